Background: an optimization exercise with open tools, aiming at small area. Do not read the settings as production practice. The RTL was checked by simulation tests, not by an equivalence proof against the original design. Order is by start time. A run may have started before the one above it ended, and the first run may already hold edits. Some runs may be left out. An edit can pass the tests and still lose a function that they never use. No driver is modelled on the clock port, so clocking that relies on it looks cheaper here than on a real chip. Power and IR drop assume default switching activity.

### flow/design.v
module CODES(
	input  clk,         
	input  reset,       
	input  enable,
	output available,
	input  [ADDR_WIDTH - 1:0] addr_in,
	input  [DATA_WIDTH - 1:0] data_in,
	input  [128:0] code,
	output reg genie_ovr,
	output reg [DATA_WIDTH - 1:0] genie_data
);
parameter ADDR_WIDTH   = 24;  
parameter DATA_WIDTH   = 8;   
parameter MAX_CODES    = 32;
localparam INDEX_SIZE  = $clog2(MAX_CODES-1);  
localparam DATA_S      = DATA_WIDTH - 1;
localparam COMP_S      = DATA_S + DATA_WIDTH;
localparam ADDR_S      = COMP_S + ADDR_WIDTH;
localparam COMP_F_S    = ADDR_S + 1;
localparam ENA_F_S     = COMP_F_S + 1;
localparam CODE_WIDTH  = ENA_F_S + 1;
reg [ENA_F_S:0] codes[MAX_CODES];
wire [ADDR_WIDTH-1: 0] code_addr    = code[64+:ADDR_WIDTH];
wire [DATA_WIDTH-1: 0] code_compare = code[32+:DATA_WIDTH];
wire [DATA_WIDTH-1: 0] code_data    = code[0+:DATA_WIDTH];
wire code_comp_f = code[96];
wire [COMP_F_S:0] code_trimmed = {code_comp_f, code_addr, code_compare, code_data};
wire [INDEX_SIZE-1:0] index;
reg [INDEX_SIZE-1:0] dup_index;
reg [INDEX_SIZE:0] next_index;
reg found_dup;
assign index = found_dup ? dup_index : next_index[INDEX_SIZE-1:0];
always_comb begin
	dup_index = 0;
	found_dup = 0;
	for (int x = 0; x < MAX_CODES; x = x + 1) begin
		if (codes[x][ADDR_S-:ADDR_WIDTH] == code_addr) begin
			dup_index = x[INDEX_SIZE-1:0];
			found_dup = 1;
		end
	end
end
assign available = |next_index;
reg code_change;
always_ff @(posedge clk) begin
	if (reset) begin
		next_index <= 0;
		code_change <= 0;
		for (int x = 0; x < MAX_CODES; x = x + 1) codes[x] <= '0;
	end else begin
		code_change <= code[128];
		if (code[128] && ~code_change && (found_dup || next_index < MAX_CODES)) begin  
			codes[index] <= {1'b1, code_trimmed};
			if (~found_dup) next_index <= next_index + 1'b1;
		end
	end
end
always_comb begin
	genie_ovr = 0;
	genie_data = '0;
	if (enable) begin
		for (int x = 0; x < MAX_CODES; x = x + 1) begin
			if (codes[x][ENA_F_S] && codes[x][ADDR_S-:ADDR_WIDTH] == addr_in) begin
				if (!codes[x][COMP_F_S] || (codes[x][COMP_S-:DATA_WIDTH] == data_in)) begin
					genie_ovr = 1;
					genie_data = codes[x][DATA_S-:DATA_WIDTH];
				end
			end
		end
	end
end
endmodule
### flow/run.sh
#!/bin/bash
# synth_recipe.tcl (not shown) runs the flow's synth.tcl, then flattens the netlist and writes it again
# the make line also repeats each setting of config.mk as NAME=value (left out here)
make -C /OpenROAD-flow-scripts/flow DESIGN_CONFIG=/design/flow/config.mk WORK_HOME=/design/flow/orfs CLKGATE_MAP_FILE= SYNTH_SCRIPT=/design/flow/synth_recipe.tcl finish
### flow/config.mk
export PLATFORM = sky130hd
export DESIGN_NAME = CODES
export DESIGN_NICKNAME = CODES
export VERILOG_FILES = /design/flow/design.v
export SDC_FILE = /design/flow/constraint.sdc
export NUM_CORES = 4
export LEC_CHECK = 0
export CAP_MARGIN = 20
export CORE_MARGIN = 2
export CORE_UTILIZATION = 40
export SLEW_MARGIN = 20
### flow/constraint.sdc
create_clock -name core_clock -period 10.0 [get_ports {clk}]
set_input_delay 2.0000 -clock core_clock [delete_from_list [all_inputs] [get_ports {clk}]]
set_output_delay 2.0000 -clock core_clock [all_outputs]
set_load 0.01 [all_outputs]
==> impl_metrics.yaml, run 1 <==
status:
  run_status: "finished clean"
pwr:
  netSwitchingPower_uw: 3410
  static-leakage-power_uw: 0.0307
  p_clk_share_pct: 40.7
  pwr-share-comb_pct: 9.9
  cellInternalPower_uw: 9830
  powerDensity_mw_per_mm2: 159
  irDropWorstVdd_mv: 0.199
  sequentialPowerShare_pct: 49.4
  power_switching_share_pct: 25.7
cts:
  tritoncts_num_sinks: 1351
  cts_inserted_buffers: 150
  post_cts_hold_buffer_count: 0
  tritoncts_clock_tree: "yes"
  clockRootBuffer: "clkbuf_16"
  cts_setup_buffers: 0
  clock_buffer_depth: 3
  cts.repair.resized: 0
  h-tree-depth: 4
  insertion_delay_ns: 0.83
  worst_setup_hold_path_clk_slew_ns: 0.06
setup_path:
  path_class: "in2out"
  rr_worst_depth: 14
  crit_top_cell: "buf_4"
  cp_max_fo: 21
  critical_path.startpoint_type: "input pin"
  crit_slowest_cell: "a2111oi_1"
  endpoint_kind: "output port"
  worst_ep_arrival_time_ns: 7.76
  timing.critical_path.slowest_cell_delay_ns: 1.19
  cells_traversed_along_the_worst_timing_path: "buf_4 -> xnor2_1 -> nand4_1 -> nor4_1 -> nand3_1 -> nand2_1 -> a221oi_1 -> o211ai_1 -> o2111ai_1 -> a2111oi_1 -> buf_4 -> o311ai_0 -> buf_4 -> a21oi_1 -> clkdlybuf4s50_1"
  cp_data_required_time_ns: 8.00
routing:
  route.detailed.vias_per_inst: 5.45
  dr.pass1.iters: 16
  drt-initial-drc-count: 4901
  drc: 0
  route.final.wire_length_um: 245000
  ant_nets: 0
  vias: 48500
  wire_per_inst_um: 27.4
synthesis:
  synth_async_reset_ratio_pct: 0
  postSynth.topFlopCell: "edfxtp_1"
  syn-cell-area_mm2: 0.0756
  postSynthCellCount: 6326
  synth_warnings: 1
  sequential_element_share_of_the_synthesized_area_pct: 53.2
  synthesized_flop_and_latch_total: 1351
  mappedNetlistNets: 6492
  number_of_flops_mapped_to_enable_cells_by_yosys: 1312
  synth.avg_cell_area_um2: 11.9
  synth_cell_type_count: 73
grt:
  largest_net_degree_at_the_start_of_global_routing: 46
  globalRouteOverflowTotal: 0
  grt_util_overall_pct: 25.1
  grt_pass1_vias: 47500
  antenna_found_initial: 11
  grt_first_pass_wirelength_um: 348000
place:
  hpwl_um: 154000
  gp_congestion: 0.916
  dpl.cell_count: 8629
  place.port_buffers: 86
finish:
  layout.core_utilization_pct: 44.4
  post_layout_nonfiller_instances: 8912
  syn2layout_area_growth_pct: 10.3
  final_net_count: 6453
  drive_above_1_share_pct: 10.1
hold_path:
  whs_path_depth: 1
  min_delay_worst_type: "reg2reg"
floorplan:
  std_cell_rows: 159
  total_i_o_pin_count: 174
  chipWidth_um: 439
  die_area_mm2: 0.192
  die_h_um: 439
  floorplan.core_area_mm2: 0.188
  start_util_pct: 40.2
sta:
  fmax_mhz: 102
  tightestPinTransition_ns: 1.28
  final_period_minus_worst_setup_slack_ns: 9.76
  slew_headroom_pct: 14.7
  hold_viol: 0
  final_min_period_over_clock_period_pct: 97.6
  final_max_slew_viol_count: 0
  skew_ns: 0.0462
  setup-violations-final: 0
  finalSetupTns_ns: 0
  rsz0062_at_grt: "no"
job:
  drv_cap: 0
-- sequential cells by signal (all words and copies together), names as in the netlist --
name	cells
code_change	1
codes	1344
next_index	6
-- through the flow --
step,instance area (um^2),hold WS (ns),setup WS (ns),total power (uW)
2_1_floorplan,75600,0.422,3.01,7470
3_3_place_gp,78600,0.428,0.287,7940
3_5_place_dp,78600,0.435,0.512,7950
4_1_cts,83300,0.448,0.467,13300
5_1_grt,83300,0.461,0.345,13600
6_report,83400,0.448,0.236,13200
-- worst paths after layout --
kind	from	endpoint	slack (ns)
worst max register to register	codes[11][34]	codes[26][37]	3.95
worst min-delay path	codes[7][41]	codes[7][41]	0.45
worst max-delay path	addr_in[14]	genie_data[0]	0.24
worst min register to register	codes[7][41]	codes[7][41]	0.45
-- synth_stat cells (7+ instances only) --
cell,n,area [um^2]
nor2b_1,7,43.8
nor3_1,56,280
nand2b_1,7,43.8
o2111a_1,9,101
buf_6,44,495
buf_4,68,510
a21oi_1,35,175
buf_2,224,1120
clkbuf_1,171,642
inv_1,77,289
nor4_1,242,1510
nor4_2,7,87.6
nand2_1,90,338
or2_1,16,100
nor3_2,17,170
mux2i_1,49,490
o22ai_1,8,50.1
o21ai_0,87,435
nor3b_1,11,82.6
o211ai_1,16,120
edfxtp_1,1312,39400
a31oi_1,17,106
a2111oi_0,23,201
o21bai_1,8,60.1
nor3_4,20,325
nand4_1,249,1560
mux2_2,24,270
and2_1,1314,8220
or2_2,25,156
xor2_1,943,8260
nand3_1,60,300
a21o_1,33,248
o2111ai_1,8,70.1
a221oi_1,8,70.1
dfxtp_1,39,781
xnor2_1,853,7470
nor2_1,82,308
-- power by group through the flow --
stage | clock, uW | combinational (uW) | sequential (uW)
6_report | 5390 | 1310 | 6540
5_1_grt | 5650 | 1380 | 6560
4_1_cts | 5450 | 1300 | 6540
3_5_place_dp | 0 | 1290 | 6660
3_3_place_gp | 0 | 1290 | 6650
2_1_floorplan | 0 | 839 | 6630
-- final cells by class --
type,count,area [um^2]
antenna,9,22.5
clock buffer,192,4020
clock inverter,81,646
fill,17300,104000
inverter,77,289
multi-input combinational,4385,32400
sequential,1351,40200
tap,2495,3120
timing repair buffer,322,2640
-- metal layers --
layer | vias to the layer above | wire [um] | track usage [%]
met5 | - | 0 | 0
met4 | 0 | 8230 | 8.26
met3 | 402 | 17600 | 3.23
met2 | 1924 | 115000 | 41.0
met1 | 24600 | 104000 | 34.3
li1 | 21600 | - | -
-- placed cells by master (no fill, tap or decap), types with 16 or more instances in the layout --
cell type	instances
clkinv_1	31
clkinv_2	28
a21o_1	33
dfxtp_1	39
xor2_1	943
o211ai_1	16
a2111oi_0	22
nor4_1	238
nor2_1	82
nor3_1	55
clkbuf_1	32
buf_12	17
nand2_1	90
buf_2	17
nand4_1	249
xnor2_1	853
or2_2	24
a21oi_1	35
o21ai_0	87
inv_1	76
mux2_2	24
buf_4	268
a31oi_1	17
nand3_1	60
edfxtp_1	1312
clkdlybuf4s50_1	20
clkbuf_16	151
mux2i_1	49
and2_1	1314
nor3_4	32
-- logic make-up after synthesis --
family                     Yosys count  synth area share (%)
DFF                               1351                  53.2
buffers and inverters              590                  4.08
and+or+nand+nor                   2228                  18.2
AOI/OAI and AO/OA                  286                  2.67
xor gates and xnor gates          1796                  20.8
muxes                               73                  1.01
adders and majority gates            2                0.0331
-- worst max-delay path: cells and delay by family --
kind / cells / cell delay, ns
xor+xnor: 1 / 0.20
buf+inv: 4 / 1.67
simple gates: 4 / 1.84
compound gates: 6 / 2.00
==> inputs of run 2 (changes only) <==
==> flow/design.v (replaced) <==
module CODES(
	input  clk,
	input  reset,
	input  enable,
	output available,
	input  [ADDR_WIDTH - 1:0] addr_in,
	input  [DATA_WIDTH - 1:0] data_in,
	input  [128:0] code,
	output genie_ovr,
	output [DATA_WIDTH - 1:0] genie_data
);
parameter ADDR_WIDTH   = 24;
parameter DATA_WIDTH   = 8;
localparam MAX_CODES   = 32;
wire [ADDR_WIDTH-1:0] code_addr    = code[64+:ADDR_WIDTH];
wire [DATA_WIDTH-1:0] code_compare = code[32+:DATA_WIDTH];
wire [DATA_WIDTH-1:0] code_data    = code[0+:DATA_WIDTH];
wire                  code_comp_f  = code[96];
reg [ADDR_WIDTH-1:0] e_addr [MAX_CODES];
reg [DATA_WIDTH-1:0] e_cmp  [MAX_CODES];
reg [DATA_WIDTH-1:0] e_data [MAX_CODES];
reg                  e_cf   [MAX_CODES];
reg [5:0] count;
reg       code_change;
reg       zq;
assign available = |count;
wire [MAX_CODES-1:0] alloc_v;
genvar g;
generate
	for (g = 0; g < MAX_CODES; g = g + 1) begin : gv
		assign alloc_v[g] = (count > g);
	end
endgenerate
reg [MAX_CODES-1:0] dm;
always_comb begin
	for (int x = 0; x < MAX_CODES; x = x + 1)
		dm[x] = alloc_v[x] && (e_addr[x] == code_addr);
end
wire zhit      = (code_addr == 0) && !count[5];
wire found_dup = (|dm) || zhit;
wire load      = code[128] && !code_change;
wire alloc     = load && !found_dup && !count[5];
reg [MAX_CODES-1:0] we;
always_comb begin
	for (int x = 0; x < MAX_CODES; x = x + 1)
		we[x] = load && (dm[x] || (!found_dup && !count[5] && count[4:0] == x));
	we[MAX_CODES-1] = we[MAX_CODES-1] || (load && zhit);
end
always_ff @(posedge clk) begin
	for (int x = 0; x < MAX_CODES; x = x + 1) begin
		if (we[x]) begin
			e_addr[x] <= code_addr;
			e_cmp[x]  <= code_compare;
			e_data[x] <= code_data;
			e_cf[x]   <= code_comp_f;
		end
	end
end
always_ff @(posedge clk) begin
	if (reset) begin
		count       <= 0;
		code_change <= 0;
		zq          <= 0;
	end else begin
		code_change <= code[128];
		if (alloc) count <= count + 1'b1;
		if (load && zhit) zq <= 1;
	end
end
reg [MAX_CODES-1:0] m;
always_comb begin
	for (int x = 0; x < MAX_CODES; x = x + 1)
		m[x] = alloc_v[x] && (e_addr[x] == addr_in);
	m[MAX_CODES-1] = (alloc_v[MAX_CODES-1] || zq) && (e_addr[MAX_CODES-1] == addr_in);
end
reg [DATA_WIDTH-1:0] s_cmp, s_data;
reg                  s_cf;
always_comb begin
	s_cmp  = '0;
	s_data = '0;
	s_cf   = 0;
	for (int x = 0; x < MAX_CODES; x = x + 1) begin
		s_cmp  = s_cmp  | ({DATA_WIDTH{m[x]}} & e_cmp[x]);
		s_data = s_data | ({DATA_WIDTH{m[x]}} & e_data[x]);
		s_cf   = s_cf   | (m[x] & e_cf[x]);
	end
end
assign genie_ovr  = enable && (|m) && (!s_cf || s_cmp == data_in);
assign genie_data = s_data;
endmodule
==> impl_metrics.yaml, run 2 <==
status:
  run_status: "finished clean"
routing:
  route.detailed.vias_per_inst: 6.02
  drt-initial-drc-count: 5659
  ant_nets: 0
  route.final.wire_length_um: 225000
  dr.pass1.iters: 7
  wire_per_inst_um: 33.1
  drc: 0
  vias: 40900
floorplan:
  die_h_um: 402
  total_i_o_pin_count: 174
  die_area_mm2: 0.161
  start_util_pct: 40.4
  chipWidth_um: 402
  floorplan.core_area_mm2: 0.157
  std_cell_rows: 145
grt:
  grt_util_overall_pct: 27.4
  largest_net_degree_at_the_start_of_global_routing: 46
  grt_first_pass_wirelength_um: 310000
  antenna_found_initial: 5
  globalRouteOverflowTotal: 0
  grt_pass1_vias: 39100
setup_path:
  cp_max_fo: 21
  timing.critical_path.slowest_cell_delay_ns: 1.16
  crit_top_cell: "buf_4"
  cp_data_required_time_ns: 8.00
  critical_path.startpoint_type: "input pin"
  worst_ep_arrival_time_ns: 7.10
  cells_traversed_along_the_worst_timing_path: "buf_4 -> buf_4 -> xor2_1 -> nor4_1 -> nand4_2 -> nor2_1 -> a2111oi_0 -> nand4_1 -> or3_1 -> a22o_1 -> nor4_2 -> o211a_1 -> clkdlybuf4s50_1"
  endpoint_kind: "output port"
  path_class: "in2out"
  crit_slowest_cell: "a2111oi_0"
cts:
  cts_inserted_buffers: 144
  cts.repair.resized: 0
  h-tree-depth: 4
  cts_setup_buffers: 0
  worst_setup_hold_path_clk_slew_ns: 0.06
  insertion_delay_ns: 0.79
  clock_buffer_depth: 3
  post_cts_hold_buffer_count: 0
  clockRootBuffer: "clkbuf_16"
  tritoncts_num_sinks: 1320
  tritoncts_clock_tree: "yes"
sta:
  fmax_mhz: 110
  worst_hold_slack_ns: 0.499
  setup-violations-final: 0
  final_max_slew_viol_count: 0
  skew_ns: 0.0383
  finalSetupTns_ns: 0
  tightestPinTransition_ns: 1.28
  hold_viol: 0
  final_min_period_over_clock_period_pct: 91.0
  final_period_minus_worst_setup_slack_ns: 9.10
  rsz0062_at_grt: "no"
  slew_headroom_pct: 12.6
synthesis:
  synth_top_cells_by_area: "edfxtp_1 (62%), xnor2_1 (13%), xor2_1 (7.9%)"
  yosysMostFrequentCell: "edfxtp_1"
  synth_async_reset_ratio_pct: 0
  postSynth.topFlopCell: "edfxtp_1"
  postSynthCellCount: 4426
  synth_commonest_cells: "edfxtp_1 (1312), xnor2_1 (969), xor2_1 (570), nand4_1 (325), nor4_1 (189)"
  synth_cell_type_count: 77
  synthesized_flop_and_latch_total: 1320
  synth_largest_type_area_fraction_pct: 62.3
  synth_warnings: 5
  syn-cell-area_mm2: 0.0633
  synthDominantAreaCellType: "edfxtp_1"
  synth.avg_cell_area_um2: 14.3
  sequential_element_share_of_the_synthesized_area_pct: 62.5
  number_of_flops_mapped_to_enable_cells_by_yosys: 1312
  mappedNetlistNets: 4596
pwr:
  powerDensity_mw_per_mm2: 171
  static-leakage-power_uw: 0.0222
  irDropWorstVdd_mv: 0.173
place:
  dpl.cell_count: 6539
  gp_congestion: 0.922
  post_dp_cell_area_mm2: 0.0669
  place.port_buffers: 86
  hpwl_um: 141000
finish:
  largest_registers: "e_addr: 768 flops, e_cmp: 256 flops, e_data: 256 flops"
  syn2layout_area_growth_pct: 12.9
  largest_register_ffs: 768
  largest_register: "e_addr"
  drive_above_1_share_pct: 11.3
  post_layout_nonfiller_instances: 6798
  most_frequent_standard_cell_in_the_layout_excluding_fill_and_tap_cells: "edfxtp_1"
  final_net_count: 4797
  postLayoutCellArea_mm2: 0.0714
  layout.core_utilization_pct: 45.6
  mostFrequentLayoutCells: "edfxtp_1 (1312), xnor2_1 (969), xor2_1 (570)"
  fill_cells: 13900
  num_antenna_cells: 0
hold_path:
  min_delay_worst_type: "reg2reg"
job:
  drv_cap: 0
[run 2: cell count changes in the layout (fill, tap and decap cells not counted), sizes merged, moves of 78 or more]
| cell | before | now |
|---|---|---|
| a22oi | 0 | 86 |
| o21ai | 89 | 11 |
| xnor2 | 853 | 969 |
| and2 | 1315 | 26 |
| xor2 | 943 | 570 |
| nand3 | 60 | 167 |
[run 2: power by group]
part / total (uW) / leakage, uW / switching (uW) / internal (uW)
Sequential: 6130 / 0.0119 / 15.3 / 6110
Combinational: 853 / 0.00814 / 592 / 261
Clock: 5220 / 0.00218 / 2250 / 2970
Total: 12200 / 0.0222 / 2860 / 9340
[run 2: cell type report]
cell class | count | area [um^2] | area share [%]
inverter | 60 | 225 | 0.315
clock buffer | 189 | 3840 | 5.37
clock inverter | 70 | 658 | 0.921
timing repair buffer | 302 | 2570 | 3.61
multi-input combinational | 2799 | 22000 | 30.8
tap | 2058 | 2570 | 3.61
sequential | 1320 | 39600 | 55.4
[run 2: final timing paths]
path,to,depth (start not counted),slack (ns),startpoint
setup / recovery,genie_ovr,13,0.90,addr_in[7]
hold / removal,zq,2,0.50,zq
setup reg to reg,e_cmp[11][7],12,3.83,count[0]
hold reg to reg,zq,2,0.50,zq
[run 2: logic make-up after synthesis]
| kind of cell | count (synthesis) | share of synthesized area, % |
|---|---|---|
| xor gates and xnor gates | 1539 | 21.3 |
| DFF | 1320 | 62.5 |
| and+or+nand+nor | 983 | 9.36 |
| buffers and inverters | 307 | 3.29 |
| AOI/OAI and AO/OA | 270 | 3.35 |
| adders and majority gates | 6 | 0.119 |
| muxes | 1 | 0.0178 |
[run 2: layer usage]
| metal | track usage, % | vias to the layer above | wire [um] |
|---|---|---|---|
| li1 | - | 16900 | - |
| met1 | 38.5 | 21200 | 92900 |
| met2 | 42.6 | 2379 | 102000 |
| met3 | 4.97 | 406 | 22400 |
| met4 | 9.39 | 4 | 8310 |
| met5 | 0 | - | 21 |
[run 2: metrics by stage]
| stage | setup slack, ns | total power, uW |
|---|---|---|
| final | 0.903 | 12200 |
| after detailed placement | 1.10 | 7080 |
| after CTS | 1.04 | 12200 |
| after global placement | 1.19 | 7080 |
| after floorplan | 3.29 | 6730 |
| after global routing | 0.858 | 12500 |
[run 2: worst max-delay path: cells and delay by family]
kind,cells,cell delay (ns)
buf+inv,3,1.59
simple gates,6,1.60
compound gates,3,1.68
xor+xnor,1,0.20
==> inputs of run 3 (changes only) <==
--- a/flow/config.mk
+++ b/flow/config.mk
@@ -7,5 +7,7 @@
 export LEC_CHECK = 0
 export CAP_MARGIN = 20
 export CORE_MARGIN = 2
-export CORE_UTILIZATION = 40
+export CORE_UTILIZATION = 55
+export CTS_BUF_LIST = sky130_fd_sc_hd__clkbuf_4 sky130_fd_sc_hd__clkbuf_8
+export CTS_CLUSTER_SIZE = 20
 export SLEW_MARGIN = 20
==> impl_metrics.yaml, run 3 <==
sta:
  hold_viol: 0
  setup-violations-final: 0
  slew_headroom_pct: 16.8
  final_max_slew_viol_count: 0
  fmax_mhz: 115
  skew_ns: 0.0633
  finalSetupTns_ns: 0
  rsz0062_at_grt: "no"
  tightestPinTransition_ns: 1.24
  fin_ws_ns: 1.30
  final_period_minus_worst_setup_slack_ns: 8.70
  final_min_period_over_clock_period_pct: 87.0
cts:
  cts_inserted_buffers: 219
  h-tree-depth: 4
  tritoncts_clock_tree: "yes"
  insertion_delay_ns: 0.98
  cts_setup_buffers: 0
  cts.repair.resized: 0
  worst_setup_hold_path_clk_slew_ns: 0.06
  clockRootBuffer: "clkbuf_8"
  tritoncts_num_sinks: 1320
  post_cts_hold_buffer_count: 0
  clock_buffer_depth: 3
setup_path:
  worst_ep_arrival_time_ns: 6.70
  rr_worst_depth: 12
  path_class: "in2out"
  crit_slowest_cell: "nor4_2"
  cp_top_family: "buffers and inverters"
  crit-reg2reg-launch: "count[0]"
  cp_max_fo: 20
  rr_endpoint: "e_cmp[9][3]"
  reg2reg_setup_slack_ns: 3.88
  critPathBufInv: 4
  critical_path.startpoint_type: "input pin"
  crit_top_cell: "buf_4"
  cp_data_required_time_ns: 8.00
  cells_traversed_along_the_worst_timing_path: "buf_4 -> buf_4 -> xnor2_1 -> nand4_1 -> nor4_2 -> and2_1 -> buf_4 -> a22oi_1 -> and4_1 -> a31o_2 -> a22o_1 -> nor4_2 -> o211a_1 -> clkdlybuf4s50_1"
  timing.critical_path.slowest_cell_delay_ns: 0.66
  endpoint_kind: "output port"
hold_path:
  min_from: "zq"
  whs_path_depth: 2
  min_delay_worst_type: "reg2reg"
  whs_endpoint: "zq"
routing:
  drc: 0
  route.final.wire_length_um: 225000
  vias: 41100
  drt-initial-drc-count: 5938
  wire_per_inst_um: 35.3
  dr.pass1.iters: 5
  route.detailed.vias_per_inst: 6.43
  ant_nets: 0
floorplan:
  die_h_um: 343
  std_cell_rows: 124
  die_area_mm2: 0.118
  start_util_pct: 55.4
  total_i_o_pin_count: 174
  floorplan.core_area_mm2: 0.114
  chipWidth_um: 343
grt:
  grt_pass1_vias: 39700
  antenna_found_initial: 5
  globalRouteOverflowTotal: 0
  largest_net_degree_at_the_start_of_global_routing: 44
  grt_util_overall_pct: 38.3
  grt_first_pass_wirelength_um: 311000
finish:
  largest_registers: "e_addr: 768 flops, e_cmp: 256 flops, e_data: 256 flops"
  mostFrequentLayoutCells: "edfxtp_1 (1312), xnor2_1 (969), xor2_1 (570)"
  drive_above_1_share_pct: 13.9
  layout.core_utilization_pct: 61.8
  largest_register_ffs: 768
  syn2layout_area_growth_pct: 11.5
  largest_register: "e_addr"
  final_net_count: 4861
  most_frequent_standard_cell_in_the_layout_excluding_fill_and_tap_cells: "edfxtp_1"
pwr:
  fin_total_pwr_uw: 11700
  irDropWorstVdd_mv: 0.133
  static-leakage-power_uw: 0.0222
  powerDensity_mw_per_mm2: 166
synthesis:
  postSynth.topFlopCell: "edfxtp_1"
  sequential_element_share_of_the_synthesized_area_pct: 62.5
  synth_async_reset_ratio_pct: 0
  synth_commonest_cells: "edfxtp_1 (1312), xnor2_1 (969), xor2_1 (570), nand4_1 (325), nor4_1 (189)"
  synth_cell_type_count: 77
  synth.avg_cell_area_um2: 14.3
  synthDominantAreaCellType: "edfxtp_1"
  yosysMostFrequentCell: "edfxtp_1"
  mappedNetlistNets: 4596
  synthesized_flop_and_latch_total: 1320
  synth_largest_type_area_fraction_pct: 62.3
  synth_top_cells_by_area: "edfxtp_1 (62%), xnor2_1 (13%), xor2_1 (7.9%)"
  syn-cell-area_mm2: 0.0633
  synth_warnings: 5
  number_of_flops_mapped_to_enable_cells_by_yosys: 1312
  postSynthCellCount: 4426
status:
  run_status: "finished clean"
place:
  hpwl_um: 141000
  post_place_setup_slack_ns: 1.38
  place.port_buffers: 86
  gp_congestion: 0.929
job:
  drv_cap: 0
-- run 3: cell counts after synthesis --
Identical to the previous run, type by type.
-- run 3: cell type report --
type                       count  area, um^2
clock buffer                 297        3610
fill                        9129       43700
inverter                      60         225
sequential                  1320       39600
timing repair buffer         291        2590
antenna                        6        15.0
multi-input combinational   2799       22000
clock inverter                98         586
tap                         1512        1890
-- run 3: through the flow --
stage	area [um^2]	cells	hold WS, ns
floorplan	63300	4426	0.441
global placement	66300	5980	0.466
detailed placement	66300	5982	0.467
CTS	70500	6377	0.481
global route	70500	6380	0.497
finish	70500	6383	0.486
-- run 3: tightest hold or removal path, stage by stage (launching register included) --
cell	delay, ns
dfxtp_1	0.33
nor2_1	0.05
nor2_1	0.07
-- run 3: power by group --
part	switching, uW	internal (uW)	leakage [uW]
Combinational	593	268	0.00815
Clock	2290	2400	0.00222
Sequential	14.4	6110	0.0119
Total	2900	8780	0.0222
-- run 3: worst max path at each step --
stage,end,cells past startpoint,start
after floorplan,e_addr[29][0],7,code[76]
after global placement,genie_ovr,14,addr_in[17]
after detailed placement,genie_ovr,14,addr_in[17]
after CTS,genie_ovr,14,addr_in[17]
after global routing,genie_ovr,14,addr_in[1]
final,genie_ovr,14,addr_in[17]
-- run 3: logic make-up (layout without fill, tap and decap cells) --
family                     count (synthesis)  count (layout)  synth area share, %
other                                      0               6                    0
and+or+nand+nor                          983             983                 9.36
buffers and inverters                    307             746                 3.29
muxes                                      1               1               0.0178
DFF                                     1320            1320                 62.5
AOI/OAI and AO/OA                        270             270                 3.35
xor gates and xnor gates                1539            1539                 21.3
adders and majority gates                  6               6                0.119
-- run 3: layer usage --
layer / wire length (um) / up-vias / global-route usage (%)
met5: 0 / - / 0
met3: 22100 / 471 / 7.13
li1: - / 17100 / -
met2: 102000 / 2438 / 59.5
met4: 10700 / 0 / 16.6
met1: 90100 / 21100 / 53.1
==> inputs of run 4 (changes only) <==
--- a/flow/design.v
+++ b/flow/design.v
@@ -86,5 +86,5 @@
 	end
 end
 assign genie_ovr  = enable && (|m) && (!s_cf || s_cmp == data_in);
-assign genie_data = s_data;
+assign genie_data = s_data & {DATA_WIDTH{genie_ovr}};
 endmodule
==> flow/flow/run.sh (new file) <==
#!/bin/bash
set -euo pipefail
HERE=$(pwd)
C=sky130_fd_sc_hd__clkbuf
export CTS_ARGS="-sink_clustering_enable -repair_clock_nets -dont_use_dummy_load -root_buf ${C}_16 -tree_buf ${C}_16 -sink_clustering_buffer ${C}_8 -buf_list {${C}_8 ${C}_16} -sink_clustering_size 20 -sink_clustering_max_diameter 60 -distance_between_buffers 100"
export POST_CTS_TCL="$HERE/flow/post_cts.tcl"
export FLOW_CLK_SLEW_LIM=0.09
bash standard.sh finish > "$HERE/flow_make.log" 2>&1
==> flow/flow/post_cts.tcl (new file) <==
# Upsize clock buffers whose sinks see a slow clock edge, then re-legalise.
set_propagated_clock [all_clocks]
estimate_parasitics -placement
proc my_sink_slew {c} {
  set z [get_pins -of_objects $c -filter "direction==output"]
  set net [get_nets -of_objects $z]
  set mx 0
  foreach p [get_pins -of_objects $net -filter "direction==input"] {
    set s [get_property $p slew_max]
    if {$s > $mx} { set mx $s }
  }
  return $mx
}
set lim $::env(FLOW_CLK_SLEW_LIM)
for {set it 0} {$it < 4} {incr it} {
  set n 0
  foreach c [get_cells clkbuf_*] {
    if {[my_sink_slew $c] > $lim} {
      set r [get_property $c ref_name]
      if {$r == "sky130_fd_sc_hd__clkbuf_4"} {
        replace_cell $c sky130_fd_sc_hd__clkbuf_8; incr n
      } elseif {$r == "sky130_fd_sc_hd__clkbuf_8"} {
        replace_cell $c sky130_fd_sc_hd__clkbuf_16; incr n
      }
    }
  }
  estimate_parasitics -placement
  puts "post_cts: pass $it upsized $n clock buffers"
  if {$n == 0} break
}
detailed_placement
check_placement -verbose
estimate_parasitics -placement
set mx 0
foreach p [get_pins -hierarchical */CLK] {
  set s [get_property $p slew_max]
  if {$s > $mx} { set mx $s }
}
puts "post_cts: max flip-flop clock slew $mx"
==> flow/standard.sh (new file) <==
#!/bin/bash
# synth_recipe.tcl (not shown) runs the flow's synth.tcl, then flattens the netlist and writes it again
# the make line also repeats each setting of config.mk as NAME=value (left out here)
make -C /OpenROAD-flow-scripts/flow DESIGN_CONFIG=/design/flow/config.mk WORK_HOME=/design/flow/orfs CLKGATE_MAP_FILE= SYNTH_SCRIPT=/design/flow/synth_recipe.tcl "${@:-finish}"
--- a/flow/config.mk
+++ b/flow/config.mk
@@ -8,6 +8,4 @@
 export CAP_MARGIN = 20
 export CORE_MARGIN = 2
 export CORE_UTILIZATION = 55
-export CTS_BUF_LIST = sky130_fd_sc_hd__clkbuf_4 sky130_fd_sc_hd__clkbuf_8
-export CTS_CLUSTER_SIZE = 20
 export SLEW_MARGIN = 20
removed: flow/run.sh
==> impl_metrics.yaml, run 4 <==
status:
  run_status: "finished clean"
setup_path:
  cp_max_fo: 24
  cp_data_required_time_ns: 8.00
  cells_traversed_along_the_worst_timing_path: "buf_4 -> xor2_1 -> nor4_1 -> nand3b_1 -> nor2_1 -> buf_4 -> a2111oi_0 -> nand4_1 -> or4_1 -> a22o_1 -> o41ai_4 -> buf_4 -> o311a_1 -> clkdlybuf4s50_1"
  timing.critical_path.slowest_cell_delay_ns: 0.65
  critical_path.startpoint_type: "input pin"
  crit_slowest_cell: "buf_4"
  endpoint_kind: "output port"
  rr_worst_depth: 13
  worst_ep_arrival_time_ns: 7.07
  path_class: "in2out"
  crit_top_cell: "buf_4"
finish:
  post_layout_nonfiller_instances: 6119
  mostFrequentLayoutCells: "edfxtp_1 (1312), xnor2_1 (822), xor2_1 (717)"
  largest_register: "e_addr"
  most_frequent_standard_cell_in_the_layout_excluding_fill_and_tap_cells: "edfxtp_1"
  final_net_count: 4777
  largest_register_ffs: 768
  syn2layout_area_growth_pct: 8.53
  drive_above_1_share_pct: 10.3
  largest_registers: "e_addr: 768 flops, e_cmp: 256 flops, e_data: 256 flops"
  postLayoutCellArea_mm2: 0.0685
cts:
  worst_setup_hold_path_clk_slew_ns: 0.08
  insertion_delay_ns: 0.78
  tritoncts_clock_tree: "yes"
  tritoncts_num_sinks: 1320
synthesis:
  number_of_flops_mapped_to_enable_cells_by_yosys: 1312
  synth_largest_type_area_fraction_pct: 62.4
  synth_top_cells_by_area: "edfxtp_1 (62%), xnor2_1 (11%), xor2_1 (10%)"
  sequential_element_share_of_the_synthesized_area_pct: 62.7
  postSynthCellCount: 4429
  synth_commonest_cells: "edfxtp_1 (1312), xnor2_1 (822), xor2_1 (717), nand4_1 (301), nor4_1 (219)"
  syn-cell-area_mm2: 0.0631
  synth_cell_type_count: 79
  synth.avg_cell_area_um2: 14.2
  mappedNetlistNets: 4599
  synthDominantAreaCellType: "edfxtp_1"
  postSynth.topFlopCell: "edfxtp_1"
  synthesized_flop_and_latch_total: 1320
  synth_warnings: 5
  synth_async_reset_ratio_pct: 0
  yosysMostFrequentCell: "edfxtp_1"
sta:
  skew_ns: 0.0816
  final_period_minus_worst_setup_slack_ns: 9.07
  fmax_mhz: 110
  hold_viol: 0
  slew_headroom_pct: 19.7
  final_min_period_over_clock_period_pct: 90.7
  setup-violations-final: 0
  final_max_slew_viol_count: 0
  rsz0062_at_grt: "no"
  tightestPinTransition_ns: 1.20
  fin_ws_ns: 0.928
  finalSetupTns_ns: 0
routing:
  route.detailed.vias_per_inst: 6.65
  route.final.wire_length_um: 227000
  vias: 40700
  ant_nets: 0
  dr.pass1.iters: 6
  drt-initial-drc-count: 6207
  drc: 0
  wire_per_inst_um: 37.1
pwr:
  static-leakage-power_uw: 0.0214
  irDropWorstVdd_mv: 0.170
  powerDensity_mw_per_mm2: 151
floorplan:
  chipWidth_um: 343
  die_h_um: 343
  floorplan.core_area_mm2: 0.114
  die_area_mm2: 0.117
  start_util_pct: 55.3
  total_i_o_pin_count: 174
  std_cell_rows: 124
place:
  gp_congestion: 0.909
  place.port_buffers: 86
  post_place_setup_slack_ns: 1.17
  post_dp_cell_area_mm2: 0.0662
  dpl.cell_count: 5991
  hpwl_um: 144000
grt:
  grt_first_pass_wirelength_um: 313000
  largest_net_degree_at_the_start_of_global_routing: 52
  antenna_found_initial: 9
  grt_pass1_vias: 39400
  grt_util_overall_pct: 38.4
  globalRouteOverflowTotal: 0
hold_path:
  whs_path_depth: 2
  min_delay_worst_type: "reg2reg"
job:
  drv_cap: 0
## run 4: layer usage
layer | global-route usage, % | wire length [um]
met1 | 54.5 | 90100
met2 | 58.7 | 101000
met3 | 7.44 | 24800
met4 | 15.4 | 11000
met5 | 0 | 0
## run 4: final cells by class
type	instances	area [um^2]
fill	9082	45500
sequential	1320	39600
multi-input combinational	2782	21900
timing repair buffer	303	2650
clock buffer	125	2230
tap	1512	1890
inverter	75	282
antenna	2	5.00
## run 4: worst max-delay path: cells and delay by family
family / cells / cell delay, ns
xor gates and xnor gates: 1 / 0.24
buffers and inverters: 4 / 1.69
and+or+nand+nor: 5 / 1.77
AOI/OAI and AO/OA: 4 / 1.28
## run 4: where the power goes
group          switching (uW)  internal [uW]
clock                    1840           1510
sequential               17.9           6110
combinational             619            264
## run 4: cell families after synthesis
logic type	count (synthesis)	share of synthesized area [%]
multiplexers	1	0.0159
AND/OR/NAND/NOR	930	8.73
AO/OA/AOI/OAI	306	3.79
XOR/XNOR	1539	21.4
buffers and inverters	327	3.31
flip-flops	1320	62.7
adder cells (fa/ha/maj)	6	0.119
## run 4: per-stage QoR
step	power (uW)	util (%)	hold slack, ns
2_1_floorplan	6740	-	0.432
3_3_place_gp	7110	58.0	0.543
3_5_place_dp	7120	58.1	0.537
5_1_grt	10600	60.1	0.586
6_report	10400	60.1	0.554
## run 4: path summary, 6_finish.rpt
check,from,end,slack [ns]
min,zq,zq,0.55
max reg2reg,count[0],e_addr[20][17],3.58
min reg2reg,zq,zq,0.55
max,addr_in[6],genie_data[3],0.93
==> inputs of run 5 (changes only) <==
==> flow/run.sh (new file) <==
#!/bin/bash
# synth_recipe.tcl (not shown) runs the flow's synth.tcl, then flattens the netlist and writes it again
# the make line also repeats each setting of config.mk as NAME=value (left out here)
make -C /OpenROAD-flow-scripts/flow DESIGN_CONFIG=/design/flow/config.mk WORK_HOME=/design/flow/orfs CLKGATE_MAP_FILE= SYNTH_SCRIPT=/design/flow/synth_recipe.tcl finish
==> flow/config.mk (replaced) <==
export PLATFORM = sky130hd
export DESIGN_NAME = CODES
export DESIGN_NICKNAME = CODES
export VERILOG_FILES = /design/flow/design.v
export SDC_FILE = /design/flow/constraint.sdc
export NUM_CORES = 4
export LEC_CHECK = 0
export CAP_MARGIN = 0
export CORE_MARGIN = 2
export CORE_UTILIZATION = 60
export CTS_BUF_LIST = sky130_fd_sc_hd__clkbuf_8 sky130_fd_sc_hd__clkbuf_16
export CTS_CLUSTER_DIAMETER = 60
export CTS_CLUSTER_SIZE = 20
export SLEW_MARGIN = 0
removed: flow/flow/run.sh
removed: flow/flow/post_cts.tcl
removed: flow/standard.sh
==> impl_metrics.yaml, run 5 <==
setup_path:
  cp_data_required_time_ns: 8.00
  reg2reg_setup_slack_ns: 3.54
  rr_worst_depth: 11
  rr_endpoint: "e_data[19][1]"
  endpoint_kind: "output port"
  crit-reg2reg-launch: "count[4]"
  path_class: "in2out"
  critical_path.startpoint_type: "input pin"
  worst_ep_arrival_time_ns: 7.15
  cp_max_fo: 23
pwr:
  power_switching_share_pct: 25.3
  irDropWorstVdd_mv: 0.170
  powerDensity_mw_per_mm2: 169
  cellInternalPower_uw: 8860
  p_clk_share_pct: 40.8
  sequentialPowerShare_pct: 51.6
  static-leakage-power_uw: 0.0223
  fin_total_pwr_uw: 11900
  pwr-share-comb_pct: 7.5
  netSwitchingPower_uw: 3010
place:
  dpl.cell_count: 5873
  gp_congestion: 0.938
  hpwl_um: 141000
  place.port_buffers: 86
cts:
  post_cts_hold_buffer_count: 0
  tritoncts_clock_tree: "yes"
  clock_buffer_depth: 3
  tritoncts_num_sinks: 1320
  cts_inserted_buffers: 114
  cts_setup_buffers: 0
  cts.repair.resized: 0
  worst_setup_hold_path_clk_slew_ns: 0.08
  clockRootBuffer: "clkbuf_16"
  h-tree-depth: 3
  insertion_delay_ns: 0.75
finish:
  most_frequent_standard_cell_in_the_layout_excluding_fill_and_tap_cells: "edfxtp_1"
  largest_register: "e_addr"
  drive_above_1_share_pct: 11.9
  layout.core_utilization_pct: 67.6
  largest_register_ffs: 768
  post_layout_nonfiller_instances: 6090
  syn2layout_area_growth_pct: 11.3
  mostFrequentLayoutCells: "edfxtp_1 (1312), xnor2_1 (822), xor2_1 (717)"
  final_net_count: 4779
  largest_registers: "e_addr: 768 flops, e_cmp: 256 flops, e_data: 256 flops"
grt:
  grt_util_overall_pct: 41.0
  grt_first_pass_wirelength_um: 305000
  grt_pass1_vias: 39300
  largest_net_degree_at_the_start_of_global_routing: 43
  antenna_found_initial: 8
  globalRouteOverflowTotal: 0
hold_path:
  whs_path_depth: 2
  min_from: "zq"
  min_delay_worst_type: "reg2reg"
  whs_endpoint: "zq"
synthesis:
  yosysMostFrequentCell: "edfxtp_1"
  synth_top_cells_by_area: "edfxtp_1 (62%), xnor2_1 (11%), xor2_1 (10%)"
  synthesized_flop_and_latch_total: 1320
  synth_async_reset_ratio_pct: 0
  synth_commonest_cells: "edfxtp_1 (1312), xnor2_1 (822), xor2_1 (717), nand4_1 (301), nor4_1 (219)"
  sequential_element_share_of_the_synthesized_area_pct: 62.7
  mappedNetlistNets: 4599
  synth_cell_type_count: 79
  postSynthCellCount: 4429
  postSynth.topFlopCell: "edfxtp_1"
  synth_warnings: 5
  syn-cell-area_mm2: 0.0631
  synth_largest_type_area_fraction_pct: 62.4
  synthDominantAreaCellType: "edfxtp_1"
  synth.avg_cell_area_um2: 14.2
  number_of_flops_mapped_to_enable_cells_by_yosys: 1312
sta:
  tightestPinTransition_ns: 1.25
  final_period_minus_worst_setup_slack_ns: 9.15
  finalSetupTns_ns: 0
  hold_viol: 0
  fmax_mhz: 109
  setup-violations-final: 0
  skew_ns: 0.0367
  final_min_period_over_clock_period_pct: 91.5
  final_max_slew_viol_count: 0
  rsz0062_at_grt: "no"
  slew_headroom_pct: 14.5
status:
  run_status: "finished clean"
floorplan:
  total_i_o_pin_count: 174
  die_h_um: 328
  chipWidth_um: 328
  std_cell_rows: 118
  start_util_pct: 60.7
  floorplan.core_area_mm2: 0.104
  die_area_mm2: 0.108
routing:
  drc: 0
  drt-initial-drc-count: 6468
  route.final.wire_length_um: 222000
  dr.pass1.iters: 6
  vias: 41100
  wire_per_inst_um: 36.5
  route.detailed.vias_per_inst: 6.76
  ant_nets: 0
job:
  drv_cap: 0
## run 5: changes by cell type in the layout (fill, tap and decap cells not counted), moves of 8 or more
| cell | previous run | this run |
|---|---|---|
| clkbuf_8 | 80 | 0 |
| clkbuf_16 | 45 | 114 |
| inv_8 | 0 | 20 |
| buf_4 | 243 | 262 |
| clkinv_4 | 0 | 15 |
| clkinv_8 | 0 | 15 |
| inv_6 | 0 | 15 |
| bufinv_16 | 0 | 10 |
| clkinvlp_4 | 0 | 8 |
## run 5: metal layers
layer	vias to the layer above	GRT usage, %	part of all wire [%]	routed length, um
li1	16900	-	-	-
met1	20900	56.9	38	84000
met2	2814	62.9	45	99600
met3	585	8.94	12	26700
met4	6	17.9	5.2	11600
met5	-	0	0.019	42
## run 5: per-stage QoR
step / hold slack (ns) / cell area [um^2] / worst slack [ns]
5_1_grt: 0.654 / 70200 / 0.887
3_5_place_dp: 0.583 / 66100 / 1.13
6_report: 0.608 / 70200 / 0.851
4_1_cts: 0.594 / 70200 / 1.09
2_1_floorplan: 0.432 / 63100 / 3.09
3_3_place_gp: 0.569 / 66100 / 1.13
## run 5: kinds of logic after synthesis
group,share of synthesized area [%]
AOI/OAI and AO/OA,3.79
xor gates and xnor gates,21.4
adders and majority gates,0.119
buffers and inverters,3.31
DFF,62.7
muxes,0.0159
and+or+nand+nor,8.73
## run 5: power groups by stage
stage | registers (uW) | logic, uW | clock network [uW]
final | 6130 | 894 | 4850
after global routing | 6130 | 917 | 5060
after floorplan | 6250 | 489 | 0
after detailed placement | 6260 | 870 | 0
after CTS | 6130 | 874 | 4860
after global placement | 6250 | 867 | 0
## run 5: how the worst max path moves through the flow
stage	from	cells after the start	slack [ns]	endpoint
2_1_floorplan	code[71]	13	3.09	e_addr[12][0]
3_3_place_gp	addr_in[22]	14	1.13	genie_data[7]
3_5_place_dp	addr_in[22]	14	1.13	genie_data[7]
4_1_cts	addr_in[13]	15	1.09	genie_data[7]
5_1_grt	addr_in[13]	15	0.89	genie_data[7]
6_report	addr_in[13]	15	0.85	genie_data[7]
## run 5: worst max-delay path, cell delays in order
cell and delay, ns:
buf_4 0.67, buf_4 0.33, xor2_1 0.17, nor4_1 0.07
nand4_2 0.31, nor2_1 0.11, buf_4 0.26, a22o_1 0.21
nor4_1 1.03, nand4_1 0.18, a22o_1 0.28, o41ai_4 0.34
buf_4 0.27, o311a_1 0.27, clkdlybuf4s50_1 0.56
## run 5: area by class of cell
| type | instances | area [um^2] |
|---|---|---|
| diodes | 2 | 5.00 |
| flip-flops and latches | 1320 | 39600 |
| well taps | 1380 | 1730 |
| repair buffers | 316 | 2660 |
| clock inverters | 101 | 1260 |
| clock buffers | 114 | 2850 |
| inverters | 75 | 282 |
| multi-input cells | 2782 | 21900 |
| fillers | 7578 | 33700 |
==> inputs of run 6 (changes only) <==
==> flow/design.v (replaced) <==
module CODES_aoi2(
	input  a0, b0, a1, b1,
	output y
);
assign y = ~((a0 & b0) | (a1 & b1));
endmodule
module CODES_aoi3(
	input  a0, b0, a1, b1, a2, b2,
	output y
);
assign y = ~((a0 & b0) | (a1 & b1) | (a2 & b2));
endmodule
module CODES_oai22(
	input  a1, a2, b1, b2,
	output y
);
assign y = ~((a1 | a2) & (b1 | b2));
endmodule
module CODES_ao22(
	input  t, n, k, q,
	output y
);
assign y = (t & n) | (k & q);
endmodule
module CODES_nand4(
	input  a, b, c, d,
	output y
);
assign y = ~(a & b & c & d);
endmodule
module CODES_nor2(
	input  a, b,
	output y
);
assign y = ~(a | b);
endmodule
module CODES_eq #(parameter W = 24) (
	input  [W-1:0] a,
	input  [W-1:0] an,
	input  [W-1:0] x,
	input  [W-1:0] xn,
	output [1:0]   eq        
);
wire [2*W-1:0] tp, tq;
genvar i;
generate
	for (i = 0; i < W; i = i + 1) begin : gt
		assign tp[2*i]   = a[i];
		assign tq[2*i]   = xn[i];
		assign tp[2*i+1] = an[i];
		assign tq[2*i+1] = x[i];
	end
endgenerate
wire [2*W/3-1:0] ok;
generate
	for (i = 0; i < 2*W/3; i = i + 1) begin : gg
		CODES_aoi3 u (.a0(tp[3*i]), .b0(tq[3*i]), .a1(tp[3*i+1]), .b1(tq[3*i+1]),
		              .a2(tp[3*i+2]), .b2(tq[3*i+2]), .y(ok[i]));
	end
endgenerate
wire [3:0] nk;
generate
	for (i = 0; i < 4; i = i + 1) begin : gn
		CODES_nand4 u (.a(ok[4*i]), .b(ok[4*i+1]), .c(ok[4*i+2]), .d(ok[4*i+3]), .y(nk[i]));
	end
endgenerate
CODES_nor2 u_lo (.a(nk[0]), .b(nk[1]), .y(eq[0]));
CODES_nor2 u_hi (.a(nk[2]), .b(nk[3]), .y(eq[1]));
endmodule
module CODES(
	input  clk,
	input  reset,
	input  enable,
	output available,
	input  [ADDR_WIDTH - 1:0] addr_in,
	input  [DATA_WIDTH - 1:0] data_in,
	input  [128:0] code,
	output genie_ovr,
	output [DATA_WIDTH - 1:0] genie_data
);
parameter ADDR_WIDTH   = 24;
parameter DATA_WIDTH   = 8;
localparam MAX_CODES   = 32;
localparam EW          = ADDR_WIDTH + 2*DATA_WIDTH + 1;    
wire [ADDR_WIDTH-1:0] code_addr = code[64+:ADDR_WIDTH];
wire [EW-1:0]         tbl  [MAX_CODES];    
wire [ADDR_WIDTH-1:0] tbln [MAX_CODES];    
wire [2*DATA_WIDTH:0] fld  [MAX_CODES];    
reg [5:0] count;
reg       code_change;
reg       zq;
assign available = |count;
wire [MAX_CODES-1:0] alloc_v;
genvar g;
generate
	for (g = 0; g < MAX_CODES; g = g + 1) begin : gv
		assign alloc_v[g] = (count > g);
	end
endgenerate
wire [ADDR_WIDTH-1:0] addr_in_n   = ~addr_in;
wire [ADDR_WIDTH-1:0] code_addr_n = ~code_addr;
wire [1:0] eqp_code [MAX_CODES];
wire [1:0] eqp_in   [MAX_CODES];
wire [MAX_CODES-1:0] eq_code, eq_in;
generate
	for (g = 0; g < MAX_CODES; g = g + 1) begin : gc
		wire [ADDR_WIDTH-1:0] ea  = tbl[g][2*DATA_WIDTH+:ADDR_WIDTH];
		wire [ADDR_WIDTH-1:0] ean = tbln[g];
		CODES_eq #(.W(ADDR_WIDTH)) u_dup (.a(ea), .an(ean), .x(code_addr), .xn(code_addr_n), .eq(eqp_code[g]));
		CODES_eq #(.W(ADDR_WIDTH)) u_lu  (.a(ea), .an(ean), .x(addr_in),   .xn(addr_in_n),   .eq(eqp_in[g]));
		assign eq_code[g] = &eqp_code[g];
		assign eq_in[g]   = &eqp_in[g];
	end
endgenerate
wire [MAX_CODES-1:0] dm = alloc_v & eq_code;
wire zhit      = (code_addr == 0) && !count[5];
wire found_dup = (|dm) || zhit;
wire load      = code[128] && !code_change;
wire alloc     = load && !found_dup && !count[5];
reg [MAX_CODES-1:0] we;
always_comb begin
	for (int x = 0; x < MAX_CODES; x = x + 1)
		we[x] = load && (dm[x] || (!found_dup && !count[5] && count[4:0] == x));
	we[MAX_CODES-1] = we[MAX_CODES-1] || (load && zhit);
end
localparam FW = 2*DATA_WIDTH + 1;    
wire [FW-1:0] code_fields = {code[96], code[32+:DATA_WIDTH], code[0+:DATA_WIDTH]};
generate
	for (g = 0; g < MAX_CODES; g = g + 1) begin : ge
		wire t = we[g];
		wire k = !we[g];
		reg  [ADDR_WIDTH-1:0] an;
		wire [ADDR_WIDTH-1:0] a = ~an;
		wire [ADDR_WIDTH-1:0] dn;
		genvar b;
		for (b = 0; b < ADDR_WIDTH; b = b + 1) begin : gb
			CODES_oai22 u (.a1(code_addr[b]), .a2(k), .b1(a[b]), .b2(t), .y(dn[b]));
		end
		always_ff @(posedge clk)
			an <= dn;
		reg  [FW-1:0] f;
		wire [FW-1:0] d;
		for (b = 0; b < FW; b = b + 1) begin : gf
			CODES_ao22 u (.t(t), .n(code_fields[b]), .k(k), .q(f[b]), .y(d[b]));
		end
		always_ff @(posedge clk)
			f <= d;
		assign tbl[g]  = {f[FW-1], a, f[FW-2:0]};
		assign tbln[g] = an;
		assign fld[g]  = f;
	end
endgenerate
always_ff @(posedge clk) begin
	if (reset) begin
		count       <= 0;
		code_change <= 0;
		zq          <= 0;
	end else begin
		code_change <= code[128];
		if (alloc) count <= count + 1'b1;
		if (load && zhit) zq <= 1;
	end
end
wire [MAX_CODES-1:0] lv = {alloc_v[MAX_CODES-1] | zq, alloc_v[MAX_CODES-2:0]};
wire [MAX_CODES-1:0] m  = lv & eq_in;
reg [FW-1:0] sel;
generate
	for (g = 0; g < FW; g = g + 1) begin : gs
		wire [MAX_CODES-1:0] dd;
		wire [10:0] nz;    
		genvar j;
		for (j = 0; j < MAX_CODES; j = j + 1) begin : gd
			assign dd[j] = fld[j][g];
		end
		for (j = 0; j < 10; j = j + 1) begin : gj
			CODES_aoi3 u (.a0(m[3*j]), .b0(dd[3*j]), .a1(m[3*j+1]), .b1(dd[3*j+1]),
			              .a2(m[3*j+2]), .b2(dd[3*j+2]), .y(nz[j]));
		end
		CODES_aoi2 u_last (.a0(m[30]), .b0(dd[30]), .a1(m[31]), .b1(dd[31]), .y(nz[10]));
		always_comb sel[g] = ~&nz;
	end
endgenerate
wire                  s_cf   = sel[FW-1];
wire [DATA_WIDTH-1:0] s_cmp  = sel[DATA_WIDTH+:DATA_WIDTH];
wire [DATA_WIDTH-1:0] s_data = sel[0+:DATA_WIDTH];
assign genie_ovr  = enable && (|m) && (!s_cf || s_cmp == data_in);
assign genie_data = s_data & {DATA_WIDTH{genie_ovr}};
endmodule
==> flow/flow/run.sh (new file) <==
#!/bin/bash
set -euo pipefail
HERE=$(pwd)
C=sky130_fd_sc_hd__clkbuf
export CTS_ARGS="-sink_clustering_enable -repair_clock_nets -dont_use_dummy_load -root_buf ${C}_16 -tree_buf ${C}_16 -sink_clustering_buffer ${C}_8 -buf_list {${C}_8 ${C}_16} -sink_clustering_size 20 -sink_clustering_max_diameter 60 -distance_between_buffers 100"
export POST_CTS_TCL="$HERE/flow/post_cts.tcl"
export FLOW_CLK_SLEW_LIM=0.09
bash standard.sh finish > "$HERE/flow_make.log" 2>&1
==> flow/flow/post_cts.tcl (new file) <==
# Upsize clock buffers whose sinks see a slow clock edge, then re-legalise.
set_propagated_clock [all_clocks]
estimate_parasitics -placement
proc my_sink_slew {c} {
  set z [get_pins -of_objects $c -filter "direction==output"]
  set net [get_nets -of_objects $z]
  set mx 0
  foreach p [get_pins -of_objects $net -filter "direction==input"] {
    set s [get_property $p slew_max]
    if {$s > $mx} { set mx $s }
  }
  return $mx
}
set lim $::env(FLOW_CLK_SLEW_LIM)
for {set it 0} {$it < 4} {incr it} {
  set n 0
  foreach c [get_cells clkbuf_*] {
    if {[my_sink_slew $c] > $lim} {
      set r [get_property $c ref_name]
      if {$r == "sky130_fd_sc_hd__clkbuf_4"} {
        replace_cell $c sky130_fd_sc_hd__clkbuf_8; incr n
      } elseif {$r == "sky130_fd_sc_hd__clkbuf_8"} {
        replace_cell $c sky130_fd_sc_hd__clkbuf_16; incr n
      }
    }
  }
  estimate_parasitics -placement
  puts "post_cts: pass $it upsized $n clock buffers"
  if {$n == 0} break
}
detailed_placement
check_placement -verbose
estimate_parasitics -placement
set mx 0
foreach p [get_pins -hierarchical */CLK] {
  set s [get_property $p slew_max]
  if {$s > $mx} { set mx $s }
}
puts "post_cts: max flip-flop clock slew $mx"
==> flow/standard.sh (new file) <==
#!/bin/bash
# synth_recipe.tcl (not shown) runs the flow's synth.tcl, then flattens the netlist and writes it again
# the make line also repeats each setting of config.mk as NAME=value (left out here)
make -C /OpenROAD-flow-scripts/flow DESIGN_CONFIG=/design/flow/config.mk WORK_HOME=/design/flow/orfs CLKGATE_MAP_FILE= SYNTH_SCRIPT=/design/flow/synth_recipe.tcl "${@:-finish}"
==> flow/config.mk (replaced) <==
export PLATFORM = sky130hd
export DESIGN_NAME = CODES
export DESIGN_NICKNAME = CODES
export VERILOG_FILES = /design/flow/design.v
export SDC_FILE = /design/flow/constraint.sdc
export NUM_CORES = 4
export LEC_CHECK = 0
export CAP_MARGIN = 20
export CORE_MARGIN = 2
export CORE_UTILIZATION = 55
export SLEW_MARGIN = 20
export SYNTH_HIERARCHICAL = 1
removed: flow/run.sh
==> impl_metrics.yaml, run 6 <==
status:
  run_status: "finished with violations"
  reasons_for_failing_layout_checks: "negative setup slack"
sta:
  fin_ws_ns: -0.0639
  final_max_slew_viol_count: 0
  skew_ns: 0.0891
  slew_headroom_pct: 18.7
  hold_viol: 0
  fmax_mhz: 99.4
  setup-violations-final: 2
  final_min_period_over_clock_period_pct: 101
  rsz0062_at_grt: "no"
  tightestPinTransition_ns: 1.22
  final_period_minus_worst_setup_slack_ns: 10.06
grt:
  grt_pass1_vias: 56200
  grt_first_pass_wirelength_um: 377000
  antenna_found_initial: 5
  grt_util_overall_pct: 48.2
  globalRouteOverflowTotal: 0
  largest_net_degree_at_the_start_of_global_routing: 66
place:
  gp_congestion: 1.05
  dpl.cell_count: 7206
  hpwl_um: 166000
  place.port_buffers: 86
routing:
  met3RoutedLength_um: 44800
  route.final.wire_length_um: 266000
  ant_nets: 0
  route.detailed.vias_per_inst: 8.31
  drc: 0
  detailroute.wirelength.met2_um: 107000
  drt-initial-drc-count: 15800
  dr.pass1.iters: 17
  total_routed_wire_length_on_the_met1_layer_um: 91700
  vias: 60900
  wire_per_inst_um: 36.3
  dr.max_layer_used: "met5"
cts:
  worst_setup_hold_path_clk_slew_ns: 0.07
  insertion_delay_ns: 0.79
  tritoncts_clock_tree: "yes"
  tritoncts_num_sinks: 1320
finish:
  largest_register: "ge.an"
  drive_above_1_share_pct: 9.14
  largest_register_ffs: 768
  largest_registers: "ge.an: 768 flops, ge.f: 544 flops, count: 6 flops"
  syn2layout_area_growth_pct: 13.3
  layout.core_utilization_pct: 62.6
  final_net_count: 6127
  post_layout_nonfiller_instances: 7322
  most_frequent_standard_cell_in_the_layout_excluding_fill_and_tap_cells: "dfxtp_1"
  mostFrequentLayoutCells: "dfxtp_1 (1320), a222oi_1 (1194), inv_1 (811)"
setup_path:
  timing.critical_path.slowest_cell_delay_ns: 0.80
  critical_path.startpoint_type: "input pin"
  cells_traversed_along_the_worst_timing_path: "clkdlybuf4s50_1 -> inv_1 -> a222oi_1 -> nand4_1 -> nor2_1 -> o211a_1 -> buf_4 -> a222oi_1 -> nand4_1 -> nor3_1 -> xor2_1 -> nand4_1 -> o21ai_0 -> o311ai_2 -> a41oi_1 -> clkdlybuf4s50_1"
  worst_ep_arrival_time_ns: 8.06
  cp_top_family: "compound AO/OA/AOI/OAI gates"
  path_class: "in2out"
  cp_data_required_time_ns: 8.00
  cp_max_fo: 16
  critPathBufInv: 4
  crit_top_cell: "nand4_1"
  crit_slowest_cell: "o211a_1"
  endpoint_kind: "output port"
floorplan:
  die_h_um: 323
  std_cell_rows: 117
  total_i_o_pin_count: 174
  floorplan.core_area_mm2: 0.101
  start_util_pct: 55.3
  chipWidth_um: 323
  die_area_mm2: 0.104
synthesis:
  postSynth.topFlopCell: "dfxtp_1"
  synth_warnings: 7
  mappedNetlistNets: 5668
  synth_top_cells_by_area: "dfxtp_1 (47%), a222oi_1 (21%), o22ai_1 (8.6%)"
  number_of_flops_mapped_to_enable_cells_by_yosys: 0
  sequential_element_share_of_the_synthesized_area_pct: 47.1
  synth_async_reset_ratio_pct: 0
  synthDominantAreaCellType: "dfxtp_1"
  synth_commonest_cells: "dfxtp_1 (1320), a222oi_1 (1194), inv_1 (821), o22ai_1 (772), a22o_1 (545)"
  synth_cell_type_count: 58
  synth_largest_type_area_fraction_pct: 47.1
  postSynthCellCount: 5496
  synthesized_flop_and_latch_total: 1320
  syn-cell-area_mm2: 0.0561
  yosysMostFrequentCell: "dfxtp_1"
  synth.avg_cell_area_um2: 10.2
pwr:
  powerDensity_mw_per_mm2: 169
  p_clk_share_pct: 31.5
  irDropWorstVdd_mv: 0.136
  static-leakage-power_uw: 0.0274
  netSwitchingPower_uw: 3020
  sequentialPowerShare_pct: 54.8
  power_switching_share_pct: 28.2
  pwr-share-comb_pct: 13.7
  cellInternalPower_uw: 7690
hold_path:
  min_delay_worst_type: "reg2reg"
job:
  drv_cap: 0
[run 6: cells by family (layout without fill, tap and decap cells)]
logic type | count (synthesis) | after routing | synth area share, %
AO/OA/AOI/OAI | 2674 | 2674 | 40.8
flip-flops | 1320 | 1320 | 47.1
XOR/XNOR | 8 | 8 | 0.125
other | 0 | 1 | 0
adder cells (fa/ha/maj) | 8 | 8 | 0.179
buffers and inverters | 856 | 1313 | 5.77
AND/OR/NAND/NOR | 630 | 630 | 6.03
[run 6: stage by stage]
step	setup WS (ns)	hold slack, ns	total power (uW)	instance area, um^2	TNS [ns]
final	-0.0639	0.472	10700	63500	-0.0691
after detailed placement	0.410	0.453	7360	61300	0
after global placement	0.394	0.450	7310	61300	0
after global routing	0.0307	0.482	11000	63500	0
after floorplan	2.77	0.437	6750	56100	0
[run 6: path summary, 6_finish.rpt]
kind / from / to / slack, ns / cells past startpoint
hold / removal: ge[17].f[13] / ge[17].f[13] / 0.47 / 1
hold reg to reg: ge[17].f[13] / ge[17].f[13] / 0.47 / 1
setup reg to reg: count[5] / ge[14].an[2] / 3.86 / 8
setup / recovery: addr_in[15] / genie_data[5] / -0.06 / 16
[run 6: routing by layer]
metal  global-route usage (%)  vias up
met2                     68.5     5517
met1                     61.2    29100
met3                     16.6     1103
li1                         -    25200
met4                     33.1        8
met5                        0        -
[run 6: final cells by class]
type / count / area, um^2
clock buffers: 114 / 2210
fillers: 8658 / 38000
diodes: 1 / 2.50
repair buffers: 377 / 2990
inverters: 822 / 3090
well taps: 1368 / 1710
flip-flops and latches: 1320 / 26400
multi-input cells: 3320 / 27100
[run 6: power groups by stage]
stage               Clock [uW]  Sequential (uW)  Combinational [uW]
floorplan                    0             5920                 827
global placement             0             5960                1350
detailed placement           0             5970                1380
global route              3540             5910                1540
finish                    3370             5870                1470
[run 6: modules after synthesis, one instance, submodules excluded, excerpt]
| module | area, um^2 | times used | flops+latches | cells |
|---|---|---|---|---|
| CODES_aoi2 | 12.5 | 17 | 0 | 1 |
| CODES_aoi3 | 10.0 | 1194 | 0 | 1 |
| CODES_oai22 | 6.26 | 768 | 0 | 1 |
| CODES | 32200 | 1 | 1320 | 2589 |
| CODES_nor2 | 3.75 | 128 | 0 | 1 |
| CODES_nand4 | 6.26 | 256 | 0 | 1 |
| CODES_ao22 | 8.76 | 544 | 0 | 1 |
[run 6: worst register-to-register path, cell delays in order (launching register included)]
cell and delay, ns:
dfxtp_1 0.95, clkinv_1 0.88, a21oi_1 0.88, nor3_1 0.15
nand4_1 0.56, nand2b_1 0.95, o32a_2 1.05, buf_4 0.49
o22ai_1 0.13
==> inputs of run 7 (changes only) <==
==> flow/design.v (replaced) <==
module CODES_ao22(
	input  t, n, k, q,
	output y
);
assign y = (t & n) | (k & q);
endmodule
module CODES(
	input  clk,
	input  reset,
	input  enable,
	output available,
	input  [ADDR_WIDTH - 1:0] addr_in,
	input  [DATA_WIDTH - 1:0] data_in,
	input  [128:0] code,
	output genie_ovr,
	output [DATA_WIDTH - 1:0] genie_data
);
parameter ADDR_WIDTH   = 24;
parameter DATA_WIDTH   = 8;
localparam MAX_CODES   = 32;
wire [ADDR_WIDTH-1:0] code_addr    = code[64+:ADDR_WIDTH];
wire [DATA_WIDTH-1:0] code_compare = code[32+:DATA_WIDTH];
wire [DATA_WIDTH-1:0] code_data    = code[0+:DATA_WIDTH];
wire                  code_comp_f  = code[96];
wire [ADDR_WIDTH-1:0] e_addr [MAX_CODES];
wire [DATA_WIDTH-1:0] e_cmp  [MAX_CODES];
wire [DATA_WIDTH-1:0] e_data [MAX_CODES];
wire                  e_cf   [MAX_CODES];
reg [5:0] count;
reg       code_change;
reg       zq;
assign available = |count;
wire [MAX_CODES-1:0] alloc_v;
genvar g;
generate
	for (g = 0; g < MAX_CODES; g = g + 1) begin : gv
		assign alloc_v[g] = (count > g);
	end
endgenerate
reg [MAX_CODES-1:0] dm;
always_comb begin
	for (int x = 0; x < MAX_CODES; x = x + 1)
		dm[x] = alloc_v[x] && (e_addr[x] == code_addr);
end
wire zhit      = (code_addr == 0) && !count[5];
wire found_dup = (|dm) || zhit;
wire load      = code[128] && !code_change;
wire alloc     = load && !found_dup && !count[5];
reg [MAX_CODES-1:0] we;
always_comb begin
	for (int x = 0; x < MAX_CODES; x = x + 1)
		we[x] = load && (dm[x] || (!found_dup && !count[5] && count[4:0] == x));
	we[MAX_CODES-1] = we[MAX_CODES-1] || (load && zhit);
end
localparam EW = ADDR_WIDTH + 2*DATA_WIDTH + 1;
wire [EW-1:0] code_entry = {code_comp_f, code_addr, code_compare, code_data};
genvar g2;
generate
	for (g2 = 0; g2 < MAX_CODES; g2 = g2 + 1) begin : ge
		wire t = we[g2];
		wire k = !we[g2];
		reg  [EW-1:0] r;
		wire [EW-1:0] d;
		genvar b;
		for (b = 0; b < EW; b = b + 1) begin : gb
			CODES_ao22 u (.t(t), .n(code_entry[b]), .k(k), .q(r[b]), .y(d[b]));
		end
		always_ff @(posedge clk)
			r <= d;
		assign {e_cf[g2], e_addr[g2], e_cmp[g2], e_data[g2]} = r;
	end
endgenerate
always_ff @(posedge clk) begin
	if (reset) begin
		count       <= 0;
		code_change <= 0;
		zq          <= 0;
	end else begin
		code_change <= code[128];
		if (alloc) count <= count + 1'b1;
		if (load && zhit) zq <= 1;
	end
end
reg [MAX_CODES-1:0] m;
always_comb begin
	for (int x = 0; x < MAX_CODES; x = x + 1)
		m[x] = alloc_v[x] && (e_addr[x] == addr_in);
	m[MAX_CODES-1] = (alloc_v[MAX_CODES-1] || zq) && (e_addr[MAX_CODES-1] == addr_in);
end
reg [DATA_WIDTH-1:0] s_cmp, s_data;
reg                  s_cf;
always_comb begin
	s_cmp  = '0;
	s_data = '0;
	s_cf   = 0;
	for (int x = 0; x < MAX_CODES; x = x + 1) begin
		s_cmp  = s_cmp  | ({DATA_WIDTH{m[x]}} & e_cmp[x]);
		s_data = s_data | ({DATA_WIDTH{m[x]}} & e_data[x]);
		s_cf   = s_cf   | (m[x] & e_cf[x]);
	end
end
assign genie_ovr  = enable && (|m) && (!s_cf || s_cmp == data_in);
assign genie_data = s_data & {DATA_WIDTH{genie_ovr}};
endmodule
==> impl_metrics.yaml, run 7 <==
synthesis:
  sequential_element_share_of_the_synthesized_area_pct: 43.2
  synth_warnings: 7
  synth_cell_type_count: 65
  xor_xnor_fraction_of_synth_area_pct: 22.0
  number_of_flops_mapped_to_enable_cells_by_yosys: 0
  yosys-mux-area-fraction_pct: 0.0164
  synth_async_reset_ratio_pct: 0
  synth_top_family_by_area: "compound AO/OA/AOI/OAI gates"
  synth_simple_gate_area_share_pct: 9.26
  synth.avg_cell_area_um2: 10.7
  synth_largest_type_area_fraction_pct: 43.2
  syn-cell-area_mm2: 0.0611
  synth_adder_area_share_pct: 0.123
  synthDominantAreaCellType: "dfxtp_1"
  synthesized_flop_and_latch_total: 1320
  synth_commonest_cells: "a22o_1 (1352), dfxtp_1 (1320), xnor2_1 (995), xor2_1 (543), nand4_1 (333)"
  synth_compound_area_share_pct: 22.7
  postSynth.topFlopCell: "dfxtp_1"
  yosysMostFrequentCell: "a22o_1"
  postSynthCellCount: 5693
  mappedNetlistNets: 5863
  synth_top_cells_by_area: "dfxtp_1 (43%), a22o_1 (19%), xnor2_1 (14%)"
place:
  hpwl_um: 165000
  place.port_buffers: 86
  gp_congestion: 0.941
  dpl.cell_count: 7297
status:
  run_status: "finished clean"
floorplan:
  start_util_pct: 55.4
  std_cell_rows: 122
  chipWidth_um: 337
  die_h_um: 337
  total_i_o_pin_count: 174
  floorplan.core_area_mm2: 0.110
  die_area_mm2: 0.114
cts:
  tritoncts_clock_tree: "yes"
  tritoncts_num_sinks: 1320
  insertion_delay_ns: 0.81
  worst_setup_hold_path_clk_slew_ns: 0.07
sta:
  final_period_minus_worst_setup_slack_ns: 8.86
  final_max_slew_viol_count: 0
  final_min_period_over_clock_period_pct: 88.6
  setup-violations-final: 0
  hold_viol: 0
  fmax_mhz: 113
  rsz0062_at_grt: "no"
  tightestPinTransition_ns: 1.23
  worst_hold_slack_ns: 0.473
  slew_headroom_pct: 17.4
  finalSetupTns_ns: 0
  skew_ns: 0.0574
grt:
  globalRouteOverflowTotal: 0
  grt_util_overall_pct: 44.8
  grt_pass1_vias: 49300
  grt_first_pass_wirelength_um: 368000
  antenna_found_initial: 3
  largest_net_degree_at_the_start_of_global_routing: 58
finish:
  largest_register: "ge.r"
  mostFrequentLayoutCells: "a22o_1 (1352), dfxtp_1 (1320), xnor2_1 (995)"
  multi_input_area_mm2: 0.0335
  syn2layout_area_growth_pct: 10.1
  largest_registers: "ge.r: 1312 flops, count: 6 flops"
  largest_register_ffs: 1312
  final_net_count: 6124
  final-seq-area_mm2: 0.0264
  fill_cells: 9518
  most_frequent_standard_cell_in_the_layout_excluding_fill_and_tap_cells: "a22o_1"
  drive_above_1_share_pct: 9.68
  post_layout_nonfiller_instances: 7441
routing:
  dr.pass1.iters: 7
  ant_nets: 0
  vias: 53000
  drc: 0
  route.detailed.vias_per_inst: 7.12
  route.final.wire_length_um: 262000
  drt-initial-drc-count: 7015
  wire_per_inst_um: 35.2
pwr:
  static-leakage-power_uw: 0.0251
  powerDensity_mw_per_mm2: 167
  fin_total_pwr_uw: 11200
  irDropWorstVdd_mv: 0.117
setup_path:
  cp_data_required_time_ns: 8.00
  critical_path.startpoint_type: "input pin"
  cp_max_fo: 26
  path_class: "in2out"
  endpoint_kind: "output port"
  worst_ep_arrival_time_ns: 6.86
hold_path:
  min_delay_worst_type: "reg2reg"
job:
  drv_cap: 0
==> run 7: kinds of logic (layout without fill, tap and decap cells) <==
family                     count (synthesis)  after routing
DFF                                     1320           1320
xor gates and xnor gates                1538           1538
buffers and inverters                    263            522
AOI/OAI and AO/OA                       1618           1618
and+or+nand+nor                          947            947
muxes                                      1              1
adders and majority gates                  6              6
other                                      0              1
==> run 7: per-module statistics from Yosys (local to each module, per instance) <==
module	cells	flops+latches	area [um^2]	copies in the design
CODES_ao22	1	0	8.76	1312
CODES	4381	1320	49600	1
==> run 7: power breakdown <==
part           leakage (uW)  total, uW  internal (uW)  switching, uW
Combinational        0.0131       1570            715            853
Clock               0.00132       3720           1780           1940
Sequential           0.0107       5950           5620            328
==> run 7: final cells by class <==
class                           count  share of cell area (%)
Antenna cell                        1                 0.00372
Timing Repair Buffer              358                    4.20
Clock buffer                      143                    3.86
Tap cell                         1488                    2.77
Sequential cell                  1320                    39.3
Multi-Input combinational cell   4110                    49.8
Inverter                           21                   0.117
==> run 7: per-stage QoR <==
step / worst slack [ns] / util (%) / instance area [um^2]
2_1_floorplan: 2.87 / - / 61100
5_1_grt: 1.17 / 60.9 / 67300
6_report: 1.14 / 61.0 / 67300
3_3_place_gp: 1.30 / 58.6 / 64600
3_5_place_dp: 1.33 / 58.6 / 64700
==> run 7: worst paths after layout <==
| kind | from | to | slack [ns] | depth (start not counted) |
|---|---|---|---|---|
| worst max-delay path | addr_in[16] | genie_data[3] | 1.14 | 14 |
| worst min-delay path | ge[20].r[6] | ge[20].r[6] | 0.47 | 1 |
| worst max register to register | count[5] | ge[30].r[38] | 3.27 | 13 |
| worst min register to register | ge[20].r[6] | ge[20].r[6] | 0.47 | 1 |
==> run 7: worst max-delay path: stages <==
cell and delay, ns:
buf_4 0.69, buf_4 0.41, xnor2_1 0.19, nand4_1 0.12, nor4_1 0.46, buf_4 0.25, and2_1 0.53, a22oi_1 0.23
and4_1 0.25, a31o_2 0.21, a2bb2oi_1 0.19, a41o_2 0.42, o311a_1 0.30, clkdlybuf4s50_1 0.56
==> run 7: layer usage <==
| layer | part of all wire, % | wire length, um | track usage, % | vias up |
|---|---|---|---|---|
| met1 | 40 | 104000 | 60.2 | 26400 |
| li1 | - | - | - | 22100 |
| met4 | 6.7 | 17500 | 25.0 | 0 |
| met5 | 0 | 0 | 0 | - |
| met3 | 12 | 30100 | 9.71 | 895 |
| met2 | 42 | 110000 | 66.8 | 3572 |
==> inputs of run 8 (changes only) <==
--- a/flow/design.v
+++ b/flow/design.v
@@ -3,6 +3,18 @@
 	output y
 );
 assign y = (t & n) | (k & q);
+endmodule
+module CODES_aoi2(
+	input  a0, b0, a1, b1,
+	output y
+);
+assign y = ~((a0 & b0) | (a1 & b1));
+endmodule
+module CODES_aoi3(
+	input  a0, b0, a1, b1, a2, b2,
+	output y
+);
+assign y = ~((a0 & b0) | (a1 & b1) | (a2 & b2));
 endmodule
 module CODES(
 	input  clk,
@@ -87,18 +99,27 @@
 		m[x] = alloc_v[x] && (e_addr[x] == addr_in);
 	m[MAX_CODES-1] = (alloc_v[MAX_CODES-1] || zq) && (e_addr[MAX_CODES-1] == addr_in);
 end
-reg [DATA_WIDTH-1:0] s_cmp, s_data;
-reg                  s_cf;
-always_comb begin
-	s_cmp  = '0;
-	s_data = '0;
-	s_cf   = 0;
-	for (int x = 0; x < MAX_CODES; x = x + 1) begin
-		s_cmp  = s_cmp  | ({DATA_WIDTH{m[x]}} & e_cmp[x]);
-		s_data = s_data | ({DATA_WIDTH{m[x]}} & e_data[x]);
-		s_cf   = s_cf   | (m[x] & e_cf[x]);
+localparam FW = 2*DATA_WIDTH + 1;
+wire [FW-1:0] sel;
+generate
+	for (g2 = 0; g2 < FW; g2 = g2 + 1) begin : gs
+		wire [MAX_CODES-1:0] dd;
+		wire [10:0] nz;    
+		genvar j;
+		for (j = 0; j < MAX_CODES; j = j + 1) begin : gd
+			assign dd[j] = {e_cf[j], e_cmp[j], e_data[j]} >> g2;
+		end
+		for (j = 0; j < 10; j = j + 1) begin : gj
+			CODES_aoi3 u (.a0(m[3*j]), .b0(dd[3*j]), .a1(m[3*j+1]), .b1(dd[3*j+1]),
+			              .a2(m[3*j+2]), .b2(dd[3*j+2]), .y(nz[j]));
+		end
+		CODES_aoi2 u_last (.a0(m[30]), .b0(dd[30]), .a1(m[31]), .b1(dd[31]), .y(nz[10]));
+		assign sel[g2] = ~&nz;
 	end
-end
+endgenerate
+wire                  s_cf   = sel[FW-1];
+wire [DATA_WIDTH-1:0] s_cmp  = sel[DATA_WIDTH+:DATA_WIDTH];
+wire [DATA_WIDTH-1:0] s_data = sel[0+:DATA_WIDTH];
 assign genie_ovr  = enable && (|m) && (!s_cf || s_cmp == data_in);
 assign genie_data = s_data & {DATA_WIDTH{genie_ovr}};
 endmodule
==> impl_metrics.yaml, run 8 <==
hold_path:
  whs_path_depth: 1
  whs_endpoint: "ge[7].r[4]"
  min_from: "ge[7].r[4]"
  min_delay_worst_type: "reg2reg"
synthesis:
  synth_cell_type_count: 63
  syn-cell-area_mm2: 0.0600
  xor_xnor_fraction_of_synth_area_pct: 22.6
  yosysMostFrequentCell: "dfxtp_1"
  synth_adder_area_share_pct: 0.146
  synth_top_family_by_area: "compound AO/OA/AOI/OAI gates"
  sequential_element_share_of_the_synthesized_area_pct: 44.1
  postSynth.topFlopCell: "dfxtp_1"
  synth_async_reset_ratio_pct: 0
  synth_simple_gate_area_share_pct: 7.60
  synth_warnings: 7
  synth_largest_type_area_fraction_pct: 44.1
  yosys-mux-area-fraction_pct: 0.0543
  number_of_flops_mapped_to_enable_cells_by_yosys: 0
  postSynthCellCount: 5454
  synthDominantAreaCellType: "dfxtp_1"
  synth.avg_cell_area_um2: 11.0
  mappedNetlistNets: 5625
  synthesized_flop_and_latch_total: 1320
  synth_commonest_cells: "dfxtp_1 (1320), a22o_1 (1313), xnor2_1 (802), xor2_1 (743), nand4_1 (271)"
  synth_compound_area_share_pct: 23.5
  synth_top_cells_by_area: "dfxtp_1 (44%), a22o_1 (19%), xnor2_1 (12%)"
sta:
  finalSetupTns_ns: 0
  setup-violations-final: 0
  fmax_mhz: 110
  final_max_slew_viol_count: 0
  worst_hold_slack_ns: 0.472
  final_min_period_over_clock_period_pct: 90.9
  final_period_minus_worst_setup_slack_ns: 9.09
  hold_viol: 0
  skew_ns: 0.0536
  rsz0062_at_grt: "no"
  tightestPinTransition_ns: 1.19
  slew_headroom_pct: 20.4
finish:
  most_frequent_standard_cell_in_the_layout_excluding_fill_and_tap_cells: "dfxtp_1"
  largest_registers: "ge.r: 1312 flops, count: 6 flops"
  syn2layout_area_growth_pct: 10.3
  final_net_count: 5840
  largest_register_ffs: 1312
  mostFrequentLayoutCells: "dfxtp_1 (1320), a22o_1 (1312), xnor2_1 (802)"
  fill_cells: 9264
  drive_above_1_share_pct: 9.05
  largest_register: "ge.r"
cts:
  worst_setup_hold_path_clk_slew_ns: 0.07
  tritoncts_num_sinks: 1320
  tritoncts_clock_tree: "yes"
  insertion_delay_ns: 0.77
pwr:
  static-leakage-power_uw: 0.0250
  irDropWorstVdd_mv: 0.157
  powerDensity_mw_per_mm2: 165
floorplan:
  total_i_o_pin_count: 174
  std_cell_rows: 121
  floorplan.core_area_mm2: 0.109
  chipWidth_um: 334
  die_h_um: 334
  start_util_pct: 55.2
  die_area_mm2: 0.112
place:
  gp_congestion: 0.936
  hpwl_um: 139000
  place.port_buffers: 86
setup_path:
  crit-reg2reg-launch: "count[1]"
  endpoint_kind: "output port"
  path_class: "in2out"
  reg2reg_setup_slack_ns: 3.95
  critical_path.startpoint_type: "input pin"
  cp_data_required_time_ns: 8.00
  cp_max_fo: 20
  rr_worst_depth: 13
  worst_ep_arrival_time_ns: 7.09
  rr_endpoint: "ge[24].r[11]"
grt:
  antenna_found_initial: 2
  globalRouteOverflowTotal: 0
  grt_pass1_vias: 46900
  grt_first_pass_wirelength_um: 332000
  largest_net_degree_at_the_start_of_global_routing: 47
  grt_util_overall_pct: 39.9
routing:
  drt-initial-drc-count: 6369
  drc: 0
  dr.pass1.iters: 9
  route.final.wire_length_um: 231000
  route.detailed.vias_per_inst: 7.04
  wire_per_inst_um: 32.7
  vias: 49800
  ant_nets: 0
job:
  drv_cap: 0
status:
  run_status: "finished clean"
-- run 8: stage by stage --
stage / total power [uW] / cells / worst slack, ns / util, % / instance area (um^2)
global placement: 7600 / 6957 / 0.930 / 58.8 / 63800
finish: 10900 / 7083 / 0.906 / 60.9 / 66100
floorplan: 7070 / 5454 / 1.01 / - / 60000
global route: 11300 / 7081 / 0.767 / 60.9 / 66100
detailed placement: 7620 / 6959 / 1.10 / 58.8 / 63800
-- run 8: modules after synthesis, one instance, submodules excluded --
| module | flip-flops and latches | cells | times used |
|---|---|---|---|
| CODES | 1320 | 3955 | 1 |
| CODES_aoi2 | 0 | 1 | 17 |
| CODES_aoi3 | 0 | 1 | 170 |
| CODES_ao22 | 0 | 1 | 1312 |
-- run 8: layer usage --
metal,GRT usage (%),vias to the layer above,share of wire [%]
met1,54.2,25000,41
li1,-,21400,-
met3,5.31,688,9.1
met4,19.4,0,5.8
met2,62.5,2723,44
met5,0,-,0
-- run 8: power breakdown --
group / internal (uW) / switching [uW]
registers: 5640 / 343
clock network: 1520 / 1860
logic: 718 / 851
-- run 8: area by class of cell --
class                   instances  area [um^2]  share of cell area, %
clock buffers                 121         2230                   3.37
flip-flops and latches       1320        26400                   40.0
repair buffers                307         2710                   4.10
inverters                       8         30.0                 0.0454
multi-input cells            3911        33000                   49.8
well taps                    1414         1770                   2.68
diodes                          2         5.00                0.00757
-- run 8: worst max path at each step --
stage / startpoint / to / slack [ns] / cells after the start
after detailed placement: addr_in[5] / genie_data[3] / 1.10 / 18
after floorplan: addr_in[9] / genie_data[0] / 1.01 / 15
after global routing: addr_in[5] / genie_data[3] / 0.77 / 18
final: addr_in[5] / genie_data[7] / 0.91 / 18
after global placement: addr_in[5] / genie_data[3] / 0.93 / 18
-- run 8: kinds of logic after synthesis --
kind of cell	after synthesis
xor+xnor	1545
compound gates	1604
simple gates	752
flops	1320
mux	3
fa+ha+maj	7
buf+inv	223
-- run 8: worst max-delay path, cell delays in order --
cell	delay (ns)
buf_4	0.59
buf_4	0.35
xnor2_1	0.18
nand4_1	0.13
nor4_1	0.27
nand3_1	0.14
nor4_2	0.45
buf_4	0.41
a222oi_1	0.13
nand4_1	0.21
nor3_1	0.17
xnor2_1	0.16
nor4_1	0.29
a21oi_1	0.10
nor2b_1	0.27
o31ai_4	0.20
a41oi_1	0.36
clkdlybuf4s50_1	0.62

-- re-timing with driven ports --
No port has a modelled driver above. Below, the same layouts with a new extraction and two added sets of constraints.
Step 1 assumes that a clkbuf_16 drives the clock port and a buf_2 every other input.
Step 2 times the ports against the registers' clock, not the clock port: input delays grow and output delays shrink by t, the midpoint of the rising clock arrivals with the driver on.
Three values: ideal, step 1, step 2; two values: the first two.
| run | t, ns | setup slack, ns | hold slack, ns | cell pins on the clock port's net |
|---|---|---|---|---|
| run 1 | 0.893 | 0.236 / 0.204 / 0.204 | 0.448 / 0.448 / 0.448 | 1 |
| run 2 | 0.859 | 0.903 / 0.877 / 0.877 | 0.499 / 0.499 / 0.499 | 1 |
| run 3 | 1.026 | 1.299 / 1.274 / 1.274 | 0.486 / 0.486 / 0.486 | 1 |
| run 4 | 0.815 | 0.928 / 0.900 / 0.900 | 0.554 / 0.554 / 0.554 | 1 |
| run 5 | 0.821 | 0.851 / 0.825 / 0.825 | 0.608 / 0.608 / 0.608 | 1 |
| run 6 | 0.820 | -0.064 / -0.090 / -0.090 | 0.472 / 0.472 / 0.472 | 1 |
| run 7 | 0.865 | 1.138 / 1.112 / 1.112 | 0.473 / 0.473 / 0.473 | 1 |
| run 8 | 0.819 | 0.906 / 0.876 / 0.876 | 0.472 / 0.472 / 0.472 | 1 |
For run 1, which loses most, drivers alone change the setup slack by -0.032 ns; drivers and shift together by -0.032 ns.
